What follows belongs to an exercise in optimizing a design on an open flow for small area; a production flow would make more cautious choices.
In this exercise RTL edits were held to simulation tests only and were not proved equivalent to the original.
Order is by start time. A run may have started before the one above it ended, and the first run may already hold edits.
Not every run is shown, and edits may drop behaviour that the tests do not exercise.
The flow treats the clock pin as an ideal source, which a real chip does not have.

`design/flow/constraint.sdc`:
```
create_clock -name core_clock -period 20.0 [get_ports {clk}]
set_input_delay 4.0000 -clock core_clock [delete_from_list [all_inputs] [get_ports {clk}]]
set_output_delay 4.0000 -clock core_clock [all_outputs]
set_load 0.01 [all_outputs]
```
`design/flow/design.v`:
```
module uart_core (
    input            I_CLK,
    input            I_RESETN,    
    input            I_TX_EN,     
    input      [2:0] I_WADDR,
    input      [7:0] I_WDATA,
    input            I_RX_EN,     
    input      [2:0] I_RADDR,
    output     [7:0] O_RDATA,
    input            SIN,
    output           RxRDYn,      
    output           SOUT,
    output           TxRDYn       
);
    localparam BIT_CLKS  = 2812;
    localparam HALF_CLKS = 1406;
    reg        rx_s1, rx_s2;      
    reg [1:0]  rx_phase;          
    reg [11:0] rx_cnt;
    reg [2:0]  rx_bit;
    reg [7:0]  rx_shift;
    reg [7:0]  rx_buf;
    reg        rx_ready;
    always @(posedge I_CLK) begin
        if (!I_RESETN) begin
            rx_s1    <= 1'b1;
            rx_s2    <= 1'b1;
            rx_phase <= 2'd0;
            rx_cnt   <= 12'd0;
            rx_bit   <= 3'd0;
            rx_shift <= 8'd0;
            rx_buf   <= 8'd0;
            rx_ready <= 1'b0;
        end else begin
            rx_s1 <= SIN;
            rx_s2 <= rx_s1;
            if (I_RX_EN && I_RADDR == 3'd0)
                rx_ready <= 1'b0;
            case (rx_phase)
                2'd0: begin
                    rx_cnt <= 12'd0;
                    if (!rx_s2)
                        rx_phase <= 2'd1;
                end
                2'd1: begin
                    if (rx_cnt == HALF_CLKS - 1) begin
                        rx_cnt <= 12'd0;
                        rx_bit <= 3'd0;
                        rx_phase <= rx_s2 ? 2'd0 : 2'd2;
                    end else begin
                        rx_cnt <= rx_cnt + 12'd1;
                    end
                end
                2'd2: begin
                    if (rx_cnt == BIT_CLKS - 1) begin
                        rx_cnt <= 12'd0;
                        rx_shift <= {rx_s2, rx_shift[7:1]};
                        rx_bit <= rx_bit + 3'd1;
                        if (rx_bit == 3'd7)
                            rx_phase <= 2'd3;
                    end else begin
                        rx_cnt <= rx_cnt + 12'd1;
                    end
                end
                default: begin
                    if (rx_cnt == BIT_CLKS - 1) begin
                        rx_cnt <= 12'd0;
                        rx_phase <= 2'd0;
                        if (rx_s2) begin
                            rx_buf <= rx_shift;
                            rx_ready <= 1'b1;
                        end
                    end else begin
                        rx_cnt <= rx_cnt + 12'd1;
                    end
                end
            endcase
        end
    end
    assign O_RDATA = rx_buf;
    assign RxRDYn  = ~rx_ready;
    reg        tx_busy;
    reg [11:0] tx_cnt;
    reg [3:0]  tx_bit;
    reg [9:0]  tx_shift;
    always @(posedge I_CLK) begin
        if (!I_RESETN) begin
            tx_busy  <= 1'b0;
            tx_cnt   <= 12'd0;
            tx_bit   <= 4'd0;
            tx_shift <= 10'h3ff;
        end else if (!tx_busy) begin
            if (I_TX_EN && I_WADDR == 3'd0) begin
                tx_busy  <= 1'b1;
                tx_cnt   <= 12'd0;
                tx_bit   <= 4'd0;
                tx_shift <= {1'b1, I_WDATA, 1'b0};
            end
        end else begin
            if (tx_cnt == BIT_CLKS - 1) begin
                tx_cnt   <= 12'd0;
                tx_shift <= {1'b1, tx_shift[9:1]};
                tx_bit   <= tx_bit + 4'd1;
                if (tx_bit == 4'd9)
                    tx_busy <= 1'b0;
            end else begin
                tx_cnt <= tx_cnt + 12'd1;
            end
        end
    end
    assign SOUT   = tx_busy ? tx_shift[0] : 1'b1;
    assign TxRDYn = tx_busy;
endmodule
module pwm (
  input wire clk,
  input wire rst,
  input wire up,
  input wire down,
  input wire [2:0] state_desired,
  input wire uart_command_valid,
  output reg target_reached,
  output reg [7:0] current_state_msg,
  output wire moving,
  output reg pwm
  );
  parameter size_counter = 25;  
  parameter max_count = 2**25;  
  parameter cycle_count = 539_999;  
  parameter duty_count = 53_999; 
  reg [size_counter:0] prev_count_cycle;
  reg [size_counter:0] count_cycle;
  reg [size_counter:0] count_duty;
  reg [size_counter:0] duty_count_reg;
  reg cycle_flag;
  reg value;
  reg up_prev;
  reg down_prev;
  reg [25:0] target_position;
  reg [17:0] increment_timer;      
  reg start_movement;              
  reg movement_active;             
  reg uart_command_valid_prev;     
  reg [7:0] current_state_reg;
  localparam auto_increment = 45;               
  localparam timer_5ms = 135_000;               
  localparam idle_count = 21_499,  
             preload_count = 12_499,  
             load_count = 21_499,  
             delivery_count = 37_999,  
             top_count = 42_999,  
             increment_count = 1000,
             decrement_count = 1000;
  localparam IDLE = 3'b001,
             PRELOAD = 3'b010,
             LOAD = 3'b011,
             DELIVERY = 3'b100,
             TOP = 3'b101,
             INCREMENT = 3'b110,
             DECREMENT = 3'b111;
  assign moving = movement_active;
  always @(posedge clk) begin
    if (rst) begin
      up_prev <= 0;
      down_prev <= 0;
      uart_command_valid_prev <= 0;
      start_movement <= 0;
      target_position <= idle_count;
      current_state_reg <= "I";
    end else begin
      up_prev <= up;
      down_prev <= down;
      uart_command_valid_prev <= uart_command_valid;
      start_movement <= 0;   
      if (uart_command_valid && !uart_command_valid_prev && !moving) begin
          case (state_desired)
              IDLE: begin
                  target_position <= idle_count;
                  current_state_reg <= "I";
                  start_movement <= 1;
              end
              PRELOAD: begin
                  target_position <= preload_count;
                  current_state_reg <= "P";
                  start_movement <= 1;
              end
              LOAD: begin
                  target_position <= load_count;
                  current_state_reg <= "L";
                  start_movement <= 1;
              end
              DELIVERY: begin
                  target_position <= delivery_count;
                  current_state_reg <= "E";
                  start_movement <= 1;
              end
              TOP: begin
                  target_position <= top_count;
                  current_state_reg <= "T";
                  start_movement <= 1;
              end
              INCREMENT: begin
                  if (target_position + increment_count <= top_count) begin
                      target_position <= target_position + increment_count;
                      current_state_reg <= "U";
                      start_movement <= 1;
                  end
              end
              DECREMENT: begin
                  if (target_position >= preload_count + decrement_count) begin
                      target_position <= target_position - decrement_count;
                      current_state_reg <= "D";
                      start_movement <= 1;
                  end
              end
              default: begin
              end
          endcase
      end else if (!moving && !uart_command_valid) begin
          if (up && !up_prev) begin
            if (target_position + increment_count <= top_count) begin
                target_position <= target_position + increment_count;
                current_state_reg <= "U";
                start_movement <= 1;
            end
          end
          if (down && !down_prev) begin
            if (target_position >= preload_count + decrement_count) begin
              target_position <= target_position - decrement_count;
              current_state_reg <= "D";
              start_movement <= 1;
            end
          end
      end 
    end
  end  
  always @(posedge clk) begin
    if (rst) begin
      target_reached <= 0;
      movement_active <= 0;
      increment_timer <= 0;
      duty_count_reg <= idle_count;
      current_state_msg <= "I";
    end else begin
      target_reached <= 0;   
      if (start_movement) begin
          movement_active <= 1;
          increment_timer <= 0;
      end
      else if (movement_active) begin
          if (increment_timer >= timer_5ms) begin
              increment_timer <= 0;
              if (duty_count_reg < target_position) begin
                  if ((target_position - duty_count_reg) >= auto_increment) begin
                      duty_count_reg <= duty_count_reg + auto_increment;
                  end else begin
                      duty_count_reg <= target_position;   
                      movement_active <= 0;
                      target_reached <= 1;   
                      current_state_msg <= current_state_reg;
                  end
              end else if (duty_count_reg > target_position) begin
                  if ((duty_count_reg - target_position) >= auto_increment) begin
                      duty_count_reg <= duty_count_reg - auto_increment;
                  end else begin
                      duty_count_reg <= target_position;   
                      movement_active <= 0;
                      target_reached <= 1;   
                      current_state_msg <= current_state_reg;
                  end
              end else begin
                  movement_active <= 0;   
                  target_reached <= 1;    
                  current_state_msg <= current_state_reg;
              end
          end else begin
              increment_timer <= increment_timer + 1;
          end
      end else begin
          increment_timer <= 0;
      end
    end
  end
  always @ (posedge clk ) begin  
    if (rst) begin
      count_cycle <= { (size_counter+1) {1'b0} };
      prev_count_cycle <= { (size_counter+1) {1'b0} };
      cycle_flag <= 1'b0;
    end else begin
    count_cycle <= count_cycle + 1'b1;
    if ( ( (count_cycle - prev_count_cycle) + max_count ) % max_count >= cycle_count ) begin
      cycle_flag <= 1'b1;
      prev_count_cycle <= count_cycle;
    end else begin
      cycle_flag <= 1'b0;
    end
    end
  end
  always @ (posedge clk) begin  
    if (rst) begin
      count_duty <= { (size_counter+1) {1'b0} };
      value = 1'b0;
    end else begin
    if(cycle_flag) begin 
      count_duty <= { (size_counter+1) {1'b0} };  
    end else begin
      count_duty <= count_duty + 1'b1;
    end
    if (count_duty < duty_count_reg ) begin
      value = 1'b1;
    end else begin
      value = 1'b0;
    end
    end
  end
  always @ ( * ) begin  
    pwm <= value; 
  end
endmodule
module uart (
    input clk,          
    input rst,          
    input rx,           
    input target_reached,   
    input [7:0] current_state_msg,   
    output tx,          
    output reg [2:0] state_desired,   
    output reg command_valid          
);
    reg reset_n;
    reg [7:0] reset_counter;
    always @(posedge clk) begin
        if (rst) begin
            reset_counter <= 0;
            reset_n <= 0;
        end else if (reset_counter < 100) begin
            reset_counter <= reset_counter + 1;
            reset_n <= 0;
        end else begin
            reset_n <= 1;
        end
    end
    reg tx_en;                  
    reg [2:0] waddr;            
    reg [7:0] wdata;            
    reg rx_en;                  
    reg [2:0] raddr;            
    wire [7:0] rdata;           
    wire rx_rdy_n;              
    wire tx_rdy_n;              
    reg [2:0] tx_state;
    reg [1:0] tx_pending;       
    reg [3:0] rx_state;
    localparam IDLE = 3'b001,
             PRELOAD = 3'b010,
             LOAD = 3'b011,
             DELIVERY = 3'b100,
             TOP = 3'b101,
             INCREMENT = 3'b110,
             DECREMENT = 3'b111;
    localparam timer_100ms = 2700000;   
    reg [21:0] timer_count_reg;         
    reg target_reached_prev;
    uart_core uart_master(
        .I_CLK(clk),               
        .I_RESETN(reset_n & ~rst),  
        .I_TX_EN(tx_en),           
        .I_WADDR(waddr),           
        .I_WDATA(wdata),           
        .I_RX_EN(rx_en),           
        .I_RADDR(raddr),           
        .O_RDATA(rdata),           
        .SIN(rx),                  
        .RxRDYn(rx_rdy_n),         
        .SOUT(tx),                 
        .TxRDYn(tx_rdy_n)          
    );
    always @(posedge clk) begin
        if (rst) begin
            tx_en <= 0;
            rx_en <= 0;
            waddr <= 0;
            wdata <= 0;
            raddr <= 0;
            tx_state <= 0;
            tx_pending <= 0;
            rx_state <= 0;
            state_desired <= IDLE;
            command_valid <= 0;
            timer_count_reg <= 0;
            target_reached_prev <= 0;
        end else if (!reset_n) begin
            timer_count_reg <= 0;
            tx_pending <= 0;
            target_reached_prev <= 0;
        end else begin
            if (timer_count_reg >= timer_100ms) begin
                timer_count_reg <= 0;
                if (tx_pending == 0) begin
                    tx_pending <= 2'b11;   
                end
            end else begin
                timer_count_reg <= timer_count_reg + 1;
            end
            target_reached_prev <= target_reached;
            if (target_reached && !target_reached_prev) begin
                if (tx_pending == 0 || tx_pending == 2'b11) begin
                    tx_pending <= 2'b10;  
                end
            end
            case (tx_state)
                0: begin   
                    if (tx_pending != 0 && !tx_rdy_n) begin
                        tx_state <= 1;
                    end
                end
                1: begin   
                    case (tx_pending)
                        2'b01: wdata <= "A";                     
                        2'b10: wdata <= "R";                     
                        2'b11: wdata <= current_state_msg;       
                        default: wdata <= "?";                   
                    endcase
                    waddr <= 3'b000;   
                    tx_en <= 1;
                    tx_state <= 2;
                end
                2: begin   
                    tx_en <= 0;
                    if (!tx_rdy_n) begin
                        tx_pending <= 0;   
                        tx_state <= 0;
                    end
                end
                default: tx_state <= 0;
            endcase
            command_valid <= 0;   
            case (rx_state)
                0: begin   
                    raddr <= 3'b000;   
                    rx_en <= 1;
                    if (!rx_rdy_n) begin   
                        rx_state <= 1;
                    end
                end               
                1: begin   
                    rx_en <= 0;
                    case (rdata)
                       "i": begin   
                            state_desired <= IDLE;
                            command_valid <= 1;
                            if (tx_pending == 0 || tx_pending == 2'b11) begin
                                tx_pending <= 2'b01;
                            end
                        end
                        "p": begin   
                            state_desired <= PRELOAD;
                            command_valid <= 1;
                            if (tx_pending == 0 || tx_pending == 2'b11) begin
                                tx_pending <= 2'b01;
                            end
                        end
                       "l": begin   
                            state_desired <= LOAD;
                            command_valid <= 1;
                            if (tx_pending == 0 || tx_pending == 2'b11) begin
                                tx_pending <= 2'b01;
                            end
                        end
                        "t": begin   
                            state_desired <= TOP;
                            command_valid <= 1;
                            if (tx_pending == 0 || tx_pending == 2'b11) begin
                                tx_pending <= 2'b01;
                            end
                        end
                        "e": begin   
                            state_desired <= DELIVERY;
                            command_valid <= 1;
                            if (tx_pending == 0 || tx_pending == 2'b11) begin
                                tx_pending <= 2'b01;
                            end
                        end
                        "u": begin   
                            state_desired <= INCREMENT;
                            command_valid <= 1;
                            if (tx_pending == 0 || tx_pending == 2'b11) begin
                                tx_pending <= 2'b01;
                            end
                        end
                        "d": begin   
                            state_desired <= DECREMENT;
                            command_valid <= 1;
                            if (tx_pending == 0 || tx_pending == 2'b11) begin
                                tx_pending <= 2'b01;
                            end
                        end
                        default: begin
                        end
                    endcase
                    rx_state <= 0;   
                end
                default: rx_state <= 0;
            endcase
        end
    end
endmodule
module top (
    input wire clk,           
    input wire rst,           
    input wire up,            
    input wire down,          
    input wire rx,            
    output wire tx,           
    output wire pwm           
);
    wire [2:0] state_desired;
    wire uart_command_valid;
    wire target_reached;
    wire [7:0] current_state_msg;
    pwm pwm_inst (
        .clk(clk),
        .rst(rst),
        .up(up),
        .down(down),
        .state_desired(state_desired),
        .uart_command_valid(uart_command_valid),
        .target_reached(target_reached),
        .current_state_msg(current_state_msg),
        .moving(),   
        .pwm(pwm)
    );
    uart uart_inst (
        .clk(clk),
        .rst(rst),
        .rx(rx),
        .target_reached(target_reached),
        .tx(tx),
        .state_desired(state_desired),
        .current_state_msg(current_state_msg),
        .command_valid(uart_command_valid)
    );
endmodule
```
`design/flow/run.sh`:
```
#!/bin/bash
# synth_recipe.tcl (not shown) runs the flow's synth.tcl, then flattens the netlist and writes it again
# the make line also repeats each setting of config.mk as NAME=value (left out here)
make -C /OpenROAD-flow-scripts/flow DESIGN_CONFIG=/design/flow/config.mk WORK_HOME=/design/flow/orfs CLKGATE_MAP_FILE= SYNTH_SCRIPT=/design/flow/synth_recipe.tcl finish
```
`design/flow/config.mk`:
```
export PLATFORM = sky130hd
export DESIGN_NAME = top
export DESIGN_NICKNAME = top
export VERILOG_FILES = /design/flow/design.v
export SDC_FILE = /design/flow/constraint.sdc
export NUM_CORES = 4
export LEC_CHECK = 0
export CAP_MARGIN = 20
export CORE_MARGIN = 2
export CORE_UTILIZATION = 40
export PLACE_DENSITY = 0.6
export SLEW_MARGIN = 20
```
==> metrics.md, run 1 <==
| Metric | Value |
|---|---|
| Drt initial violations | 1977 |
| CTS max path bufs | 3 |
| CTS Buf Count | 34 |
| Layout cells sized above 1 | 5.26% |
| Clock Latency Late Sink | 550 ps |
| Outcome | finished clean |
| Cell area after synthesis | 0.0204 mm2 |
| Via count | 19900 |
| Critical path startpoint category | flip-flop |
| PortBufs | 6 |
| Synth Flop Type | dfxtp_1 |
| Final max-slew violation count | 0 |
| Crit path cell chain | inv_1, ha_1, nand4_1, o31ai_1, a21boi_0, xnor2_1, or4_1, or4_4, nand2_1, o21ai_0, o21ai_0, a21oi_1 |
| Drt drc | 0 |
| CP max stage cell | dfxtp_1 |
| CP required | 20380 ps |
| Final critical-path required period | 6100 ps |
| # clock sinks | 282 |
| Remaining Overflow, GRT | 0 |
| Number of antenna violations at the first check in global routing | 0 |
| Total core area | 0.0503 mm2 |
| Setup Viol. Count Final | 0 |
| Detail-routed via count per cell | 5.97 |
| Diode count | 0 |
| Max Cap Viol | 0 |
| Global-route usage over all layers | 22.4% |
| Detailed Place HPWL | 45.7 mm |
| Max_slew headroom | 29.8% |
| Drt pass-1 iters | 6 |
| Mean post-synth cell area | 7.50 um2 |
| Register bit total from synthesis | 282 |
| CTS tree | yes |
| Warnings, synthesis | 3 |
| Critical path class | reg -> reg |
| CP Data Arrival Time | 6480 ps |
| First-pass GRT wire length | 98.0 mm |
| Post-CTS Setup Bufs | 0 |
| Worst-margin pin slew | 1030 ps |
| Fmax | 164 MHz |
| Most used cell, CP | o21ai_0 |
| Async set-reset flop share out of synthesis | 0% |
| Critical path endpoint category | flip-flop |
| Largest net degree at the start of global routing | 80 |
| Post-route clock period utilization | 30.5% |
| H-tree levels | 2 |
| Post-cts sizing count | 0 |
| Fin Setup TNS | 0 ps |
| Post-synth EDFFs | 0 |
| Sequential area share after synthesis | 27.7% |
| Ranking of synthesized cells by area | dfxtp_1, ha_1, nor2_1 |
| Die area | 0.0528 mm2 |
| Routability cong. | 1.08 |
| Library cells used by synthesis | 99 |
| CP peak stage delay | 750 ps |
| Die Wd | 230 um |
| Final Hold Viols | 0 |
| WL final | 61.5 mm |
| Skew final | 26.9 ps |
| Post-detailed-route wirelength per cell | 18.4 um |
| Syn nets | 2852 |
| Starting Density | 40.5% |
| Row count | 82 |
| Vias in the first global route | 18400 |
| Largest delay share family, worst path | simple AND/OR/NAND/NOR gates |
| RSZ-0062 raised after global routing | false |
| Worst Path Max Fanout | 20 |
| Clock transition at path regs | 60 ps |
| IO Count | 7 |
| Synthesized instance count | 2717 |
| Yosys top cell by area | dfxtp_1 |
| Root buf cell | clkbuf_16 |
| Final ANT Viol Nets | 0 |
| Worst min path class | reg -> reg |
| # hold bufs at CTS | 0 |
| Share of the synthesized area in the top cell type | 27.7% |
| Synthesis-to-layout area growth | 7.75% |
| # nets final | 2771 |
| Buf/Inv on CP | 1 |
| Die Ht | 230 um |
==> per-stage QoR <==
step / hold WS (ps) / cell area (um2) / setup slack (ps) / util (%) / instances
after floorplan: 386 / 20400 / 14770 / - / 2717
after global placement: 400 / 20800 / 13800 / 41.3 / 3272
after detailed placement: 400 / 20800 / 13700 / 41.3 / 3272
after CTS: 414 / 22000 / 14010 / 43.7 / 3333
after global routing: 454 / 22000 / 13810 / 43.7 / 3333
final: 408 / 22000 / 13900 / 43.7 / 3333
==> cell usage in the layout (no fill, tap or decap), types with 29 or more instances in the layout <==
| cell type | Yosys | final |
|---|---|---|
| a211oi_1 | 32 | 32 |
| a21o_1 | 38 | 38 |
| a21oi_1 | 232 | 232 |
| a31oi_1 | 37 | 37 |
| and3_1 | 45 | 45 |
| clkbuf_16 | 0 | 34 |
| dfxtp_1 | 282 | 282 |
| ha_1 | 127 | 127 |
| inv_1 | 123 | 123 |
| mux2i_1 | 50 | 50 |
| nand2_1 | 256 | 256 |
| nand2b_1 | 35 | 35 |
| nand3_1 | 119 | 119 |
| nand4_1 | 51 | 51 |
| nor2_1 | 322 | 321 |
| nor2b_1 | 29 | 29 |
| nor3_1 | 73 | 73 |
| o211ai_1 | 33 | 33 |
| o21ai_0 | 155 | 155 |
| xnor2_1 | 78 | 78 |
| xor2_1 | 74 | 74 |
==> area by class of cell <==
class	count	area, um2
inverter	124	465
clock buffer	48	1000
sequential	282	5650
fill	5120	28300
clock inverter	13	176
tap	672	841
timing repair buffer	25	200
multi-input combinational	2169	13600
==> routing by layer <==
| metal | wire length [um] | up-vias | global-route usage [%] |
|---|---|---|---|
| met3 | 3930 | 125 | 2.93 |
| li1 | - | 9636 | - |
| met1 | 28100 | 9372 | 30.6 |
| met4 | 2600 | 0 | 9.70 |
| met5 | 0 | - | 0 |
| met2 | 26900 | 753 | 35.4 |
==> kinds of logic after synthesis <==
group                    Yosys count  synth area share, %
adder cells (fa/ha/maj)          130                 8.09
AND/OR/NAND/NOR                 1085                 25.8
multiplexers                      54                 2.68
XOR/XNOR                         152                 6.53
buffers and inverters            266                 5.47
flip-flops                       282                 27.7
AO/OA/AOI/OAI                    748                 23.7
==> worst paths after layout <==
kind                                                  start                                      to  slack [ps]  depth (start not counted)
setup reg to reg  pwm_inst.target_position[13]$_SDFFE_PP0P_     pwm_inst.movement_active$_SDFF_PP0_       13900                         12
hold reg to reg      uart_inst.uart_master.rx_s1$_SDFF_PN1_  uart_inst.uart_master.rx_s2$_SDFF_PN1_         410                          1
hold / removal       uart_inst.uart_master.rx_s1$_SDFF_PN1_  uart_inst.uart_master.rx_s2$_SDFF_PN1_         410                          1
setup / recovery  pwm_inst.target_position[13]$_SDFFE_PP0P_     pwm_inst.movement_active$_SDFF_PP0_       13900                         12
==> cells in the mapped netlist (all sizes together), types with 25 or more instances <==
cell	n
a211oi	35
a21o	38
a21oi	236
a31oi	37
and3	46
buf	44
clkbuf	98
dfxtp	282
ha	127
inv	123
mux2i	50
nand2	259
nand2b	36
nand3	119
nand4	52
nor2	323
nor2b	29
nor3	73
o211ai	33
o21ai	164
or3	25
xnor2	78
xor2	74
Power of run 1 is not shown: the default activity estimate is doubtful for this run.
==> run 2: changes to the inputs <==
==> design/flow/design.v (replaced) <==
module top (
    input  wire clk,
    input  wire rst,
    input  wire up,
    input  wire down,
    input  wire rx,
    output wire tx,
    output wire pwm
);
    reg [19:0] cnt;
    reg        first;
    reg        pwm_q;
    wire cnt_wrap = first ? (cnt == 20'd540000) : (cnt == 20'd539998);
    always @(posedge clk) begin
        if (rst) begin
            cnt   <= 20'd0;
            first <= 1'b1;
        end else if (cnt_wrap) begin
            cnt   <= 20'd0;
            first <= 1'b0;
        end else begin
            cnt <= cnt + 20'd1;
        end
    end
    wire ureset = rst | (first & (cnt < 20'd101));
    localparam [3:0] L_I = 4'b0101, L_P = 4'b1000, L_L = 4'b0110,
                     L_T = 4'b1010, L_E = 4'b0011, L_U = 4'b1011,
                     L_D = 4'b0010;
    reg [15:0] duty;
    reg [13:0] tgt_q;
    reg [17:0] itmr;           
    reg        active, start, reached;
    reg [3:0]  cur_l, msg_l;
    reg        up_p, dn_p;
    wire [3:0] rxd;            
    wire       cv;             
    wire can_up = (tgt_q <= 14'd10499);
    wire can_dn = (tgt_q >= 14'd3374);
    wire [13:0] tgt_inc = tgt_q + 14'd250;
    wire [13:0] tgt_dec = tgt_q - 14'd250;
    always @(posedge clk) begin
        if (rst) begin
            up_p  <= 1'b0;
            dn_p  <= 1'b0;
            start <= 1'b0;
            tgt_q <= 14'd5374;
            cur_l <= L_I;
        end else begin
            up_p  <= up;
            dn_p  <= down;
            start <= 1'b0;
            if (cv && !active) begin
                case (rxd)
                    L_I, L_L: begin tgt_q <= 14'd5374;  cur_l <= rxd; start <= 1'b1; end
                    L_P:      begin tgt_q <= 14'd3124;  cur_l <= rxd; start <= 1'b1; end
                    L_E:      begin tgt_q <= 14'd9499;  cur_l <= rxd; start <= 1'b1; end
                    L_T:      begin tgt_q <= 14'd10749; cur_l <= rxd; start <= 1'b1; end
                    L_U: if (can_up) begin tgt_q <= tgt_inc; cur_l <= rxd; start <= 1'b1; end
                    L_D: if (can_dn) begin tgt_q <= tgt_dec; cur_l <= rxd; start <= 1'b1; end
                    default: ;
                endcase
            end else if (!active && !cv) begin
                if (up && !up_p && can_up) begin
                    tgt_q <= tgt_inc; cur_l <= L_U; start <= 1'b1;
                end
                if (down && !dn_p && can_dn) begin
                    tgt_q <= tgt_dec; cur_l <= L_D; start <= 1'b1;
                end
            end
        end
    end
    wire [15:0] tgt  = {tgt_q, 2'b11};
    wire [16:0] diff = {1'b0, tgt} - {1'b0, duty};
    wire        near = diff[16] ? (~diff < 17'd44) : (diff < 17'd45);
    wire        itmr_done = (itmr == 18'h35314);
    always @(posedge clk) begin
        if (rst) begin
            reached <= 1'b0;
            active  <= 1'b0;
            duty    <= 16'd21499;
            msg_l   <= L_I;
        end else begin
            reached <= 1'b0;
            if (start) begin
                active <= 1'b1;
            end else if (active && itmr_done) begin
                if (!near) begin
                    duty <= diff[16] ? duty - 16'd45 : duty + 16'd45;
                end else begin
                    duty    <= tgt;
                    active  <= 1'b0;
                    reached <= 1'b1;
                    msg_l   <= cur_l;
                end
            end
        end
    end
    always @(posedge clk) begin
        if (start || !active || itmr_done)
            itmr <= 18'd0;
        else
            itmr <= {itmr[16:0], ~(itmr[17] ^ itmr[10])};
    end
    always @(posedge clk) begin
        if (rst) pwm_q <= 1'b0;
        else     pwm_q <= (cnt < {4'd0, duty});
    end
    assign pwm = pwm_q;
    reg [21:0] utmr;           
    wire utmr_done = (utmr == 22'h34f018);
    always @(posedge clk) begin
        if (ureset || utmr_done)
            utmr <= 22'd0;
        else
            utmr <= {utmr[20:0], ~(utmr[21] ^ utmr[20])};
    end
    reg        s1, s2;
    reg [3:0]  rxv;            
    reg [11:0] rc;
    reg [3:0]  rxd_q;          
    reg        rok;            
    reg [1:0]  rp;             
    wire rc_done = (rc == 12'h0c5);
    always @(posedge clk) begin
        if (ureset) begin
            s1  <= 1'b1;
            s2  <= 1'b1;
            rxv <= 4'd0;
            rp  <= 2'd0;
        end else begin
            s1 <= rx;
            s2 <= s1;
            if (rp != 2'd0)
                rp <= rp + 2'd1;
            else if (rxv == 4'd10 && rc_done && s2)
                rp <= 2'd1;
            case (rxv)
                4'd0: if (!s2) rxv <= 4'd1;
                4'd1: if (rc_done) rxv <= s2 ? 4'd0 : 4'd2;
                4'd10: if (rc_done) rxv <= 4'd0;
                4'd2, 4'd3, 4'd4, 4'd5, 4'd6, 4'd7, 4'd8, 4'd9:
                    if (rc_done) rxv <= rxv + 4'd1;
                default: rxv <= 4'd0;
            endcase
        end
    end
    always @(posedge clk) begin
        if (rxv == 4'd0)
            rc <= 12'hd8b;
        else if (rc_done)
            rc <= 12'd0;
        else
            rc <= {rc[10:0], ~(rc[11] ^ rc[10])};
    end
    always @(posedge clk) begin
        if (rc_done) begin
            case (rxv)
                4'd2: begin rxd_q[0] <= s2; rok <= 1'b1; end
                4'd3: rok <= rok & ~s2;
                4'd4: rxd_q[1] <= s2;
                4'd5: rxd_q[2] <= s2;
                4'd6: rxd_q[3] <= s2;
                4'd7, 4'd8: rok <= rok & s2;
                4'd9: rok <= rok & ~s2;
                default: ;
            endcase
        end
    end
    assign rxd = rxd_q;
    reg rvalid;
    always @(*) begin
        case (rxd_q)
            L_I, L_P, L_L, L_T, L_E, L_U, L_D: rvalid = rok;
            default: rvalid = 1'b0;
        endcase
    end
    assign cv = (rp == 2'd3) & rvalid;
    reg [1:0]  pend;           
    reg [3:0]  txv;
    reg [11:0] tc;
    reg [4:0]  ch;             
    wire tc_done = (tc == 12'h0c5);
    wire busy    = txv[3] | (txv[2] & txv[1]);
    wire p_free  = (pend == 2'd0) | (pend == 2'd3);
    always @(posedge clk) begin
        if (ureset) begin
            pend <= 2'd0;
        end else if (rp == 2'd2 && rvalid && p_free) begin
            pend <= 2'd1;
        end else if (txv == 4'd5) begin
            pend <= 2'd0;
        end else if (reached && p_free) begin
            pend <= 2'd2;
        end else if (utmr_done && pend == 2'd0) begin
            pend <= 2'd3;
        end
    end
    always @(posedge clk) begin
        if (ureset) begin
            txv <= 4'd0;
        end else begin
            case (txv)
                4'd0: if (pend != 2'd0) txv <= 4'd4;
                4'd4, 4'd5: txv <= txv + 4'd1;
                4'd1, 4'd2, 4'd3: txv <= 4'd0;
                default: if (tc_done) txv <= txv + 4'd1;
            endcase
        end
    end
    always @(posedge clk) begin
        if (!busy || tc_done)
            tc <= 12'd0;
        else
            tc <= {tc[10:0], ~(tc[11] ^ tc[10])};
    end
    always @(posedge clk) begin
        if (txv == 4'd4) begin
            case (pend)
                2'd1:    ch <= 5'b00001;                                    
                2'd2:    ch <= 5'b10010;                                    
                default: ch <= {msg_l[3], msg_l[2], msg_l[1], 1'b0, msg_l[0]};
            endcase
        end
    end
    reg txo;
    always @(*) begin
        case (txv)
            4'd6:  txo = 1'b0;
            4'd7:  txo = ch[0];
            4'd8:  txo = ch[1];
            4'd9:  txo = ch[2];
            4'd10: txo = ch[3];
            4'd11: txo = ch[4];
            4'd12: txo = 1'b0;
            4'd13: txo = 1'b1;
            4'd14: txo = 1'b0;
            default: txo = 1'b1;
        endcase
    end
    assign tx = txo;
endmodule
==> metrics.md, run 2 <==
| Metric | Value |
|---|---|
| Outcome | finished clean |
| Final max-slew violation count | 0 |
| # clock sinks | 153 |
| Via count | 7315 |
| CP max stage cell | clkdlybuf4s50_1 |
| Max Cap Viol | 0 |
| Drt pass-1 iters | 5 |
| CTS Buf Count | 17 |
| Post-synth EDFFs | 10 |
| M1 GR Usage | 24.0% |
| Post-route setup slack | 13580 ps |
| Row count | 54 |
| Die Ht | 152 um |
| Final ANT Viol Nets | 0 |
| CP Data Arrival Time | 2420 ps |
| Share of the synthesized area in the top cell type | 32.5% |
| Filler Cells Inserted | 2116 |
| Die Wd | 152 um |
| Largest net degree at the start of global routing | 31 |
| WL final | 19.8 mm |
| Critical path endpoint category | output port |
| Detail-routed via count per cell | 5.57 |
| Fin Setup TNS | 0 ps |
| CTS tree | yes |
| Detailed Place HPWL | 14.1 mm |
| Library cells used by synthesis | 85 |
| Critical path class | reg -> out |
| Number of antenna violations at the first check in global routing | 0 |
| Setup WS pre-CTS | 13380 ps |
| PortBufs | 6 |
| Most frequent cell after synthesis | dfxtp_1 |
| CTS max path bufs | 2 |
| Sequential area share after synthesis | 35.9% |
| Register bit total from synthesis | 153 |
| CP peak stage delay | 500 ps |
| Global-route usage over all layers | 17.3% |
| Total core area | 0.0217 mm2 |
| Final Hold Viols | 0 |
| Synth top cells by count | dfxtp_1, nor2_1, nand2_1 |
| Routability cong. | 0.868 |
| Cell area after synthesis | 0.00880 mm2 |
| Syn nets | 1111 |
| Met3 Track Usage GR | 3.04% |
| Remaining Overflow, GRT | 0 |
| Drt drc | 0 |
| Warnings, synthesis | 1 |
| Most frequent cells in the layout | dfxtp_1, nor2_1, nand2_1 |
| Skew final | 8.33 ps |
| Layout cells sized above 1 | 5.71% |
| IO Count | 7 |
| Reg2reg path depth | 16 |
| Drt initial violations | 424 |
| Commonest non-fill, non-tap cell in the layout | dfxtp_1 |
| Root buf cell | clkbuf_16 |
| First-pass GRT wire length | 33.6 mm |
| Synthesized instance count | 1040 |
| Fmax | 156 MHz |
| Max_slew headroom | 39.2% |
| Ranking of synthesized cells by area | dfxtp_1, ha_1, nor2_1 |
| Post-CTS Setup Bufs | 0 |
| Post-detailed-route wirelength per cell | 15.1 um |
| Vias in the first global route | 6777 |
| H-tree levels | 4 |
| Most used cell, CP | o21ai_0 |
| RSZ-0062 raised after global routing | false |
| Diode count | 0 |
| Worst min path class | reg -> reg |
| Worst-margin pin slew | 910 ps |
| Die area | 0.0232 mm2 |
| # hold bufs at CTS | 0 |
| Starting Density | 40.6% |
| Mean post-synth cell area | 8.46 um2 |
| Synthesis-to-layout area growth | 9.19% |
| Synth Flop Type | dfxtp_1 |
| Busiest layer in global routing | met2 |
| # nets final | 1091 |
| Setup Viol. Count Final | 0 |
| Yosys top cell by area | dfxtp_1 |
| Largest Register | utmr |
| CP required | 16000 ps |
| Worst Path Max Fanout | 6 |
| Cells on Worst Hold Path | 1 |
| Clock transition at path regs | 70 ps |
| Async set-reset flop share out of synthesis | 0% |
| Crit path cell chain | inv_1, ha_1, a22o_1, a221oi_1, o21ai_0, nand2_1, o21ai_0, clkdlybuf4s50_1 |
| Final critical-path required period | 6420 ps |
| Post-route clock period utilization | 32.1% |
| Max reg flops | 22 |
| Clock Latency Late Sink | 430 ps |
| Post-cts sizing count | 0 |
| Met2 usage in global routing | 27.1% |
| Critical path startpoint category | flip-flop |
run 2: cell types whose count changed after synthesis, sizes merged, moves of 86 or more:
cell,previous run,this run
o21ai,164,66
nor2,323,99
dfxtp,282,143
nand2,259,75
nand3,119,33
a21oi,236,50
run 2: path summary, 6_finish.rpt:
kind | slack, ps | from | end
min | 410 | s1$_SDFF_PP1_ | s2$_SDFF_PP1_
max reg2reg | 15170 | tgt_q[9]$_SDFFE_PP0P_ | duty[14]$_SDFFE_PP1P_
max | 13580 | txv[1]$_SDFFE_PP0P_ | tx
min reg2reg | 410 | s1$_SDFF_PP1_ | s2$_SDFF_PP1_
run 2: cell families after synthesis:
| kind of cell | Yosys count | synth area share, % |
|---|---|---|
| AOI/OAI and AO/OA | 247 | 18.7 |
| xor gates and xnor gates | 39 | 3.88 |
| adders and majority gates | 66 | 9.55 |
| buffers and inverters | 102 | 4.79 |
| DFF | 153 | 35.9 |
| muxes | 15 | 1.75 |
| and+or+nand+nor | 418 | 25.3 |
run 2: cell type report:
class                           count  area [um2]  area share, %
Timing Repair Buffer               10        90.1          0.938
Inverter                           53         199           2.07
Sequential cell                   153        3160           32.9
Clock buffer                       17         425           4.43
Tap cell                          280         350           3.65
Multi-Input combinational cell    785        5220           54.3
Clock inverter                     15         165           1.72
run 2: per-stage QoR:
step           utilization (%)  area (um2)  hold slack (ps)  instances
6_report                  44.3        9610              414       1313
3_3_place_gp              41.6        9020              397       1281
3_5_place_dp              41.6        9020              400       1281
5_1_grt                   44.3        9610              450       1313
4_1_cts                   44.3        9610              417       1313
2_1_floorplan                -        8800              393       1040
run 2: per-layer routing:
metal	part of all wire, %	wire length [um]	vias up
li1	-	-	3728
met1	50	9820	3406
met2	45	8900	153
met3	3.5	684	28
met4	1.8	358	0
met5	0	0	-
run 2: critical path, delay by kind of cell, from the launching register on:
| family | cells | cell delay (ps) |
|---|---|---|
| AOI/OAI and AO/OA | 4 | 640 |
| adders and majority gates | 1 | 270 |
| buffers and inverters | 2 | 600 |
| and+or+nand+nor | 1 | 80 |
| DFF | 1 | 420 |
Power of run 2 is not shown: the default activity estimate is doubtful for this run.
==> run 3: changes to the inputs <==
--- a/design/flow/design.v
+++ b/design/flow/design.v
@@ -7,43 +7,58 @@
     output wire tx,
     output wire pwm
 );
-    reg [19:0] cnt;
+    reg [10:0] ca;
+    reg [6:0]  cb;
+    reg [2:0]  cm;
     reg        first;
     reg        pwm_q;
-    wire cnt_wrap = first ? (cnt == 20'd540000) : (cnt == 20'd539998);
-    always @(posedge clk) begin
-        if (rst) begin
-            cnt   <= 20'd0;
+    wire cm_end = (cm == 3'd4);
+    wire cb_end = (cb == 7'd99);
+    wire cnt_wrap = first ? (ca == 11'd1080 && cb == 7'd0 && cm == 3'd1)
+                          : (ca == 11'd1079 && cb_end && cm_end);
+    always @(posedge clk) begin
+        if (rst || cnt_wrap) begin
+            ca <= 11'd0;
+            cb <= 7'd0;
+            cm <= 3'd1;
+        end else if (cm_end) begin
+            cm <= 3'd0;
+            if (cb_end) begin
+                cb <= 7'd0;
+                ca <= ca + 11'd1;
+            end else begin
+                cb <= cb + 7'd1;
+            end
+        end else begin
+            cm <= cm + 3'd1;
+        end
+        if (rst)
             first <= 1'b1;
-        end else if (cnt_wrap) begin
-            cnt   <= 20'd0;
+        else if (cnt_wrap)
             first <= 1'b0;
-        end else begin
-            cnt <= cnt + 20'd1;
-        end
-    end
-    wire ureset = rst | (first & (cnt < 20'd101));
+    end
+    wire ureset = rst | (first & (ca == 11'd0) & ((cb < 7'd20) | (cb == 7'd20 && cm <= 3'd1)));
     localparam [3:0] L_I = 4'b0101, L_P = 4'b1000, L_L = 4'b0110,
                      L_T = 4'b1010, L_E = 4'b0011, L_U = 4'b1011,
                      L_D = 4'b0010;
-    reg [15:0] duty;
-    reg [13:0] tgt_q;
+    reg [6:0]  da, db;
+    reg [6:0]  tj;
     reg [17:0] itmr;           
     reg        active, start, reached;
     reg [3:0]  cur_l, msg_l;
     reg        up_p, dn_p;
     wire [3:0] rxd;            
     wire       cv;             
-    wire can_up = (tgt_q <= 14'd10499);
-    wire can_dn = (tgt_q >= 14'd3374);
-    wire [13:0] tgt_inc = tgt_q + 14'd250;
-    wire [13:0] tgt_dec = tgt_q - 14'd250;
+    wire can_up = (tj <= 7'd84);
+    wire can_dn = (tj >= 7'd27);
+    wire [6:0] tj_inc = tj + 7'd2;
+    wire [6:0] tj_dec = tj - 7'd2;
     always @(posedge clk) begin
         if (rst) begin
             up_p  <= 1'b0;
             dn_p  <= 1'b0;
             start <= 1'b0;
-            tgt_q <= 14'd5374;
+            tj    <= 7'd43;
             cur_l <= L_I;
         end else begin
             up_p  <= up;
@@ -51,46 +66,61 @@
             start <= 1'b0;
             if (cv && !active) begin
                 case (rxd)
-                    L_I, L_L: begin tgt_q <= 14'd5374;  cur_l <= rxd; start <= 1'b1; end
-                    L_P:      begin tgt_q <= 14'd3124;  cur_l <= rxd; start <= 1'b1; end
-                    L_E:      begin tgt_q <= 14'd9499;  cur_l <= rxd; start <= 1'b1; end
-                    L_T:      begin tgt_q <= 14'd10749; cur_l <= rxd; start <= 1'b1; end
-                    L_U: if (can_up) begin tgt_q <= tgt_inc; cur_l <= rxd; start <= 1'b1; end
-                    L_D: if (can_dn) begin tgt_q <= tgt_dec; cur_l <= rxd; start <= 1'b1; end
+                    L_I, L_L: begin tj <= 7'd43; cur_l <= rxd; start <= 1'b1; end
+                    L_P:      begin tj <= 7'd25; cur_l <= rxd; start <= 1'b1; end
+                    L_E:      begin tj <= 7'd76; cur_l <= rxd; start <= 1'b1; end
+                    L_T:      begin tj <= 7'd86; cur_l <= rxd; start <= 1'b1; end
+                    L_U: if (can_up) begin tj <= tj_inc; cur_l <= rxd; start <= 1'b1; end
+                    L_D: if (can_dn) begin tj <= tj_dec; cur_l <= rxd; start <= 1'b1; end
                     default: ;
                 endcase
             end else if (!active && !cv) begin
                 if (up && !up_p && can_up) begin
-                    tgt_q <= tgt_inc; cur_l <= L_U; start <= 1'b1;
+                    tj <= tj_inc; cur_l <= L_U; start <= 1'b1;
                 end
                 if (down && !dn_p && can_dn) begin
-                    tgt_q <= tgt_dec; cur_l <= L_D; start <= 1'b1;
+                    tj <= tj_dec; cur_l <= L_D; start <= 1'b1;
                 end
             end
         end
     end
-    wire [15:0] tgt  = {tgt_q, 2'b11};
-    wire [16:0] diff = {1'b0, tgt} - {1'b0, duty};
-    wire        near = diff[16] ? (~diff < 17'd44) : (diff < 17'd45);
-    wire        itmr_done = (itmr == 18'h35314);
+    wire [6:0] da_inc = da + 7'd1;
+    wire [6:0] da_dec = da - 7'd1;
+    wire       a_lt   = (da < tj);
+    wire       near   = ((da == tj) & (db < 7'd9)) | ((da_inc == tj) & (db > 7'd91));
+    wire       itmr_done = (itmr == 18'h35314);
     always @(posedge clk) begin
         if (rst) begin
             reached <= 1'b0;
             active  <= 1'b0;
-            duty    <= 16'd21499;
+            da      <= 7'd43;
+            db      <= 7'd0;
             msg_l   <= L_I;
         end else begin
             reached <= 1'b0;
             if (start) begin
                 active <= 1'b1;
             end else if (active && itmr_done) begin
-                if (!near) begin
-                    duty <= diff[16] ? duty - 16'd45 : duty + 16'd45;
-                end else begin
-                    duty    <= tgt;
+                if (near) begin
+                    da      <= tj;
+                    db      <= 7'd0;
                     active  <= 1'b0;
                     reached <= 1'b1;
                     msg_l   <= cur_l;
+                end else if (a_lt) begin
+                    if (db >= 7'd91) begin
+                        db <= db - 7'd91;
+                        da <= da_inc;
+                    end else begin
+                        db <= db + 7'd9;
+                    end
+                end else begin
+                    if (db < 7'd9) begin
+                        db <= db + 7'd91;
+                        da <= da_dec;
+                    end else begin
+                        db <= db - 7'd9;
+                    end
                 end
             end
         end
@@ -103,7 +133,7 @@
     end
     always @(posedge clk) begin
         if (rst) pwm_q <= 1'b0;
-        else     pwm_q <= (cnt < {4'd0, duty});
+        else     pwm_q <= (ca < {4'd0, da}) | ((ca == {4'd0, da}) & (cb < db));
     end
     assign pwm = pwm_q;
     reg [21:0] utmr;           
==> metrics.md, run 3 <==
| Metric | Value |
|---|---|
| Yosys top cell by area | dfxtp_1 |
| Drt pass-1 iters | 5 |
| Busiest layer in global routing | met2 |
| Post-detailed-route wirelength per cell | 13.8 um |
| WL final | 15.5 mm |
| Critical path class | reg -> out |
| Met2 usage in global routing | 24.1% |
| Skew final | 11.3 ps |
| Setup WS pre-CTS | 13420 ps |
| Synth Flop Type | dfxtp_1 |
| Diode count | 0 |
| Worst setup startpoint | txv[0]$_SDFFE_PP0P_ |
| Share of the synthesized area in the top cell type | 35.8% |
| Worst min path class | reg -> reg |
| Met3 Track Usage GR | 3.41% |
| Async set-reset flop share out of synthesis | 0% |
| RSZ-0062 raised after global routing | false |
| Mean post-synth cell area | 8.54 um2 |
| Largest net degree at the start of global routing | 42 |
| # hold bufs at CTS | 0 |
| Most frequent cells in the layout | dfxtp_1, nor2_1, nand2_1 |
| Worst Path Max Fanout | 6 |
| Post-CTS Setup Bufs | 0 |
| Max reg flops | 22 |
| Die Ht | 141 um |
| Post-synth EDFFs | 10 |
| Library cells used by synthesis | 72 |
| Sequential area share after synthesis | 39.8% |
| Starting Density | 40.5% |
| CP Data Arrival Time | 2330 ps |
| Row count | 50 |
| Reg2Reg Setup Slack | 16490 ps |
| CP required | 16000 ps |
| CTS tree | yes |
| Global-route usage over all layers | 16.4% |
| Detailed Place HPWL | 10.6 mm |
| Dpl cells | 1088 |
| Total core area | 0.0186 mm2 |
| Commonest non-fill, non-tap cell in the layout | dfxtp_1 |
| Root buf cell | clkbuf_16 |
| Layout cells sized above 1 | 5.76% |
| Syn nets | 940 |
| Synthesized instance count | 884 |
| Critical path destination | tx |
| Vias in the first global route | 5575 |
| Routability cong. | 0.802 |
| Worst R2R End | da[5]$_SDFFE_PP1P_ |
| H-tree levels | 4 |
| Clock Latency Late Sink | 420 ps |
| # clock sinks | 145 |
| Synth top cells by count | dfxtp_1, nor2_1, nand2_1 |
| CTS max path bufs | 2 |
| Die area | 0.0200 mm2 |
| Post-cts sizing count | 0 |
| Remaining Overflow, GRT | 0 |
| Via count | 6011 |
| Outcome | finished clean |
| Worst-margin pin slew | 855 ps |
| Number of antenna violations at the first check in global routing | 0 |
| Die Wd | 141 um |
| Post-route setup slack | 13670 ps |
| Critical path startpoint category | flip-flop |
| Post-route insts no fill | 1119 |
| Drt initial violations | 427 |
| M1 GR Usage | 23.6% |
| Reg2reg path depth | 10 |
| CTS Buf Count | 17 |
| Synthesis-to-layout area growth | 10.2% |
| Ranking of synthesized cells by area | dfxtp_1, ha_1, nor2_1 |
| Max_slew headroom | 42.8% |
| Register bit total from synthesis | 145 |
| Clock transition at path regs | 70 ps |
| Final Hold Viols | 0 |
| # nets final | 929 |
| Fin Setup TNS | 0 ps |
| PortBufs | 6 |
| Warnings, synthesis | 1 |
| First-pass GRT wire length | 26.8 mm |
| Most frequent cell after synthesis | dfxtp_1 |
| Worst R2R Start | da[0]$_SDFFE_PP1P_ |
| Final ANT Viol Nets | 0 |
| Final max-slew violation count | 0 |
| Final critical-path required period | 6330 ps |
| Drt drc | 0 |
| IO Count | 7 |
| Post-route clock period utilization | 31.7% |
| Detail-routed via count per cell | 5.37 |
| Fmax | 158 MHz |
| Critical path endpoint category | output port |
| Max Cap Viol | 0 |
| Final core occ | 44.7% |
| Setup Viol. Count Final | 0 |
| Largest Register | utmr |
| Cell area after synthesis | 0.00755 mm2 |
## run 3: cell types whose count changed after synthesis, moves of 8 or more
cell,previous run,this run
o21ai_0,63,46
and2_1,44,53
and3_1,23,6
a21o_1,18,6
nor2b_1,15,24
nor3_1,39,26
xor2_1,21,11
nand3_1,32,20
dfxtp_1,143,135
ha_1,64,51
a211oi_1,17,4
## run 3: critical path, stage by stage (launching register included)
cell and delay, ps:
dfxtp_1 420, inv_1 90, ha_1 250, a22o_1 220, a221oi_1 180, o21ai_0 100, nand2_1 80, o21ai_0 80
clkdlybuf4s50_1 480
## run 3: logic make-up after synthesis
kind of cell / Yosys count / share of synthesized area [%]
compound gates: 191 / 16.7
xor+xnor: 24 / 2.88
fa+ha+maj: 51 / 8.45
buf+inv: 89 / 4.72
flops: 145 / 39.8
mux: 11 / 1.57
simple gates: 373 / 25.9
## run 3: how the worst min path moves through the flow
| stage | endpoint | depth (start not counted) | slack [ps] | start |
|---|---|---|---|---|
| 4_1_cts | s2$_SDFF_PP1_ | 1 | 420 | s1$_SDFF_PP1_ |
| 6_report | s2$_SDFF_PP1_ | 1 | 420 | s1$_SDFF_PP1_ |
| 3_3_place_gp | s2$_SDFF_PP1_ | 1 | 390 | s1$_SDFF_PP1_ |
| 5_1_grt | s2$_SDFF_PP1_ | 1 | 440 | s1$_SDFF_PP1_ |
| 2_1_floorplan | s2$_SDFF_PP1_ | 1 | 390 | s1$_SDFF_PP1_ |
| 3_5_place_dp | s2$_SDFF_PP1_ | 1 | 400 | s1$_SDFF_PP1_ |
## run 3: cell type report
| class | instances | area [um2] |
|---|---|---|
| fillers | 1861 | 10300 |
| multi-input cells | 650 | 4190 |
| flip-flops and latches | 145 | 3000 |
| clock buffers | 18 | 439 |
| well taps | 234 | 293 |
| inverters | 49 | 184 |
| clock inverters | 13 | 123 |
| repair buffers | 10 | 90.1 |
## run 3: per-stage QoR
stage          cell area [um2]  hold WS [ps]
3_3_place_gp              7760           395
2_1_floorplan             7550           393
3_5_place_dp              7760           402
5_1_grt                   8330           435
4_1_cts                   8330           422
6_report                  8330           416
## run 3: routing by layer
layer  part of all wire (%)  wire (um)
met2                     42       6500
met1                     53       8180
met5                      0          0
met3                    3.4        529
met4                    1.7        256
Power of run 3 is not shown: the default activity estimate is doubtful for this run.
==> run 4: changes to the inputs <==
==> design/flow/flow/run.sh (new file) <==
#!/bin/bash
# Standard ORFS flow with two changes: an area-oriented ABC script for
# synthesis (ABC_AREA=1 with flow/abc_area.script), and a clock tree built
# from clkbuf_8 cells without dummy loads.  Everything else is standard.sh.
set -euo pipefail
rm -rf scripts
cp -r "$FLOW_HOME/scripts" scripts
cp flow/abc_area.script scripts/abc_area.script
bash standard.sh SCRIPTS_DIR="$PWD/scripts" ABC_AREA=1 \
  "CTS_ARGS=-sink_clustering_enable -repair_clock_nets -dont_use_dummy_load -buf_list sky130_fd_sc_hd__clkbuf_8" \
  finish > flow.log 2>&1
==> design/flow/flow/abc_area.script (new file) <==
strash
&get -n
&fraig -x
&put
scorr
dc2
dretime
strash
&get -n
&dch -f
&nf
&put
==> design/flow/standard.sh (new file) <==
#!/bin/bash
# synth_recipe.tcl (not shown) runs the flow's synth.tcl, then flattens the netlist and writes it again
# the make line also repeats each setting of config.mk as NAME=value (left out here)
make -C /OpenROAD-flow-scripts/flow DESIGN_CONFIG=/design/flow/config.mk WORK_HOME=/design/flow/orfs CLKGATE_MAP_FILE= SYNTH_SCRIPT=/design/flow/synth_recipe.tcl "${@:-finish}"
removed: design/flow/run.sh
==> metrics.md, run 4 <==
| Metric | Value |
|---|---|
| Outcome | finished clean |
| CP required | 16000 ps |
| Worst Path Max Fanout | 6 |
| CTS tree | yes |
| Warnings, synthesis | 1 |
| # clock sinks | 145 |
| WHS | 421 ps |
| Synth top cells by count | dfxtp_1, nor2_1, nand2_1 |
| Syn nets | 861 |
| Via count | 5758 |
| Die Ht | 139 um |
| Post-synth EDFFs | 10 |
| Most frequent cells in the layout | dfxtp_1, nor2_1, nand2_1 |
| CTS max path bufs | 2 |
| Largest net degree at the start of global routing | 24 |
| Reg area | 0.00300 mm2 |
| Post-detailed-route wirelength per cell | 14.2 um |
| Critical path endpoint category | output port |
| Detailed Place HPWL | 10.9 mm |
| IO Count | 7 |
| Sequential area share after synthesis | 41.5% |
| Drt initial violations | 297 |
| Post-route setup slack | 13640 ps |
| Most frequent cell after synthesis | dfxtp_1 |
| CTS Buf Count | 17 |
| # hold bufs at CTS | 0 |
| Setup Viol. Count Final | 0 |
| WL final | 15.1 mm |
| Synth Flop Type | dfxtp_1 |
| Die area | 0.0192 mm2 |
| DP Area | 0.00762 mm2 |
| Max reg flops | 22 |
| Die Wd | 139 um |
| H-tree levels | 4 |
| First-pass GRT wire length | 25.8 mm |
| Async set-reset flop share out of synthesis | 0% |
| Fin area | 0.00787 mm2 |
| Cell area after synthesis | 0.00724 mm2 |
| Starting Density | 40.6% |
| Largest Register | utmr |
| Layout cells sized above 1 | 2.76% |
| Fmax | 157 MHz |
| Row count | 49 |
| Post-route clock period utilization | 31.8% |
| Skew final | 33.1 ps |
| Share of the synthesized area in the top cell type | 37.3% |
| Remaining Overflow, GRT | 0 |
| Worst min path class | reg -> reg |
| Yosys top cell by area | dfxtp_1 |
| Register bit total from synthesis | 145 |
| Final max-slew violation count | 0 |
| Library cells used by synthesis | 59 |
| Total core area | 0.0178 mm2 |
| Synthesized instance count | 805 |
| Routability cong. | 0.850 |
| Critical path startpoint category | flip-flop |
| Final Hold Viols | 0 |
| Setup WS pre-CTS | 13770 ps |
| RSZ-0062 raised after global routing | false |
| Mean post-synth cell area | 8.99 um2 |
| Filler Cells Inserted | 1736 |
| Clock Latency Late Sink | 440 ps |
| Final ANT Viol Nets | 0 |
| Post-cts sizing count | 0 |
| Drt drc | 0 |
| Worst-margin pin slew | 999 ps |
| Fin Setup TNS | 0 ps |
| Clock transition at path regs | 90 ps |
| Diode count | 0 |
| # nets final | 892 |
| Drt pass-1 iters | 7 |
| Number of antenna violations at the first check in global routing | 0 |
| Area of the multi-input gates | 0.00404 mm2 |
| Max_slew headroom | 33.4% |
| Detail-routed via count per cell | 5.42 |
| Max Cap Viol | 0 |
| Root buf cell | clkbuf_8 |
| CP Data Arrival Time | 2360 ps |
| Post-CTS Setup Bufs | 0 |
| Vias in the first global route | 5373 |
| Global-route usage over all layers | 16.1% |
| Synthesis-to-layout area growth | 8.64% |
| Final critical-path required period | 6360 ps |
| PortBufs | 6 |
| Critical path class | reg -> out |
| Ranking of synthesized cells by area | dfxtp_1, ha_1, edfxtp_1 |
| Commonest non-fill, non-tap cell in the layout | dfxtp_1 |
[run 4: path summary, 6_finish.rpt]
kind                       start                    end  slack (ps)  depth (start not counted)
max          txv[1]$_SDFFE_PP0P_                     tx       13640                          6
min                s1$_SDFF_PP1_          s2$_SDFF_PP1_         420                          1
max reg2reg   da[0]$_SDFFE_PP1P_  msg_l[2]$_SDFFE_PP1P_       16540                          9
min reg2reg        s1$_SDFF_PP1_          s2$_SDFF_PP1_         420                          1
[run 4: final cells by class]
class / instances / area share (%)
Inverter: 53 / 2.53
Timing Repair Buffer: 12 / 1.34
Sequential cell: 145 / 38.2
Clock buffer: 17 / 2.97
Tap cell: 229 / 3.64
Multi-Input combinational cell: 607 / 51.3
[run 4: worst max-delay path, stage by stage (launching register included)]
cell	delay, ps
dfxtp_1	410
clkinv_1	130
ha_1	230
nor3_1	250
o21ai_0	130
o311ai_0	140
clkdlybuf4s50_1	630
[run 4: cell families after synthesis]
group	share of synthesized area, %
buf+inv	2.75
flops	41.5
mux	0.864
fa+ha+maj	8.81
xor+xnor	5.84
simple gates	25.2
compound gates	15.1
[run 4: metrics by stage]
| stage | util (%) | std cells |
|---|---|---|
| global route | 44.1 | 1063 |
| global placement | 42.7 | 1045 |
| finish | 44.1 | 1063 |
| CTS | 44.0 | 1062 |
| detailed placement | 42.7 | 1045 |
| floorplan | - | 805 |
[run 4: layer usage]
metal / routed length (um) / part of all wire [%] / vias up / GRT usage, %
li1: - / - / 2961 / -
met1: 7750 / 51 / 2664 / 23.2
met2: 6410 / 43 / 113 / 23.9
met3: 673 / 4.5 / 20 / 3.90
met4: 221 / 1.5 / 0 / 5.05
met5: 0 / 0 / - / 0
Power of run 4 is not shown: the default activity estimate is doubtful for this run.
==> run 5: changes to the inputs <==
--- a/design/flow/design.v
+++ b/design/flow/design.v
@@ -53,6 +53,17 @@
     wire can_dn = (tj >= 7'd27);
     wire [6:0] tj_inc = tj + 7'd2;
     wire [6:0] tj_dec = tj - 7'd2;
+    wire is_u   = rxd[3] & rxd[0];
+    wire is_d   = ~rxd[3] & ~rxd[2] & ~rxd[0];
+    wire idle   = ~active;
+    wire cmd    = cv & idle;
+    wire b_up   = idle & ~cv & up & ~up_p & can_up;
+    wire b_dn   = idle & ~cv & down & ~dn_p & can_dn;
+    wire do_dec = cmd ? (is_d & can_dn) : b_dn;
+    wire do_inc = cmd ? (is_u & can_up) : (b_up & ~b_dn);
+    wire do_abs = cmd & ~is_u & ~is_d;
+    wire go     = do_abs | do_inc | do_dec;
+    wire [6:0] tj_abs = rxd[3] ? (rxd[1] ? 7'd86 : 7'd25) : (rxd[2] ? 7'd43 : 7'd76);
     always @(posedge clk) begin
         if (rst) begin
             up_p  <= 1'b0;
@@ -63,31 +74,25 @@
         end else begin
             up_p  <= up;
             dn_p  <= down;
-            start <= 1'b0;
-            if (cv && !active) begin
-                case (rxd)
-                    L_I, L_L: begin tj <= 7'd43; cur_l <= rxd; start <= 1'b1; end
-                    L_P:      begin tj <= 7'd25; cur_l <= rxd; start <= 1'b1; end
-                    L_E:      begin tj <= 7'd76; cur_l <= rxd; start <= 1'b1; end
-                    L_T:      begin tj <= 7'd86; cur_l <= rxd; start <= 1'b1; end
-                    L_U: if (can_up) begin tj <= tj_inc; cur_l <= rxd; start <= 1'b1; end
-                    L_D: if (can_dn) begin tj <= tj_dec; cur_l <= rxd; start <= 1'b1; end
-                    default: ;
-                endcase
-            end else if (!active && !cv) begin
-                if (up && !up_p && can_up) begin
-                    tj <= tj_inc; cur_l <= L_U; start <= 1'b1;
-                end
-                if (down && !dn_p && can_dn) begin
-                    tj <= tj_dec; cur_l <= L_D; start <= 1'b1;
-                end
-            end
-        end
-    end
-    wire [6:0] da_inc = da + 7'd1;
-    wire [6:0] da_dec = da - 7'd1;
-    wire       a_lt   = (da < tj);
-    wire       near   = ((da == tj) & (db < 7'd9)) | ((da_inc == tj) & (db > 7'd91));
+            start <= go;
+            if (do_abs)
+                tj <= tj_abs;
+            else if (do_inc)
+                tj <= tj_inc;
+            else if (do_dec)
+                tj <= tj_dec;
+            if (go)
+                cur_l <= cmd ? rxd : (do_dec ? L_D : L_U);
+        end
+    end
+    wire [7:0] dd     = {1'b0, tj} - {1'b0, da};           
+    wire       a_lt   = ~dd[7] & (dd != 8'd0);
+    wire       wrap_up = (db > 7'd90);
+    wire       wrap_dn = (db < 7'd9);
+    wire       near   = ((dd == 8'd0) & wrap_dn) | ((dd == 8'd1) & wrap_up & (db != 7'd91));
+    wire [6:0] db_k   = a_lt ? (wrap_up ? 7'd37 : 7'd9) : (wrap_dn ? 7'd91 : 7'd119);
+    wire [6:0] db_s   = db + db_k;
+    wire [6:0] da_s   = da + (a_lt ? {6'd0, wrap_up} : {7{wrap_dn}});
     wire       itmr_done = (itmr == 18'h35314);
     always @(posedge clk) begin
         if (rst) begin
@@ -107,20 +112,9 @@
                     active  <= 1'b0;
                     reached <= 1'b1;
                     msg_l   <= cur_l;
-                end else if (a_lt) begin
-                    if (db >= 7'd91) begin
-                        db <= db - 7'd91;
-                        da <= da_inc;
-                    end else begin
-                        db <= db + 7'd9;
-                    end
                 end else begin
-                    if (db < 7'd9) begin
-                        db <= db + 7'd91;
-                        da <= da_dec;
-                    end else begin
-                        db <= db - 7'd9;
-                    end
+                    da <= da_s;
+                    db <= db_s;
                 end
             end
         end
@@ -208,7 +202,7 @@
     reg [1:0]  pend;           
     reg [3:0]  txv;
     reg [11:0] tc;
-    reg [4:0]  ch;             
+    reg [3:0]  ch;             
     wire tc_done = (tc == 12'h0c5);
     wire busy    = txv[3] | (txv[2] & txv[1]);
     wire p_free  = (pend == 2'd0) | (pend == 2'd3);
@@ -246,21 +240,22 @@
     always @(posedge clk) begin
         if (txv == 4'd4) begin
             case (pend)
-                2'd1:    ch <= 5'b00001;                                    
-                2'd2:    ch <= 5'b10010;                                    
-                default: ch <= {msg_l[3], msg_l[2], msg_l[1], 1'b0, msg_l[0]};
-            endcase
-        end
-    end
+                2'd1:    ch <= 4'b0001;    
+                2'd2:    ch <= 4'b0000;    
+                default: ch <= msg_l;
+            endcase
+        end
+    end
+    wire ch_r = (ch == 4'b0000);
     reg txo;
     always @(*) begin
         case (txv)
             4'd6:  txo = 1'b0;
             4'd7:  txo = ch[0];
-            4'd8:  txo = ch[1];
-            4'd9:  txo = ch[2];
-            4'd10: txo = ch[3];
-            4'd11: txo = ch[4];
+            4'd8:  txo = ch_r;
+            4'd9:  txo = ch[1];
+            4'd10: txo = ch[2];
+            4'd11: txo = ch[3] | ch_r;
             4'd12: txo = 1'b0;
             4'd13: txo = 1'b1;
             4'd14: txo = 1'b0;
==> design/flow/flow/run.sh (replaced) <==
#!/bin/bash
# Standard ORFS flow (standard.sh) with three changes:
#  - synthesis maps with an area-oriented ABC script (flow/abc_area.script,
#    selected with ABC_AREA=1);
#  - the clock tree uses clkbuf_4 cells (clkbuf_8 at the root) and no dummy
#    loads;
#  - right after clock tree synthesis, flow/fix_clk.tcl upsizes any clock
#    buffer that drives more than 12 pins to clkbuf_8, to keep clock-pin
#    slews low.
set -euo pipefail
rm -rf scripts
cp -r "$FLOW_HOME/scripts" scripts
cp flow/abc_area.script scripts/abc_area.script
cp flow/fix_clk.tcl scripts/fix_clk.tcl
sed -i 's|^log_cmd clock_tree_synthesis {\*}$cts_args|&\nsource $::env(SCRIPTS_DIR)/fix_clk.tcl|' scripts/cts.tcl
grep -q fix_clk scripts/cts.tcl
bash standard.sh SCRIPTS_DIR="$PWD/scripts" ABC_AREA=1 \
  "CTS_ARGS=-sink_clustering_enable -repair_clock_nets -dont_use_dummy_load -buf_list sky130_fd_sc_hd__clkbuf_4 -root_buf sky130_fd_sc_hd__clkbuf_8" \
  finish > flow.log 2>&1
==> design/flow/flow/abc_area.script (replaced) <==
strash
&get -n
&fraig -x
&put
dc2
strash
&get -n
&dch -f
&nf -R 1000
&put
==> design/flow/flow/fix_clk.tcl (new file) <==
# Upsize clock buffers that drive many flip-flops so that every clock pin
# keeps a fast edge.
set db [ord::get_db]
set big [$db findMaster sky130_fd_sc_hd__clkbuf_8]
foreach inst [[ord::get_db_block] getInsts] {
  if {[[$inst getMaster] getName] eq "sky130_fd_sc_hd__clkbuf_4"} {
    set net [[$inst findITerm X] getNet]
    if {$net ne "NULL" && [llength [$net getITerms]] > 12} {
      puts "fix_clk: upsizing [$inst getName] ([llength [$net getITerms]] pins)"
      $inst swapMaster $big
    }
  }
}
==> metrics.md, run 5 <==
| Metric | Value |
|---|---|
| Layout cells sized above 1 | 2.55% |
| Max reg flops | 22 |
| CP Data Arrival Time | 7010 ps |
| Worst min path class | reg -> reg |
| CTS tree | yes |
| Worst-margin pin slew | 947 ps |
| Setup Viol. Count Final | 0 |
| Clock transition at path regs | 90 ps |
| CTS Buf Count | 17 |
| CP peak stage delay | 470 ps |
| Drt initial violations | 250 |
| Row count | 47 |
| Synthesized instance count | 758 |
| Async set-reset flop share out of synthesis | 0% |
| Reg2Reg Setup Slack | 15350 ps |
| First-pass GRT wire length | 23.8 mm |
| Die Wd | 135 um |
| Starting Density | 40.9% |
| Register bit total from synthesis | 144 |
| Number of antenna violations at the first check in global routing | 0 |
| Total core area | 0.0166 mm2 |
| Final Hold Viols | 0 |
| Clock Latency Late Sink | 440 ps |
| Via count | 5298 |
| IO Count | 7 |
| Reg2reg path depth | 22 |
| Largest net degree at the start of global routing | 25 |
| Final ANT Viol Nets | 0 |
| WL final | 13.6 mm |
| # nets final | 850 |
| Warnings, synthesis | 1 |
| Yosys top cell by area | dfxtp_1 |
| Remaining Overflow, GRT | 0 |
| Routability cong. | 0.859 |
| Final critical-path required period | 6680 ps |
| Library cells used by synthesis | 58 |
| Die area | 0.0181 mm2 |
| Detail-routed via count per cell | 5.28 |
| Syn nets | 822 |
| Outcome | finished clean |
| # clock sinks | 144 |
| Share of the synthesized area in the top cell type | 39.7% |
| Post-synth EDFFs | 9 |
| Crit path cell chain | clkdlybuf4s50_1, nand4b_1, and4b_1, a31oi_1, nor2_1, nor2_1, ha_1, a21o_1, a21oi_1, o21bai_1, a21oi_1, xor2_1, o21ai_0, o211a_1 |
| Buf/Inv on CP | 1 |
| Diode count | 0 |
| Synthesis-to-layout area growth | 7.40% |
| Mean post-synth cell area | 8.99 um2 |
| Sequential area share after synthesis | 43.6% |
| Post-CTS Setup Bufs | 0 |
| Cell area after synthesis | 0.00681 mm2 |
| Setup WS pre-CTS | 12900 ps |
| Drt pass-1 iters | 4 |
| Max Cap Viol | 0 |
| Cells on Worst Hold Path | 1 |
| Worst Path Max Fanout | 8 |
| Global-route usage over all layers | 16.1% |
| CP required | 20330 ps |
| Synth top cells by count | dfxtp_1, nand2_1, nor2_1 |
| Post-route clock period utilization | 33.4% |
| Post-cts sizing count | 0 |
| Synth Flop Type | dfxtp_1 |
| Critical path class | in -> reg |
| Detailed Place HPWL | 9.85 mm |
| Final max-slew violation count | 0 |
| Fmax | 150 MHz |
| Ranking of synthesized cells by area | dfxtp_1, ha_1, and2_0 |
| Crit. path cell count | 14 |
| Critical path endpoint category | flip-flop |
| Final core occ | 44.0% |
| Largest Register | utmr |
| PortBufs | 6 |
| # hold bufs at CTS | 0 |
| Most frequent cell after synthesis | dfxtp_1 |
| Post-route setup slack | 13320 ps |
| Commonest non-fill, non-tap cell in the layout | dfxtp_1 |
| CP max stage cell | clkdlybuf4s50_1 |
| Post-detailed-route wirelength per cell | 13.6 um |
| Largest delay share family, worst path | compound AO/OA/AOI/OAI gates |
| Vias in the first global route | 5149 |
| Die Ht | 135 um |
| RSZ-0062 raised after global routing | false |
| Fin Setup TNS | 0 ps |
| Drt drc | 0 |
| Skew final | 33.5 ps |
| Most frequent cells in the layout | dfxtp_1, nand2_1, nor2_1 |
| Critical path startpoint category | input pin |
| Max_slew headroom | 36.3% |
run 5: metal layers:
| metal | vias up | routed length, um | track usage, % |
|---|---|---|---|
| met5 | - | 0 | 0 |
| met2 | 91 | 6140 | 25.9 |
| li1 | 2704 | - | - |
| met1 | 2483 | 6810 | 21.2 |
| met3 | 20 | 400 | 3.34 |
| met4 | 0 | 283 | 6.90 |
run 5: stage by stage:
step                hold WS, ps  cell area [um2]  std cells
global placement            412             7170        987
detailed placement          413             7170        987
finish                      445             7320       1004
global route                468             7320       1004
floorplan                   394             6810        758
CTS                         449             7320       1004
run 5: area by class of cell:
class	instances	area [um2]
Fill cell	1585	9320
Multi-Input combinational cell	559	3630
Sequential cell	144	2970
Tap cell	220	275
Inverter	55	206
Clock buffer	17	146
Timing Repair Buffer	9	82.6
run 5: logic make-up after synthesis:
| kind of cell | Yosys count | share of synthesized area [%] |
|---|---|---|
| XOR/XNOR | 25 | 3.21 |
| AO/OA/AOI/OAI | 144 | 13.1 |
| AND/OR/NAND/NOR | 326 | 25.0 |
| multiplexers | 4 | 0.624 |
| buffers and inverters | 55 | 3.03 |
| adder cells (fa/ha/maj) | 60 | 11.4 |
| flip-flops | 144 | 43.6 |
run 5: worst paths after layout:
| kind | start | end |
|---|---|---|
| min | s1$_SDFF_PP1_ | s2$_SDFF_PP1_ |
| min reg2reg | s1$_SDFF_PP1_ | s2$_SDFF_PP1_ |
| max | down | tj[6]$_SDFFE_PP0P_ |
| max reg2reg | tj[1]$_SDFFE_PP1P_ | da[6]$_SDFFE_PP0P_ |
run 5: worst register-to-register path, stage by stage, from the launching register on:
cell and delay, ps:
dfxtp_1 620, ha_1 320, a21oi_1 140, o21ai_0 100, and2_0 180, o21ai_0 190
nand2_1 120, a21o_1 190, a21o_1 200, nand2_1 70, o21a_1 260, nor2_1 90
buf_4 200, a21o_1 170, ha_1 210, fa_1 410, maj3_1 340, a21oi_1 190
nor2_1 70, o21ai_0 90, and3_1 180, o21ai_0 70, a21oi_1 180
Power of run 5 is not shown: the default activity estimate is doubtful for this run.
==> run 6: changes to the inputs <==
==> design/flow/flow/run.sh (replaced) <==
#!/bin/bash
# Standard ORFS flow (standard.sh) with these changes:
#  - synthesis maps with an area-oriented ABC script (flow/abc_area.script,
#    selected with ABC_AREA=1), and adders are left to ABC instead of being
#    mapped to half/full-adder cells first (ADDER_MAP_FILE empty);
#  - port buffers use buf_1;
#  - the clock tree uses clkbuf_4 cells (clkbuf_8 at the root) and no dummy
#    loads, and right after clock tree synthesis flow/fix_clk.tcl upsizes
#    any clock buffer that drives more than 12 pins to clkbuf_8, to keep
#    clock-pin slews low.
# The make output goes to flow.log; ORFS writes each step's log under orfs/logs.
set -euo pipefail
rm -rf scripts
cp -r "$FLOW_HOME/scripts" scripts
cp flow/abc_area.script scripts/abc_area.script
cp flow/fix_clk.tcl scripts/fix_clk.tcl
sed -i 's|^log_cmd clock_tree_synthesis {\*}$cts_args|&\nsource $::env(SCRIPTS_DIR)/fix_clk.tcl|' scripts/cts.tcl
grep -q fix_clk scripts/cts.tcl
bash standard.sh SCRIPTS_DIR="$PWD/scripts" ABC_AREA=1 ADDER_MAP_FILE= \
  "BUFFER_PORTS_ARGS=-buffer_cell sky130_fd_sc_hd__buf_1" \
  "CTS_ARGS=-sink_clustering_enable -repair_clock_nets -dont_use_dummy_load -buf_list sky130_fd_sc_hd__clkbuf_4 -root_buf sky130_fd_sc_hd__clkbuf_8" \
  finish > flow.log 2>&1
==> design/flow/flow/abc_area.script (replaced) <==
strash
&get -n
&fraig -x
&put
dc2
balance
rewrite
refactor
balance
rewrite
rewrite -z
balance
refactor -z
rewrite -z
balance
dc2
balance
rewrite
refactor
balance
rewrite
rewrite -z
balance
refactor -z
rewrite -z
balance
strash
&get -n
&dch -f
&nf -R 1000
&put
==> metrics.md, run 6 <==
| Metric | Value |
|---|---|
| Outcome | finished clean |
| Most frequent cells in the layout | dfxtp_1, nor2_1, a21oi_1 |
| Diode count | 0 |
| IO Count | 7 |
| Detailed Place HPWL | 8.55 mm |
| Layout cells sized above 1 | 3.07% |
| Syn nets | 698 |
| Yosys top cell by area | dfxtp_1 |
| Detail-routed via count per cell | 5.44 |
| Clock transition at path regs | 90 ps |
| Critical path startpoint category | input pin |
| Async set-reset flop share out of synthesis | 0% |
| Routability cong. | 0.886 |
| Starting Density | 40.6% |
| WL final | 12.1 mm |
| Synthesis-to-layout area growth | 7.19% |
| Max reg flops | 22 |
| CP required | 20320 ps |
| Post-detailed-route wirelength per cell | 13.3 um |
| Via count | 4920 |
| Worst min path class | reg -> reg |
| Setup Viol. Count Final | 0 |
| CTS Buf Count | 17 |
| Cell area after synthesis | 0.00613 mm2 |
| Critical path endpoint category | flip-flop |
| # clock sinks | 144 |
| # nets final | 724 |
| Final Hold Viols | 0 |
| Drt initial violations | 241 |
| Reg area | 0.00297 mm2 |
| Critical path class | in -> reg |
| Final core occ | 43.5% |
| Final max-slew violation count | 0 |
| Share of the synthesized area in the top cell type | 44.1% |
| Skew final | 26.4 ps |
| Library cells used by synthesis | 49 |
| Ranking of synthesized cells by area | dfxtp_1, and2_0, nor2_1 |
| Drt drc | 0 |
| Worst Path Max Fanout | 5 |
| Number of antenna violations at the first check in global routing | 0 |
| Remaining Overflow, GRT | 0 |
| Mean post-synth cell area | 8.84 um2 |
| Fmax | 146 MHz |
| Row count | 45 |
| Filler Cells Inserted | 1498 |
| Post-CTS Setup Bufs | 0 |
| Area of the multi-input gates | 0.00306 mm2 |
| Post-route clock period utilization | 34.3% |
| Warnings, synthesis | 1 |
| Max_slew headroom | 28.8% |
| Fin Setup TNS | 0 ps |
| Die area | 0.0163 mm2 |
| Sequential area share after synthesis | 48.5% |
| First-pass GRT wire length | 21.5 mm |
| Die Ht | 128 um |
| DP Area | 0.00640 mm2 |
| Dpl cells | 888 |
| Post-cts sizing count | 0 |
| Largest Register | utmr |
| PortBufs | 6 |
| Fin area | 0.00657 mm2 |
| Clock Latency Late Sink | 430 ps |
| Synthesized instance count | 693 |
| Synth top cells by count | dfxtp_1, nor2_1, a21oi_1 |
| Most frequent cell after synthesis | dfxtp_1 |
| CP Data Arrival Time | 7180 ps |
| RSZ-0062 raised after global routing | false |
| Synth Flop Type | dfxtp_1 |
| Global-route usage over all layers | 16.3% |
| Max Cap Viol | 0 |
| Register bit total from synthesis | 144 |
| Post-synth EDFFs | 9 |
| CTS tree | yes |
| Commonest non-fill, non-tap cell in the layout | dfxtp_1 |
| Die Wd | 128 um |
| Vias in the first global route | 4697 |
| Final ANT Viol Nets | 0 |
| Drt pass-1 iters | 5 |
| Final critical-path required period | 6860 ps |
| Largest net degree at the start of global routing | 36 |
| Worst-margin pin slew | 1070 ps |
| Total core area | 0.0151 mm2 |
| Post-route insts no fill | 905 |
| # hold bufs at CTS | 0 |
==> run 6: worst max-delay path: stages <==
cell	delay, ps
buf_1	80
nor4b_1	550
nor2_1	140
nand3_1	140
nand2_1	70
o2111ai_1	120
nor2b_1	410
xnor2_1	210
nand2_1	100
o21ai_0	140
o21ai_0	140
o21ai_0	140
a21boi_0	210
a21oi_1	90
a21oi_1	180
or3_1	130
nand3_1	70
a221oi_1	260
==> run 6: path summary, 6_finish.rpt <==
path | depth (start not counted) | to | from | slack (ps)
worst max-delay path | 18 | tj[6]$_SDFFE_PP0P_ | down | 13140
worst min-delay path | 2 | rc[3]$_SDFF_PN1_ | rc[2]$_SDFF_PP0_ | 430
worst max register to register | 25 | da[6]$_SDFFE_PP0P_ | tj[1]$_SDFFE_PP1P_ | 14610
worst min register to register | 2 | rc[3]$_SDFF_PN1_ | rc[2]$_SDFF_PP0_ | 430
==> run 6: cell families (layout without fill, tap and decap cells) <==
family / count (synthesis) / after routing / synth area share [%]
compound gates: 150 / 150 / 15.5
xor+xnor: 39 / 39 / 5.57
fa+ha+maj: 7 / 7 / 1.14
buf+inv: 29 / 53 / 1.78
flops: 144 / 144 / 48.5
mux: 1 / 1 / 0.163
simple gates: 323 / 323 / 27.3
==> run 6: routing by layer <==
metal	vias to the layer above	part of all wire, %	track usage (%)
li1	2516	-	-
met1	2303	49	21.6
met2	76	45	25.2
met3	25	3.2	3.80
met4	0	2.3	7.69
met5	-	0	0
==> run 6: per-stage QoR <==
step | setup slack, ps | hold WS [ps]
after floorplan | 13390 | 394
after global placement | 12980 | 409
after detailed placement | 12810 | 417
after CTS | 13220 | 414
after global routing | 12720 | 448
final | 13140 | 431
==> run 6: cell type report <==
class / count / area share, %
sequential: 144 / 45.3
timing repair buffer: 7 / 0.457
tap: 188 / 3.58
inverter: 29 / 1.66
clock buffer: 17 / 2.42
multi-input combinational: 520 / 46.6
Power of run 6 is not shown: the default activity estimate is doubtful for this run.
==> run 7: changes to the inputs <==
--- a/design/flow/design.v
+++ b/design/flow/design.v
@@ -92,7 +92,9 @@
     wire       near   = ((dd == 8'd0) & wrap_dn) | ((dd == 8'd1) & wrap_up & (db != 7'd91));
     wire [6:0] db_k   = a_lt ? (wrap_up ? 7'd37 : 7'd9) : (wrap_dn ? 7'd91 : 7'd119);
     wire [6:0] db_s   = db + db_k;
-    wire [6:0] da_s   = da + (a_lt ? {6'd0, wrap_up} : {7{wrap_dn}});
+    wire       da_up  = near ? dd[0] : (a_lt & wrap_up);
+    wire       da_dn  = ~near & ~a_lt & wrap_dn;
+    wire [6:0] da_s   = da + {{6{da_dn}}, da_up | da_dn};
     wire       itmr_done = (itmr == 18'h35314);
     always @(posedge clk) begin
         if (rst) begin
@@ -106,14 +108,13 @@
             if (start) begin
                 active <= 1'b1;
             end else if (active && itmr_done) begin
+                da <= da_s;
                 if (near) begin
-                    da      <= tj;
                     db      <= 7'd0;
                     active  <= 1'b0;
                     reached <= 1'b1;
                     msg_l   <= cur_l;
                 end else begin
-                    da <= da_s;
                     db <= db_s;
                 end
             end
@@ -130,13 +131,12 @@
         else     pwm_q <= (ca < {4'd0, da}) | ((ca == {4'd0, da}) & (cb < db));
     end
     assign pwm = pwm_q;
-    reg [21:0] utmr;           
-    wire utmr_done = (utmr == 22'h34f018);
-    always @(posedge clk) begin
-        if (ureset || utmr_done)
-            utmr <= 22'd0;
-        else
-            utmr <= {utmr[20:0], ~(utmr[21] ^ utmr[20])};
+    localparam [21:0] UT_E = 22'h34e820;
+    reg [21:0] utmr;
+    wire utmr_done = (utmr == UT_E);
+    always @(posedge clk) begin
+        utmr <= {utmr[20:0] & ~({21{utmr_done}} & UT_E[20:0]),
+                 ~ureset & ~(utmr[21] ^ utmr[12])};
     end
     reg        s1, s2;
     reg [3:0]  rxv;            
@@ -144,7 +144,9 @@
     reg [3:0]  rxd_q;          
     reg        rok;            
     reg [1:0]  rp;             
-    wire rc_done = (rc == 12'h0c5);
+    localparam [11:0] RC_E  = 12'h0c5;
+    localparam [11:0] RC_EH = 12'hec5;
+    wire rc_done = (rxv == 4'd1) ? (rc == RC_EH) : (rc == RC_E);
     always @(posedge clk) begin
         if (ureset) begin
             s1  <= 1'b1;
@@ -156,36 +158,33 @@
             s2 <= s1;
             if (rp != 2'd0)
                 rp <= rp + 2'd1;
-            else if (rxv == 4'd10 && rc_done && s2)
+            else if (rxv == 4'd2 && rc_done && s2)
                 rp <= 2'd1;
             case (rxv)
                 4'd0: if (!s2) rxv <= 4'd1;
-                4'd1: if (rc_done) rxv <= s2 ? 4'd0 : 4'd2;
-                4'd10: if (rc_done) rxv <= 4'd0;
-                4'd2, 4'd3, 4'd4, 4'd5, 4'd6, 4'd7, 4'd8, 4'd9:
+                4'd1: if (rc_done) rxv <= s2 ? 4'd0 : 4'd8;
+                4'd2: if (rc_done) rxv <= 4'd0;
+                4'd15: if (rc_done) rxv <= 4'd2;
+                4'd8, 4'd9, 4'd10, 4'd11, 4'd12, 4'd13, 4'd14:
                     if (rc_done) rxv <= rxv + 4'd1;
                 default: rxv <= 4'd0;
             endcase
         end
     end
     always @(posedge clk) begin
-        if (rxv == 4'd0)
-            rc <= 12'hd8b;
-        else if (rc_done)
-            rc <= 12'd0;
-        else
-            rc <= {rc[10:0], ~(rc[11] ^ rc[10])};
+        rc <= {rc[10:0] & ~({11{rc_done}} & (RC_E[10:0] | RC_EH[10:0])),
+               (rxv != 4'd0) & ~rc_done & ~(rc[11] ^ rc[10])};
     end
     always @(posedge clk) begin
         if (rc_done) begin
             case (rxv)
-                4'd2: begin rxd_q[0] <= s2; rok <= 1'b1; end
-                4'd3: rok <= rok & ~s2;
-                4'd4: rxd_q[1] <= s2;
-                4'd5: rxd_q[2] <= s2;
-                4'd6: rxd_q[3] <= s2;
-                4'd7, 4'd8: rok <= rok & s2;
+                4'd8: begin rxd_q[0] <= s2; rok <= 1'b1; end
                 4'd9: rok <= rok & ~s2;
+                4'd10: rxd_q[1] <= s2;
+                4'd11: rxd_q[2] <= s2;
+                4'd12: rxd_q[3] <= s2;
+                4'd13, 4'd14: rok <= rok & s2;
+                4'd15: rok <= rok & ~s2;
                 default: ;
             endcase
         end
@@ -203,15 +202,16 @@
     reg [3:0]  txv;
     reg [11:0] tc;
     reg [3:0]  ch;             
-    wire tc_done = (tc == 12'h0c5);
-    wire busy    = txv[3] | (txv[2] & txv[1]);
+    localparam [11:0] TC_E = 12'h0c5;
+    wire tc_done = (tc == TC_E);
+    wire busy    = txv[3] | (txv == 4'd7) | (txv == 4'd1);
     wire p_free  = (pend == 2'd0) | (pend == 2'd3);
     always @(posedge clk) begin
         if (ureset) begin
             pend <= 2'd0;
         end else if (rp == 2'd2 && rvalid && p_free) begin
             pend <= 2'd1;
-        end else if (txv == 4'd5) begin
+        end else if (txv == 4'd6) begin
             pend <= 2'd0;
         end else if (reached && p_free) begin
             pend <= 2'd2;
@@ -224,21 +224,22 @@
             txv <= 4'd0;
         end else begin
             case (txv)
-                4'd0: if (pend != 2'd0) txv <= 4'd4;
-                4'd4, 4'd5: txv <= txv + 4'd1;
-                4'd1, 4'd2, 4'd3: txv <= 4'd0;
-                default: if (tc_done) txv <= txv + 4'd1;
-            endcase
-        end
-    end
-    always @(posedge clk) begin
-        if (!busy || tc_done)
-            tc <= 12'd0;
-        else
-            tc <= {tc[10:0], ~(tc[11] ^ tc[10])};
-    end
-    always @(posedge clk) begin
-        if (txv == 4'd4) begin
+                4'd0: if (pend != 2'd0) txv <= 4'd5;
+                4'd5, 4'd6: txv <= txv + 4'd1;
+                4'd1: if (tc_done) txv <= 4'd0;
+                4'd15: if (tc_done) txv <= 4'd1;
+                4'd7, 4'd8, 4'd9, 4'd10, 4'd11, 4'd12, 4'd13, 4'd14:
+                    if (tc_done) txv <= txv + 4'd1;
+                default: txv <= 4'd0;
+            endcase
+        end
+    end
+    always @(posedge clk) begin
+        tc <= {tc[10:0] & ~({11{tc_done}} & TC_E[10:0]),
+               busy & ~tc_done & ~(tc[11] ^ tc[10])};
+    end
+    always @(posedge clk) begin
+        if (txv == 4'd5) begin
             case (pend)
                 2'd1:    ch <= 4'b0001;    
                 2'd2:    ch <= 4'b0000;    
@@ -250,15 +251,15 @@
     reg txo;
     always @(*) begin
         case (txv)
-            4'd6:  txo = 1'b0;
-            4'd7:  txo = ch[0];
-            4'd8:  txo = ch_r;
-            4'd9:  txo = ch[1];
-            4'd10: txo = ch[2];
-            4'd11: txo = ch[3] | ch_r;
-            4'd12: txo = 1'b0;
-            4'd13: txo = 1'b1;
-            4'd14: txo = 1'b0;
+            4'd7:  txo = 1'b0;
+            4'd8:  txo = ch[0];
+            4'd9:  txo = ch_r;
+            4'd10: txo = ch[1];
+            4'd11: txo = ch[2];
+            4'd12: txo = ch[3] | ch_r;
+            4'd13: txo = 1'b0;
+            4'd14: txo = 1'b1;
+            4'd15: txo = 1'b0;
             default: txo = 1'b1;
         endcase
     end
==> metrics.md, run 7 <==
| Metric | Value |
|---|---|
| Largest net degree at the start of global routing | 35 |
| Worst-margin pin slew | 943 ps |
| Vias in the first global route | 4428 |
| Critical path class | in -> reg |
| Die area | 0.0159 mm2 |
| Starting Density | 41.0% |
| WHS | 327 ps |
| First-pass GRT wire length | 20.2 mm |
| PortBufs | 6 |
| Drt drc | 0 |
| Layout cells sized above 1 | 3.21% |
| Fin Setup TNS | 0 ps |
| Final critical-path required period | 6990 ps |
| Post-cts sizing count | 0 |
| CP Data Arrival Time | 7290 ps |
| Max_slew headroom | 36.9% |
| Commonest non-fill, non-tap cell in the layout | dfxtp_1 |
| Via count | 4631 |
| Most frequent cells in the layout | dfxtp_1, nor2_1, a21oi_1 |
| Mean post-synth cell area | 9.07 um2 |
| CP required | 20300 ps |
| Drt pass-1 iters | 4 |
| Setup WS pre-CTS | 12680 ps |
| Critical path endpoint category | flip-flop |
| Post-CTS Setup Bufs | 0 |
| Final ANT Viol Nets | 0 |
| Drt initial violations | 282 |
| Sequential area share after synthesis | 49.7% |
| Hold wc startpoint | utmr[1]$_DFF_P_ |
| Worst Path Max Fanout | 10 |
| Skew final | 37.5 ps |
| # nets final | 693 |
| Most frequent cell after synthesis | dfxtp_1 |
| Die Ht | 126 um |
| Yosys top cell by area | dfxtp_1 |
| Clock Latency Late Sink | 420 ps |
| Clock transition at path regs | 100 ps |
| WL final | 11.6 mm |
| Post-route setup slack | 13010 ps |
| CTS tree | yes |
| CTS Buf Count | 17 |
| Worst R2R Start | tj[1]$_SDFFE_PP1P_ |
| Row count | 44 |
| Warnings, synthesis | 1 |
| Detailed Place HPWL | 8.14 mm |
| Global-route usage over all layers | 15.3% |
| # hold bufs at CTS | 0 |
| Final max-slew violation count | 0 |
| Synth Flop Type | dfxtp_1 |
| Setup Viol. Count Final | 0 |
| # clock sinks | 144 |
| Synthesized instance count | 659 |
| Routability cong. | 0.865 |
| Library cells used by synthesis | 57 |
| Critical path startpoint category | input pin |
| Fmax | 143 MHz |
| Synth top cells by count | dfxtp_1, nor2_1, a21oi_1 |
| Register bit total from synthesis | 144 |
| Syn nets | 664 |
| Detail-routed via count per cell | 5.32 |
| Outcome | finished clean |
| Async set-reset flop share out of synthesis | 0% |
| Share of the synthesized area in the top cell type | 45.2% |
| Total core area | 0.0146 mm2 |
| Worst setup startpoint | down |
| Ranking of synthesized cells by area | dfxtp_1, nor2_1, edfxtp_1 |
| RSZ-0062 raised after global routing | false |
| IO Count | 7 |
| Fin area | 0.00642 mm2 |
| Synthesis-to-layout area growth | 7.49% |
| Max Cap Viol | 0 |
| Remaining Overflow, GRT | 0 |
| Worst min path class | reg -> reg |
| Post-synth EDFFs | 9 |
| DP Area | 0.00628 mm2 |
| Die Wd | 126 um |
| Post-detailed-route wirelength per cell | 13.3 um |
| Post-route clock period utilization | 34.9% |
| Final Hold Viols | 0 |
| Number of antenna violations at the first check in global routing | 0 |
| Max reg flops | 22 |
| Diode count | 0 |
| Cell area after synthesis | 0.00598 mm2 |
| Filler Cells Inserted | 1417 |
| Largest Register | utmr |
## run 7: final timing paths
check                        to  slack, ps  cells past startpoint
max          tj[6]$_SDFFE_PP0P_      13010                     19
min             utmr[2]$_DFF_P_        330                      0
max reg2reg  da[5]$_SDFFE_PP1P_      14310                     26
min reg2reg     utmr[2]$_DFF_P_        330                      0
## run 7: per-stage QoR
stage                     instances  util, %
after floorplan                 659        -
after global placement          853     43.0
after detailed placement        853     43.0
after CTS                       870     44.0
after global routing            870     44.0
final                           870     44.0
## run 7: cell families after synthesis
| kind of cell | after synthesis | share of synthesized area, % |
|---|---|---|
| and+or+nand+nor | 288 | 24.8 |
| DFF | 144 | 49.7 |
| AOI/OAI and AO/OA | 143 | 15.6 |
| xor gates and xnor gates | 42 | 6.15 |
| buffers and inverters | 32 | 2.01 |
| adders and majority gates | 10 | 1.67 |
## run 7: layer usage
layer | vias to the layer above | track usage, % | share of wire (%)
met1 | 2156 | 19.9 | 50
met5 | - | 0 | 0
met3 | 6 | 4.04 | 3.3
met4 | 0 | 6.40 | 1.5
met2 | 68 | 24.0 | 45
li1 | 2401 | - | -
## run 7: area by class of cell
| cell class | instances | area (um2) | share of cell area (%) |
|---|---|---|---|
| sequential | 144 | 2970 | 46.3 |
| multi-input combinational | 483 | 2900 | 45.2 |
| inverter | 32 | 120 | 1.87 |
| tap | 184 | 230 | 3.58 |
| clock buffer | 17 | 146 | 2.28 |
| timing repair buffer | 10 | 52.6 | 0.818 |
## run 7: critical path, cell delays in order
cell      delay (ps)
buf_1            100
nand4b_1         170
and2_0           230
and4b_1          190
a31oi_1          240
nor2_1           110
nor2_1           510
xnor2_1          200
clkinv_1         100
nand2_1           80
a21boi_0         300
nor2_1            70
a21oi_1          190
nor2_1           100
nand2_1          100
o211ai_1         110
xor2_1           150
nand2_1           60
a221oi_1         260
Power of run 7 is not shown: the default activity estimate is doubtful for this run.
==> run 8: changes to the inputs <==
--- a/design/flow/flow/abc_area.script
+++ b/design/flow/flow/abc_area.script
@@ -24,8 +24,19 @@
 refactor -z
 rewrite -z
 balance
+dc2
+balance
+rewrite
+refactor
+balance
+rewrite
+rewrite -z
+balance
+refactor -z
+rewrite -z
+balance
 strash
 &get -n
 &dch -f
-&nf -R 1000
+&nf -R 1000 -p -E 20
 &put
==> metrics.md, run 8 <==
| Metric | Value |
|---|---|
| Buf/Inv on CP | 1 |
| CP Data Arrival Time | 6830 ps |
| Critical path class | in -> reg |
| CP required | 20300 ps |
| Row count | 44 |
| Final critical-path required period | 6530 ps |
| Skew final | 38.3 ps |
| Final Hold Viols | 0 |
| Met2 usage in global routing | 25.3% |
| Cells on Worst Hold Path | 0 |
| Worst-margin pin slew | 1100 ps |
| Final ANT Viol Nets | 0 |
| CTS tree | yes |
| Ranking of synthesized cells by area | dfxtp_1, a21oi_1, edfxtp_1 |
| # nets final | 686 |
| Most used cell, CP | maj3_1 |
| Synthesis-to-layout area growth | 7.40% |
| Starting Density | 41.1% |
| Synth Flop Type | dfxtp_1 |
| Filler Cells Inserted | 1460 |
| Die Wd | 126 um |
| Most frequent cells in the layout | dfxtp_1, nor2_1, a21oi_1 |
| Synth top cells by count | dfxtp_1, nor2_1, a21oi_1 |
| CP max stage cell | nor2b_1 |
| Layout cells sized above 1 | 3.09% |
| Mean post-synth cell area | 9.14 um2 |
| Crit. path cell count | 13 |
| Routability cong. | 0.859 |
| Die area | 0.0159 mm2 |
| Clock Latency Late Sink | 410 ps |
| First-pass GRT wire length | 20.2 mm |
| M1 GR Usage | 19.3% |
| Critical path startpoint category | input pin |
| Register bit total from synthesis | 144 |
| Reg2reg path depth | 24 |
| Hold wc startpoint | utmr[4]$_DFF_P_ |
| Most frequent cell after synthesis | dfxtp_1 |
| Post-synth EDFFs | 9 |
| Busiest layer in global routing | met2 |
| Largest net degree at the start of global routing | 34 |
| Share of the synthesized area in the top cell type | 45.3% |
| Drt drc | 0 |
| Fin area | 0.00641 mm2 |
| Largest delay share family, worst path | simple AND/OR/NAND/NOR gates |
| Met3 Track Usage GR | 3.87% |
| Vias in the first global route | 4452 |
| WHS Endpoint | utmr[5]$_DFF_P_ |
| Cell area after synthesis | 0.00597 mm2 |
| Post-cts sizing count | 0 |
| Post-route clock period utilization | 32.7% |
| Fmax | 153 MHz |
| Final max-slew violation count | 0 |
| Worst Path Max Fanout | 11 |
| Fin Setup TNS | 0 ps |
| DP Area | 0.00625 mm2 |
| Warnings, synthesis | 1 |
| Reg2Reg Setup Slack | 14590 ps |
| Post-CTS Setup Bufs | 0 |
| Clock transition at path regs | 90 ps |
| # hold bufs at CTS | 0 |
| Detail-routed via count per cell | 5.48 |
| Remaining Overflow, GRT | 0 |
| Max Cap Viol | 0 |
| PortBufs | 6 |
| IO Count | 7 |
| Syn nets | 658 |
| Global-route usage over all layers | 15.1% |
| CTS Buf Count | 17 |
| Worst min path class | reg -> reg |
| WL final | 11.7 mm |
| Worst R2R End | da[6]$_SDFFE_PP0P_ |
| Drt initial violations | 280 |
| Total core area | 0.0145 mm2 |
| Diode count | 0 |
| Post-detailed-route wirelength per cell | 13.5 um |
| Commonest non-fill, non-tap cell in the layout | dfxtp_1 |
| RSZ-0062 raised after global routing | false |
| Largest Register | utmr |
| Number of antenna violations at the first check in global routing | 0 |
| Outcome | finished clean |
| CP peak stage delay | 600 ps |
| Detailed Place HPWL | 8.31 mm |
| Library cells used by synthesis | 59 |
| Critical path endpoint category | flip-flop |
| Crit path cell chain | buf_1, nor3b_1, nor4bb_1, a31oi_1, nand2b_1, nor2b_1, maj3_1, maj3_1, o21ai_0, o211ai_1, xnor2_1, nand2_1, a221oi_1 |
| Max_slew headroom | 26.7% |
| Yosys top cell by area | dfxtp_1 |
| Via count | 4730 |
| Sequential area share after synthesis | 49.8% |
| Synthesized instance count | 653 |
| Die Ht | 126 um |
| Setup Viol. Count Final | 0 |
| Worst R2R Start | tj[1]$_SDFFE_PP1P_ |
| Drt pass-1 iters | 5 |
| # clock sinks | 144 |
| Async set-reset flop share out of synthesis | 0% |
| WHS | 332 ps |
| Max reg flops | 22 |
[run 8: area by class of cell]
type	instances	area [um2]	area share (%)
clock buffers	17	159	2.48
well taps	184	230	3.59
repair buffers	9	45.0	0.702
inverters	32	120	1.87
flip-flops and latches	144	2970	46.4
multi-input cells	477	2890	45.0
[run 8: worst max-delay path by stage]
stage,from,to
global route,down,tj[6]$_SDFFE_PP0P_
global placement,down,tj[6]$_SDFFE_PP0P_
finish,down,tj[6]$_SDFFE_PP0P_
floorplan,down,tj[6]$_SDFFE_PP0P_
detailed placement,down,tj[6]$_SDFFE_PP0P_
CTS,down,tj[6]$_SDFFE_PP0P_
[run 8: kinds of logic (layout without fill, tap and decap cells)]
logic type | after synthesis | count (layout) | share of synthesized area (%)
fa+ha+maj | 6 | 6 | 1.01
flops | 144 | 144 | 49.8
buf+inv | 32 | 58 | 2.01
simple gates | 268 | 268 | 23.8
xor+xnor | 40 | 40 | 5.87
compound gates | 163 | 163 | 17.5
[run 8: layer usage]
layer  up-vias  share of wire (%)
met5         -                  0
met4         0               0.60
met3         6                3.3
met2        63                 48
met1      2238                 49
li1       2423                  -
[run 8: worst reg2reg max path, stage by stage (launching register included)]
cell,delay (ps)
dfxtp_1,410
nor2b_1,180
o21ai_0,230
nor2_1,90
a21oi_1,210
maj3_1,260
nor2_1,50
a21oi_1,160
nor2_1,80
a21oi_1,140
a21boi_0,320
nor2_1,70
a221oi_1,910
or3b_1,540
xnor2_1,150
nor2_1,140
a21o_1,110
a21oi_1,50
a21oi_1,250
a21oi_1,80
a21oi_1,270
nand3_1,110
a21oi_1,300
o21bai_1,100
a21oi_1,120
[run 8: metrics by stage]
step / setup slack (ps) / cells / util [%]
after detailed placement: 13100 / 846 / 43.0
final: 13470 / 863 / 44.1
after global routing: 13190 / 863 / 44.1
after CTS: 13520 / 863 / 44.1
after floorplan: 13560 / 653 / -
after global placement: 13250 / 846 / 43.0
Power of run 8 is not shown: the default activity estimate is doubtful for this run.
==> run 9: changes to the inputs <==
--- a/design/flow/design.v
+++ b/design/flow/design.v
@@ -41,7 +41,9 @@
     localparam [3:0] L_I = 4'b0101, L_P = 4'b1000, L_L = 4'b0110,
                      L_T = 4'b1010, L_E = 4'b0011, L_U = 4'b1011,
                      L_D = 4'b0010;
-    reg [6:0]  da, db;
+    reg [6:0]  dan, dbn;       
+    wire [6:0] da = ~dan;
+    wire [6:0] db = ~dbn;
     reg [6:0]  tj;
     reg [17:0] itmr;           
     reg        active, start, reached;
@@ -100,22 +102,22 @@
         if (rst) begin
             reached <= 1'b0;
             active  <= 1'b0;
-            da      <= 7'd43;
-            db      <= 7'd0;
+            dan     <= ~7'd43;
+            dbn     <= ~7'd0;
             msg_l   <= L_I;
         end else begin
             reached <= 1'b0;
             if (start) begin
                 active <= 1'b1;
             end else if (active && itmr_done) begin
-                da <= da_s;
+                dan <= ~da_s;
                 if (near) begin
-                    db      <= 7'd0;
+                    dbn     <= ~7'd0;
                     active  <= 1'b0;
                     reached <= 1'b1;
                     msg_l   <= cur_l;
                 end else begin
-                    db <= db_s;
+                    dbn <= ~db_s;
                 end
             end
         end
==> metrics.md, run 9 <==
| Metric | Value |
|---|---|
| CP required | 20290 ps |
| Die area | 0.0157 mm2 |
| Synthesis-to-layout area growth | 7.43% |
| Worst min path class | reg -> reg |
| Detailed Place HPWL | 7.92 mm |
| Global-route usage over all layers | 15.4% |
| Setup Viol. Count Final | 0 |
| Worst R2R End | dan[5]$_SDFFE_PP0P_ |
| Library cells used by synthesis | 55 |
| Reg2Reg Setup Slack | 14520 ps |
| Detail-routed via count per cell | 5.41 |
| Post-route insts no fill | 838 |
| Worst Path Max Fanout | 10 |
| Filler Cells Inserted | 1417 |
| Largest net degree at the start of global routing | 28 |
| Post-detailed-route wirelength per cell | 13.4 um |
| Final Hold Viols | 0 |
| Synthesized instance count | 627 |
| Row count | 44 |
| Cells on Worst Hold Path | 0 |
| Most frequent cells in the layout | dfxtp_1, nor2_1, a21oi_1 |
| Post-CTS Setup Bufs | 0 |
| Dpl cells | 821 |
| Via count | 4531 |
| Synth top cells by count | dfxtp_1, nor2_1, a21oi_1 |
| Metal-1 WL | 5.51 mm |
| Synth Flop Type | dfxtp_1 |
| Post-route clock period utilization | 33.3% |
| CTS tree | yes |
| Drt pass-1 iters | 6 |
| Reg area | 0.00297 mm2 |
| Max_slew headroom | 40.6% |
| Share of the synthesized area in the top cell type | 46.0% |
| Ranking of synthesized cells by area | dfxtp_1, xnor2_1, edfxtp_1 |
| PortBufs | 6 |
| # nets final | 661 |
| Starting Density | 40.7% |
| WHS Endpoint | utmr[3]$_DFF_P_ |
| Most used cell, CP | maj3_1 |
| Commonest non-fill, non-tap cell in the layout | dfxtp_1 |
| Area of the multi-input gates | 0.00285 mm2 |
| RSZ-0062 raised after global routing | false |
| Die Wd | 125 um |
| Crit path cell chain | buf_1, nand3_1, nand2_1, nor4bb_1, a31oi_1, nand3b_1, nor2b_1, maj3_1, maj3_1, maj3_1, o21ai_0, nand2_1, xor2_1, a21oi_1, nor3_1 |
| Total core area | 0.0144 mm2 |
| Warnings, synthesis | 1 |
| Final critical-path required period | 6660 ps |
| Hold wc startpoint | utmr[2]$_DFF_P_ |
| Worst R2R Start | dan[0]$_SDFFE_PP0P_ |
| Worst-margin pin slew | 887 ps |
| First-pass GRT wire length | 20.0 mm |
| IO Count | 7 |
| Most frequent cell after synthesis | dfxtp_1 |
| Sequential area share after synthesis | 50.6% |
| Layout cells sized above 1 | 3.36% |
| Async set-reset flop share out of synthesis | 0% |
| Final ANT Viol Nets | 0 |
| Uppermost layer routed | met4 |
| Critical path endpoint category | flip-flop |
| Fin Setup TNS | 0 ps |
| Fmax | 150 MHz |
| WHS | 352 ps |
| Cell area after synthesis | 0.00587 mm2 |
| Skew final | 40.2 ps |
| CP Data Arrival Time | 6960 ps |
| Syn nets | 632 |
| Critical path class | in -> reg |
| Remaining Overflow, GRT | 0 |
| Drt drc | 0 |
| Drt initial violations | 319 |
| Max Cap Viol | 0 |
| Outcome | finished clean |
| WL final | 11.3 mm |
| Vias in the first global route | 4307 |
| # hold bufs at CTS | 0 |
| Post-synth EDFFs | 9 |
| # clock sinks | 144 |
| Number of antenna violations at the first check in global routing | 0 |
| Critical path startpoint category | input pin |
| Met2 wire len | 5.17 mm |
| Max reg flops | 22 |
| CP max stage cell | maj3_1 |
| Reg2reg path depth | 21 |
| Met3 routed WL | 376 um |
| Register bit total from synthesis | 144 |
| Clock transition at path regs | 80 ps |
| Final max-slew violation count | 0 |
| Routability cong. | 0.832 |
| Largest Register | utmr |
| CP peak stage delay | 450 ps |
| Yosys top cell by area | dfxtp_1 |
| Diode count | 0 |
| Mean post-synth cell area | 9.37 um2 |
| CTS Buf Count | 17 |
| Die Ht | 125 um |
| Post-cts sizing count | 0 |
| Clock Latency Late Sink | 430 ps |
run 9: changes by cell type after synthesis, sizes merged, moves of 5 or more:
cell | previous run | this run
clkinv | 32 | 16
nand2 | 44 | 37
nor2b | 10 | 28
nand2b | 14 | 8
nor2 | 60 | 68
maj3 | 6 | 12
and3 | 26 | 9
a21oi | 55 | 40
xnor2 | 28 | 38
a221oi | 8 | 3
a22oi | 2 | 8
run 9: how the worst max path moves through the flow:
stage | depth (start not counted) | start | end
floorplan | 14 | down | tj[6]$_SDFFE_PP0P_
global placement | 15 | down | tj[6]$_SDFFE_PP0P_
detailed placement | 15 | down | tj[6]$_SDFFE_PP0P_
CTS | 15 | down | tj[6]$_SDFFE_PP0P_
global route | 15 | down | tj[6]$_SDFFE_PP0P_
finish | 15 | down | tj[6]$_SDFFE_PP0P_
run 9: area by class of cell:
class / count / area share [%]
Multi-Input combinational cell: 467 / 45.1
Sequential cell: 144 / 47.1
Tap cell: 184 / 3.65
Timing Repair Buffer: 10 / 0.833
Inverter: 16 / 0.952
Clock buffer: 17 / 2.32
run 9: cells by family after synthesis:
family	share of synthesized area, %
AND/OR/NAND/NOR	23.7
flip-flops	50.6
AO/OA/AOI/OAI	15.3
multiplexers	0.192
adder cells (fa/ha/maj)	2.04
XOR/XNOR	7.16
buffers and inverters	1.02
run 9: metrics by stage:
| stage | cell area, um2 | util, % | setup slack [ps] |
|---|---|---|---|
| 6_report | 6310 | 43.8 | 13340 |
| 5_1_grt | 6310 | 43.8 | 13040 |
| 4_1_cts | 6310 | 43.8 | 13380 |
| 3_5_place_dp | 6160 | 42.7 | 12940 |
| 3_3_place_gp | 6160 | 42.7 | 13050 |
| 2_1_floorplan | 5870 | - | 13330 |
run 9: critical path: cells and delay by family:
kind            cells  cell delay (ps)
compound gates      3              360
xor+xnor            1              150
fa+ha+maj           3             1250
buf+inv             1               80
simple gates        7             1140
run 9: routing by layer:
layer,track usage (%),vias up
met5,0,-
met2,23.6,67
met4,6.60,0
met3,4.02,14
met1,20.6,2123
li1,-,2327
Power of run 9 is not shown: the default activity estimate is doubtful for this run.
==> run 10: changes to the inputs <==
--- a/design/flow/design.v
+++ b/design/flow/design.v
@@ -47,7 +47,7 @@
     reg [6:0]  tj;
     reg [17:0] itmr;           
     reg        active, start, reached;
-    reg [3:0]  cur_l, msg_l;
+    reg [2:0]  cur_c, msg_c;
     reg        up_p, dn_p;
     wire [3:0] rxd;            
     wire       cv;             
@@ -72,7 +72,7 @@
             dn_p  <= 1'b0;
             start <= 1'b0;
             tj    <= 7'd43;
-            cur_l <= L_I;
+            cur_c <= 3'b011;
         end else begin
             up_p  <= up;
             dn_p  <= down;
@@ -84,7 +84,7 @@
             else if (do_dec)
                 tj <= tj_dec;
             if (go)
-                cur_l <= cmd ? rxd : (do_dec ? L_D : L_U);
+                cur_c <= cmd ? {rxd[3], rxd[0], rxd[3] ? rxd[1] : rxd[2]} : (do_dec ? 3'b000 : 3'b111);
         end
     end
     wire [7:0] dd     = {1'b0, tj} - {1'b0, da};           
@@ -104,7 +104,7 @@
             active  <= 1'b0;
             dan     <= ~7'd43;
             dbn     <= ~7'd0;
-            msg_l   <= L_I;
+            msg_c   <= 3'b011;
         end else begin
             reached <= 1'b0;
             if (start) begin
@@ -115,7 +115,7 @@
                     dbn     <= ~7'd0;
                     active  <= 1'b0;
                     reached <= 1'b1;
-                    msg_l   <= cur_l;
+                    msg_c   <= cur_c;
                 end else begin
                     dbn <= ~db_s;
                 end
@@ -204,6 +204,8 @@
     reg [3:0]  txv;
     reg [11:0] tc;
     reg [3:0]  ch;             
+    wire [3:0] msg_l = {msg_c[2], ~msg_c[2] & msg_c[0],
+                        msg_c[2] ? msg_c[0] : ~(msg_c[1] & msg_c[0]), msg_c[1]};
     localparam [11:0] TC_E = 12'h0c5;
     wire tc_done = (tc == TC_E);
     wire busy    = txv[3] | (txv == 4'd7) | (txv == 4'd1);
@@ -245,7 +247,7 @@
             case (pend)
                 2'd1:    ch <= 4'b0001;    
                 2'd2:    ch <= 4'b0000;    
-                default: ch <= msg_l;
+                default: ch <= msg_l;    
             endcase
         end
     end
==> metrics.md, run 10 <==
| Metric | Value |
|---|---|
| Detail-routed via count per cell | 5.48 |
| Register bit total from synthesis | 142 |
| # clock sinks | 142 |
| Worst-margin pin slew | 1010 ps |
| First-pass GRT wire length | 19.9 mm |
| Synth Area in Simple Gates | 23.4% |
| Remaining Overflow, GRT | 0 |
| Warnings, synthesis | 1 |
| Clock Latency Late Sink | 430 ps |
| WHS Endpoint | utmr[18]$_DFF_P_ |
| Final Hold Viols | 0 |
| Max_slew headroom | 32.4% |
| Drt drc | 0 |
| Async set-reset flop share out of synthesis | 0% |
| Worst min path class | reg -> reg |
| CP peak stage delay | 600 ps |
| Sequential area share after synthesis | 49.9% |
| Via count | 4606 |
| RSZ-0062 raised after global routing | false |
| Multiplexer share of the synthesized area | 0.532% |
| CP Data Arrival Time | 7050 ps |
| Die Ht | 125 um |
| Fmax | 149 MHz |
| Main combinational cell family by area after synthesis | simple AND/OR/NAND/NOR gates |
| Drt pass-1 iters | 5 |
| Most frequent cells in the layout | dfxtp_1, nor2_1, a21oi_1 |
| Largest Register | utmr |
| Post-synth EDFFs | 9 |
| Die area | 0.0157 mm2 |
| Number of antenna violations at the first check in global routing | 0 |
| Synthesized instance count | 631 |
| Setup Viol. Count Final | 0 |
| Global-route usage over all layers | 15.4% |
| Detailed Place HPWL | 8.00 mm |
| Drt initial violations | 235 |
| Layout cells sized above 1 | 3.05% |
| Worst R2R End | dan[5]$_SDFFE_PP0P_ |
| Hold wc startpoint | utmr[17]$_DFF_P_ |
| Synth Area in Compound Gates | 16.7% |
| Outcome | finished clean |
| Post-CTS Setup Bufs | 0 |
| Critical path startpoint category | input pin |
| PortBufs | 6 |
| Post-detailed-route wirelength per cell | 13.7 um |
| CP required | 20350 ps |
| Reg2reg path depth | 21 |
| Max Cap Viol | 0 |
| Vias in the first global route | 4275 |
| # hold bufs at CTS | 0 |
| Commonest non-fill, non-tap cell in the layout | dfxtp_1 |
| Max reg flops | 22 |
| IO Count | 7 |
| Ranking of synthesized cells by area | dfxtp_1, xnor2_1, edfxtp_1 |
| Most frequent cell after synthesis | dfxtp_1 |
| Crit path cell chain | buf_1, nand3_1, and2_0, and4b_1, a31oi_1, nand3b_1, nor2b_1, xnor2_1, o21ai_0, maj3_1, o21ai_0, o211ai_1, o211ai_1, a211oi_1 |
| Critical path class | in -> reg |
| Reg2Reg Setup Slack | 14370 ps |
| Final critical-path required period | 6700 ps |
| Synth Flop Type | dfxtp_1 |
| Largest net degree at the start of global routing | 29 |
| Routability cong. | 0.917 |
| Post-Synth Adder-Cell Area | 1.53% |
| Mean post-synth cell area | 9.32 um2 |
| Synth top cells by count | dfxtp_1, nor2_1, a21oi_1 |
| Critical path endpoint category | flip-flop |
| Starting Density | 40.8% |
| Library cells used by synthesis | 50 |
| Xor/xnor share of the synthesized area | 7.00% |
| Post-cts sizing count | 0 |
| CTS tree | yes |
| Yosys top cell by area | dfxtp_1 |
| Worst R2R Start | tj[1]$_SDFFE_PP1P_ |
| Syn nets | 636 |
| CP max stage cell | nor2b_1 |
| Final max-slew violation count | 0 |
| CTS Buf Count | 17 |
| Synthesis-to-layout area growth | 7.17% |
| Row count | 44 |
| Fin Setup TNS | 0 ps |
| # nets final | 663 |
| Clock transition at path regs | 110 ps |
| Post-route clock period utilization | 33.5% |
| Cells on Worst Hold Path | 0 |
| Share of the synthesized area in the top cell type | 45.3% |
| Worst Path Max Fanout | 11 |
| Skew final | 32.7 ps |
| Diode count | 0 |
| Final ANT Viol Nets | 0 |
| Cell area after synthesis | 0.00588 mm2 |
| WL final | 11.5 mm |
| Total core area | 0.0144 mm2 |
| Die Wd | 125 um |
==> run 10: metrics by stage <==
stage / cell area (um2) / setup slack (ps) / utilization (%) / hold slack, ps / std cells
6_report: 6300 / 13300 / 43.7 / 344 / 840
5_1_grt: 6300 / 13030 / 43.7 / 352 / 840
4_1_cts: 6300 / 13320 / 43.7 / 348 / 840
3_5_place_dp: 6150 / 12870 / 42.7 / 332 / 823
3_3_place_gp: 6150 / 12980 / 42.7 / 330 / 823
2_1_floorplan: 5880 / 13340 / - / 322 / 631
==> run 10: how the worst max path moves through the flow <==
stage / slack (ps) / to / depth (start not counted) / from
2_1_floorplan: 13340 / tj[6]$_SDFFE_PP0P_ / 14 / down
3_3_place_gp: 12980 / tj[6]$_SDFFE_PP0P_ / 15 / down
3_5_place_dp: 12870 / tj[6]$_SDFFE_PP0P_ / 14 / down
4_1_cts: 13320 / tj[6]$_SDFFE_PP0P_ / 14 / down
5_1_grt: 13030 / tj[6]$_SDFFE_PP0P_ / 14 / down
6_report: 13300 / tj[6]$_SDFFE_PP0P_ / 14 / down
==> run 10: critical path: cells and delay by family <==
kind | cells | cell delay [ps]
buf+inv | 1 | 80
xor+xnor | 1 | 190
fa+ha+maj | 1 | 270
simple gates | 5 | 1280
compound gates | 6 | 1230
==> run 10: cells by family (layout without fill, tap and decap cells) <==
| family | Yosys count | in the layout |
|---|---|---|
| XOR/XNOR | 47 | 47 |
| adder cells (fa/ha/maj) | 9 | 9 |
| AO/OA/AOI/OAI | 159 | 159 |
| AND/OR/NAND/NOR | 257 | 257 |
| multiplexers | 3 | 3 |
| flip-flops | 142 | 142 |
| buffers and inverters | 14 | 39 |
==> run 10: layout make-up <==
| cell class | count | area, um2 |
|---|---|---|
| fill | 1405 | 8120 |
| sequential | 142 | 2930 |
| multi-input combinational | 475 | 2900 |
| tap | 184 | 230 |
| clock buffer | 17 | 146 |
| inverter | 14 | 52.6 |
| timing repair buffer | 8 | 37.5 |
==> run 10: per-layer routing <==
| metal | vias up | GRT usage (%) | share of wire [%] | wire (um) |
|---|---|---|---|---|
| met2 | 74 | 24.1 | 46 | 5270 |
| met5 | - | 0 | 0 | 0 |
| met1 | 2144 | 19.4 | 48 | 5510 |
| met3 | 22 | 5.31 | 4.2 | 478 |
| li1 | 2366 | - | - | - |
| met4 | 0 | 6.34 | 2.1 | 242 |
Power of run 10 is not shown: the default activity estimate is doubtful for this run.
==> run 11: changes to the inputs <==
--- a/design/flow/design.v
+++ b/design/flow/design.v
@@ -14,11 +14,11 @@
     reg        pwm_q;
     wire cm_end = (cm == 3'd4);
     wire cb_end = (cb == 7'd99);
-    wire cnt_wrap = first ? (ca == 11'd1080 && cb == 7'd0 && cm == 3'd1)
-                          : (ca == 11'd1079 && cb_end && cm_end);
+    wire cnt_wrap = first ? (ca == 11'd1055 && cb == 7'd0 && cm == 3'd1)
+                          : (ca == 11'd1054 && cb_end && cm_end);
     always @(posedge clk) begin
         if (rst || cnt_wrap) begin
-            ca <= 11'd0;
+            ca <= 11'd2023;
             cb <= 7'd0;
             cm <= 3'd1;
         end else if (cm_end) begin
@@ -37,24 +37,25 @@
         else if (cnt_wrap)
             first <= 1'b0;
     end
-    wire ureset = rst | (first & (ca == 11'd0) & ((cb < 7'd20) | (cb == 7'd20 && cm <= 3'd1)));
+    wire ureset = rst | (first & (ca == 11'd2023) & ((cb < 7'd20) | (cb == 7'd20 && cm <= 3'd1)));
     localparam [3:0] L_I = 4'b0101, L_P = 4'b1000, L_L = 4'b0110,
                      L_T = 4'b1010, L_E = 4'b0011, L_U = 4'b1011,
                      L_D = 4'b0010;
-    reg [6:0]  dan, dbn;       
-    wire [6:0] da = ~dan;
+    reg [5:0]  dan;            
+    reg [6:0]  dbn;
+    wire [5:0] da = ~dan;
     wire [6:0] db = ~dbn;
-    reg [6:0]  tj;
+    reg [5:0]  tj;
     reg [17:0] itmr;           
     reg        active, start, reached;
     reg [2:0]  cur_c, msg_c;
     reg        up_p, dn_p;
     wire [3:0] rxd;            
     wire       cv;             
-    wire can_up = (tj <= 7'd84);
-    wire can_dn = (tj >= 7'd27);
-    wire [6:0] tj_inc = tj + 7'd2;
-    wire [6:0] tj_dec = tj - 7'd2;
+    wire can_up = (tj <= 6'd59);
+    wire can_dn = (tj >= 6'd2);
+    wire [5:0] tj_inc = tj + 6'd2;
+    wire [5:0] tj_dec = tj - 6'd2;
     wire is_u   = rxd[3] & rxd[0];
     wire is_d   = ~rxd[3] & ~rxd[2] & ~rxd[0];
     wire idle   = ~active;
@@ -65,13 +66,13 @@
     wire do_inc = cmd ? (is_u & can_up) : (b_up & ~b_dn);
     wire do_abs = cmd & ~is_u & ~is_d;
     wire go     = do_abs | do_inc | do_dec;
-    wire [6:0] tj_abs = rxd[3] ? (rxd[1] ? 7'd86 : 7'd25) : (rxd[2] ? 7'd43 : 7'd76);
+    wire [5:0] tj_abs = rxd[3] ? (rxd[1] ? 6'd61 : 6'd0) : (rxd[2] ? 6'd18 : 6'd51);
     always @(posedge clk) begin
         if (rst) begin
             up_p  <= 1'b0;
             dn_p  <= 1'b0;
             start <= 1'b0;
-            tj    <= 7'd43;
+            tj    <= 6'd18;
             cur_c <= 3'b011;
         end else begin
             up_p  <= up;
@@ -87,22 +88,22 @@
                 cur_c <= cmd ? {rxd[3], rxd[0], rxd[3] ? rxd[1] : rxd[2]} : (do_dec ? 3'b000 : 3'b111);
         end
     end
-    wire [7:0] dd     = {1'b0, tj} - {1'b0, da};           
-    wire       a_lt   = ~dd[7] & (dd != 8'd0);
+    wire [6:0] dd     = {1'b0, tj} - {1'b0, da};           
+    wire       a_lt   = ~dd[6] & (dd != 7'd0);
     wire       wrap_up = (db > 7'd90);
     wire       wrap_dn = (db < 7'd9);
-    wire       near   = ((dd == 8'd0) & wrap_dn) | ((dd == 8'd1) & wrap_up & (db != 7'd91));
+    wire       near   = ((dd == 7'd0) & wrap_dn) | ((dd == 7'd1) & wrap_up & (db != 7'd91));
     wire [6:0] db_k   = a_lt ? (wrap_up ? 7'd37 : 7'd9) : (wrap_dn ? 7'd91 : 7'd119);
     wire [6:0] db_s   = db + db_k;
     wire       da_up  = near ? dd[0] : (a_lt & wrap_up);
     wire       da_dn  = ~near & ~a_lt & wrap_dn;
-    wire [6:0] da_s   = da + {{6{da_dn}}, da_up | da_dn};
+    wire [5:0] da_s   = da + {{5{da_dn}}, da_up | da_dn};
     wire       itmr_done = (itmr == 18'h35314);
     always @(posedge clk) begin
         if (rst) begin
             reached <= 1'b0;
             active  <= 1'b0;
-            dan     <= ~7'd43;
+            dan     <= ~6'd18;
             dbn     <= ~7'd0;
             msg_c   <= 3'b011;
         end else begin
@@ -130,7 +131,7 @@
     end
     always @(posedge clk) begin
         if (rst) pwm_q <= 1'b0;
-        else     pwm_q <= (ca < {4'd0, da}) | ((ca == {4'd0, da}) & (cb < db));
+        else     pwm_q <= (ca >= 11'd2023) | (ca < {5'd0, da}) | ((ca == {5'd0, da}) & (cb < db));
     end
     assign pwm = pwm_q;
     localparam [21:0] UT_E = 22'h34e820;
==> metrics.md, run 11 <==
| Metric | Value |
|---|---|
| Die area | 0.0152 mm2 |
| Total core area | 0.0139 mm2 |
| CP Data Arrival Time | 6440 ps |
| Fmax | 165 MHz |
| Max Cap Viol | 0 |
| Drt pass-1 iters | 4 |
| # clock sinks | 140 |
| Starting Density | 41.0% |
| Detail-routed via count per cell | 5.39 |
| Cell area after synthesis | 0.00569 mm2 |
| Number of antenna violations at the first check in global routing | 0 |
| Sequential area share after synthesis | 50.8% |
| RSZ-0062 raised after global routing | false |
| Share of the synthesized area in the top cell type | 46.1% |
| CTS Buf Count | 17 |
| Outcome | finished clean |
| Final ANT Viol Nets | 0 |
| Most frequent cells in the layout | dfxtp_1, nor2_1, a21oi_1 |
| CTS tree | yes |
| Synthesized instance count | 612 |
| Post-route clock period utilization | 30.3% |
| Post-cts sizing count | 0 |
| Syn nets | 617 |
| Final critical-path required period | 6070 ps |
| Clock transition at path regs | 110 ps |
| Register bit total from synthesis | 140 |
| Diode count | 0 |
| Via count | 4408 |
| Post-synth EDFFs | 9 |
| CP peak stage delay | 920 ps |
| Critical path startpoint category | input pin |
| Yosys top cell by area | dfxtp_1 |
| Mean post-synth cell area | 9.30 um2 |
| Synthesis-to-layout area growth | 7.35% |
| Largest Register | utmr |
| Remaining Overflow, GRT | 0 |
| Ranking of synthesized cells by area | dfxtp_1, edfxtp_1, nor2_1 |
| Worst min path class | reg -> reg |
| Critical path endpoint category | flip-flop |
| Global-route usage over all layers | 16.2% |
| # nets final | 645 |
| CP required | 20370 ps |
| Worst-margin pin slew | 1050 ps |
| Final max-slew violation count | 0 |
| Drt initial violations | 293 |
| Drt drc | 0 |
| Max_slew headroom | 29.4% |
| Post-detailed-route wirelength per cell | 13.6 um |
| Async set-reset flop share out of synthesis | 0% |
| Library cells used by synthesis | 51 |
| Die Wd | 123 um |
| Critical path class | in -> reg |
| Final Hold Viols | 0 |
| Synth top cells by count | dfxtp_1, nor2_1, a21oi_1 |
| CP max stage cell | nor4_1 |
| First-pass GRT wire length | 19.5 mm |
| PortBufs | 6 |
| Setup Viol. Count Final | 0 |
| Clock Latency Late Sink | 410 ps |
| Vias in the first global route | 4243 |
| Worst Path Max Fanout | 7 |
| Fin Setup TNS | 0 ps |
| Skew final | 25.9 ps |
| Row count | 43 |
| Most frequent cell after synthesis | dfxtp_1 |
| Detailed Place HPWL | 7.80 mm |
| IO Count | 7 |
| Largest net degree at the start of global routing | 23 |
| Commonest non-fill, non-tap cell in the layout | dfxtp_1 |
| Crit path cell chain | buf_1, and4b_1, nor4b_1, a22oi_1, a41oi_1, nor4_1, or2_0, clkinv_1, o21ai_0, o22a_1 |
| Final core occ | 44.0% |
| Die Ht | 123 um |
| Post-CTS Setup Bufs | 0 |
| Layout cells sized above 1 | 3.45% |
| Warnings, synthesis | 1 |
| # hold bufs at CTS | 0 |
| Filler Cells Inserted | 1354 |
| Routability cong. | 0.850 |
| WL final | 11.1 mm |
| Synth Flop Type | dfxtp_1 |
| Max reg flops | 22 |
==> run 11: changes by cell type after synthesis, sizes merged, moves of 5 or more <==
cell / previous run / this run
nor3: 36 / 28
a21oi: 53 / 40
and2: 27 / 15
a211o: 6 / 1
clkinv: 14 / 24
xor2: 16 / 11
and3: 9 / 27
xnor2: 31 / 25
==> run 11: cell families (layout without fill, tap and decap cells) <==
logic type	after synthesis	after routing	share of synthesized area (%)
XOR/XNOR	36	36	5.54
multiplexers	2	2	0.352
flip-flops	140	140	50.8
adder cells (fa/ha/maj)	5	5	0.880
buffers and inverters	24	50	1.58
AND/OR/NAND/NOR	257	257	24.4
AO/OA/AOI/OAI	148	148	16.4
==> run 11: path summary, 6_finish.rpt <==
check                                   startpoint                     to  slack (ps)  depth (start not counted)
worst max register to register  tj[1]$_SDFFE_PP1P_    dan[4]$_SDFFE_PP0P_       15510                         19
worst min-delay path               utmr[1]$_DFF_P_        utmr[2]$_DFF_P_         330                          0
worst max-delay path                          down  cur_c[1]$_SDFFE_PP1P_       13930                         10
worst min register to register     utmr[1]$_DFF_P_        utmr[2]$_DFF_P_         330                          0
==> run 11: cell type report <==
cell class	count	area, um2	share of cell area (%)
inverter	24	90.1	1.48
clock buffer	17	140	2.29
timing repair buffer	9	45.0	0.738
tap	180	225	3.69
sequential	140	2890	47.4
multi-input combinational	448	2710	44.4
==> run 11: through the flow <==
| stage | hold WS (ps) | instance area, um2 | std cells | setup WS (ps) |
|---|---|---|---|---|
| floorplan | 322 | 5690 | 612 | 14150 |
| global placement | 330 | 5960 | 801 | 13770 |
| detailed placement | 334 | 5960 | 801 | 13660 |
| CTS | 333 | 6100 | 818 | 14110 |
| global route | 342 | 6110 | 818 | 13810 |
| finish | 331 | 6110 | 818 | 13930 |
==> run 11: critical path: cells and delay by family <==
| kind | cells | cell delay [ps] |
|---|---|---|
| compound gates | 4 | 660 |
| buf+inv | 2 | 230 |
| simple gates | 4 | 1550 |
==> run 11: per-layer routing <==
metal | part of all wire [%] | track usage (%)
met5 | 0 | 0
met4 | 1.4 | 5.33
met3 | 2.3 | 5.63
met2 | 46 | 25.3
met1 | 50 | 20.9
Power of run 11 is not shown: the default activity estimate is doubtful for this run.

afterwards: timing with drivers on the ports:
How much do the figures lean on ideal ports? The routed layouts below were timed once more, with nothing changed but the port constraints.
Step 1 sets driving cells, clkbuf_16 on the clock port and buf_2 on the other inputs (assumed; they add their load-dependent delay and slew).
Step 2 adds t to the input delays and takes it off the output delays; t is the mean of the earliest and latest rising clock arrival at the registers after step 1. Input paths then give back, and output paths get back, about the clock's delay inside the block.
Three values: no drivers, after step 1, after step 2; two values: the first two.
| run | t (ns) | setup slack, ns | clock arrival spread, ns |
|---|---|---|---|
| run 1 | 0.584 | 13.905 / 13.905 / 13.591 | 0.032 / 0.032 |
| run 2 | 0.465 | 13.577 / 13.534 / 13.370 | 0.011 / 0.011 |
| run 3 | 0.460 | 13.668 / 13.622 / 13.435 | 0.012 / 0.012 |
| run 4 | 0.461 | 13.637 / 13.601 / 13.867 | 0.033 / 0.033 |
| run 5 | 0.457 | 13.319 / 13.335 / 12.878 | 0.034 / 0.034 |
| run 6 | 0.456 | 13.135 / 13.151 / 12.695 | 0.027 / 0.027 |
| run 7 | 0.434 | 13.011 / 13.020 / 12.586 | 0.038 / 0.038 |
| run 8 | 0.431 | 13.468 / 13.480 / 13.049 | 0.038 / 0.038 |
| run 9 | 0.444 | 13.338 / 13.352 / 12.908 | 0.040 / 0.040 |
| run 10 | 0.445 | 13.302 / 13.310 / 12.865 | 0.033 / 0.032 |
| run 11 | 0.436 | 13.933 / 13.945 / 13.509 | 0.032 / 0.032 |
After both steps setup and hold are still met in every run listed. The setup slack of run 5, which loses most, moves by +0.016 ns with the drivers and by -0.441 ns with both steps.
